Source: an optimization exercise on an open RTL-to-GDS flow (aim: small area). Production flows keep margins and buffers that such runs may drop. Only simulation tests tie the RTL to the original design; equivalence was not proved. The runs stand in the order in which they began. Some may have run side by side, so a run need not build on the results above it, and the first need not be the original design. The series may have gaps, and a smaller design here may also do less where the tests do not look. The clock input has no modelled driver; a real chip could not lean on it and would need a root buffer or a full tree.

[run.sh]
#!/bin/bash
# synth_recipe.tcl (not shown) runs the flow's synth.tcl, then flattens the netlist and writes it again
# the make line also repeats each setting of config.mk as NAME=value (left out here)
make -C /OpenROAD-flow-scripts/flow DESIGN_CONFIG=/design/flow/config.mk WORK_HOME=/design/flow/orfs CLKGATE_MAP_FILE= SYNTH_SCRIPT=/design/flow/synth_recipe.tcl finish
[config.mk]
export PLATFORM = sky130hd
export DESIGN_NAME = main
export DESIGN_NICKNAME = main
export VERILOG_FILES = /design/flow/design.v
export SDC_FILE = /design/flow/constraint.sdc
export NUM_CORES = 4
export LEC_CHECK = 0
export CAP_MARGIN = 20
export CORE_MARGIN = 2
export CORE_UTILIZATION = 40
export SLEW_MARGIN = 20
[constraint.sdc]
create_clock -name core_clock -period 10.0 [get_ports {clk}]
set_input_delay 2.0000 -clock core_clock [delete_from_list [all_inputs] [get_ports {clk}]]
set_output_delay 2.0000 -clock core_clock [all_outputs]
set_load 0.01 [all_outputs]
[design.v]
`timescale 1ns / 1ps
module FrequencyDividerController (
    input wire clk,
    input wire reset,
    input wire full,
    input wire open_door,
    output reg open_door_output,
    output reg full_output
);
  localparam TICK = 4000;
  reg [ 3:0] full_counter;
  reg [23:0] door_counter;
  reg [25:0] clk_divider_1Hz;
  reg [24:0] clk_divider_2Hz;
  always @(posedge clk or posedge reset) begin
    if (reset) begin
      clk_divider_1Hz <= 0;
      clk_divider_2Hz <= 0;
      full_counter <= 0;
      door_counter <= 0;
      full_output <= 0;
      open_door_output <= 0;
    end else begin
      if (full) begin
        open_door_output <= 0;
        door_counter <= 0;
        if (full_counter < 6) begin  
          if (clk_divider_1Hz == TICK) begin  
            full_counter <= full_counter + 1;
            full_output <= ~full_output;
            clk_divider_1Hz <= 0;
          end else begin
            clk_divider_1Hz <= clk_divider_1Hz + 1;
          end
        end else begin
          full_output <= 0;
        end
      end else if (open_door) begin
        full_output  <= 0;
        full_counter <= 0;
        if (door_counter < 40) begin  
          if (clk_divider_2Hz == TICK / 4) begin  
            door_counter <= door_counter + 1;
            open_door_output <= ~open_door_output;
            clk_divider_2Hz <= 0;
          end else begin
            clk_divider_2Hz <= clk_divider_2Hz + 1;
          end
        end else begin
          open_door_output <= 0;
        end
      end else begin
        open_door_output <= 0;
        full_counter <= 0;
        door_counter <= 0;
        full_output <= 0;
      end
    end
  end
endmodule
module seven_segment_display (
    input wire clk,
    input wire reset,
    input wire [5:0] s1a,
    output reg [7:0] set_Data,
    output reg [4:0] see_sel
);
  reg [ 3:0] digit;
  reg [ 1:0] digit_select;
  reg [21:0] refresh_counter;
  always @(posedge clk or posedge reset) begin   
    if (reset) refresh_counter <= 0;
    else if (refresh_counter[9] == 1) refresh_counter <= 0;
    else refresh_counter <= refresh_counter + 1;
  end
  always @(digit) begin
    case (digit)
      4'd0: set_Data = 8'b00111111;
      4'd1: set_Data = 8'b00000110;
      4'd2: set_Data = 8'b01011011;
      4'd3: set_Data = 8'b01001111;
      4'd4: set_Data = 8'b01100110;
      4'd5: set_Data = 8'b01101101;
      4'd6: set_Data = 8'b01111101;
      4'd7: set_Data = 8'b01000000;
      4'd8: set_Data = 8'b01111111;
      4'd9: set_Data = 8'b01101111;
      default: set_Data = 8'b00000000;
    endcase
  end
  always @(posedge clk or posedge reset) begin  
    if (reset) begin
      digit_select <= 0;
      digit <= 0;
      see_sel <= 0;
    end else if (refresh_counter[9] == 1) begin
      if (digit_select < 3) digit_select <= digit_select + 1;
      else digit_select <= 0;
      case (digit_select)
        2'b11: begin
          digit   <= s1a[2:0];
          see_sel <= 5'b00001;
        end
        2'b10: begin
          digit   <= 4'b0000;
          see_sel <= 5'b00010;
        end
        2'b01: begin
          digit   <= s1a[5:3];
          see_sel <= 5'b00100;
        end
        2'b00: begin
          digit   <= 4'b0000;
          see_sel <= 5'b01000;
        end
      endcase
    end
  end
endmodule
module main (
    input wire clk,
    input wire reset,
    input wire Entry_sensor,
    input wire Exit_sensor,
    input wire [1:0] Exit_parking,
    output wire Full_light,
    output wire Door_Open_light,
    output reg [3:0] parkings,
    output [4:0] seven_seg,
    output [7:0] seg_data
);
  localparam TICK = 4000;
  parameter IDLE = 3'b000,
CHECK_ENTRY = 3'b001,
CHECK_EXIT = 3'b010,
FULL = 3'b011,
DOOR_OPEN = 3'b100;
  reg [2:0] current_state, next_state;
  reg [2:0] location, next_location;
  reg [2:0] capacity, next_capacity;
  reg internal_full, internal_open_door;
  reg next_full, next_open_door;
  reg [31:0] delay_counter;
  reg [3:0] next_parkings;
  reg [5:0] data7;
  wire open_door;
  wire full;
  wire [5:0] data;
  assign data = data7;
  assign full = internal_full;
  assign open_door = internal_open_door;
  seven_segment_display display (
      .clk(clk),
      .reset(reset),
      .s1a(data),
      .set_Data(seg_data),
      .see_sel(seven_seg)
  );
  FrequencyDividerController controller (
      .clk(clk),
      .reset(reset),
      .full(full),
      .open_door(open_door),
      .open_door_output(Door_Open_light),
      .full_output(Full_light)
  );
  always @(posedge clk) begin
    data7[2:0] <= location;
    data7[5:3] <= capacity;
  end
  always @(posedge clk) begin  
    if (reset) begin
      delay_counter <= 0;
    end else if (internal_full) begin
      if (delay_counter <= 6 * TICK) delay_counter <= delay_counter + 1;
      else delay_counter <= 0;
    end else if (internal_open_door) begin
      if (delay_counter <= 10 * TICK) delay_counter <= delay_counter + 1;
      else delay_counter <= 0;
    end else begin
      delay_counter <= 0;
    end
  end
  always @(posedge clk or posedge reset) begin  
    if (reset) begin
      current_state <= IDLE;
      parkings <= 4'b0000;
      location <= 3'b000;
      capacity <= 3'b100;
      internal_full <= 0;
      internal_open_door <= 0;
    end else begin
      current_state <= next_state;
      capacity <= next_capacity;
      parkings <= next_parkings;
      location <= next_location;
      internal_full <= next_full;
      internal_open_door <= next_open_door;
    end
  end
  always @(*) begin
    next_state = current_state;
    next_capacity = capacity;
    next_parkings = parkings;
    next_full = internal_full;
    next_open_door = internal_open_door;
    case (current_state)
      IDLE: begin
        next_full = 0;
        next_open_door = 0;
        if (~Entry_sensor) next_state = CHECK_ENTRY;
        else if (~Exit_sensor) next_state = CHECK_EXIT;
      end
      CHECK_ENTRY: begin
        if (capacity == 0 || location == 3'b111) begin
          next_state = FULL;
        end else begin
          next_parkings[location[1:0]] = 1;
          next_capacity = capacity - 1;
          next_state = DOOR_OPEN;
        end
      end
      FULL: begin
        next_full = 1;
        if (delay_counter == 6 * TICK - 2) begin
          next_full = 0;
          next_state = IDLE;
        end
      end
      DOOR_OPEN: begin
        next_open_door = 1;
        if (delay_counter == 10 * TICK - 2) begin
          next_open_door = 0;
          next_state = IDLE;
        end
      end
      CHECK_EXIT: begin
        if (capacity == 3'b100 || parkings[Exit_parking] == 0) begin
          next_state = IDLE;
        end else begin
          next_parkings[Exit_parking] = 0;
          next_capacity = capacity + 1;
          next_state = DOOR_OPEN;
        end
      end
      default: ;
    endcase
  end
  always @(*) begin
    next_location = (parkings[0] == 0) ? 3'b000 :
                    (parkings[1] == 0) ? 3'b001 :
                    (parkings[2] == 0) ? 3'b010 :
                    (parkings[3] == 0) ? 3'b011 : 3'b111;
  end
endmodule
==> impl_metrics.ini, run 1 <==
[die]
num_rows = 48
ios = 25
die_width_um = 135
die_y_um = 135
start_util = 0.404
die_area_um2 = 18300
core_area_um2 = 17100

[worst_hold_path]
min_from = location[2]
hold_end = data7[2]
hold-path-cell-count = 0
hold_path.class = reg -> reg

[timing]
relSlewSlack = 0.502
clock.fmax_mhz = 255
tns_ps = 0
hold_viol = 0
rsz0062_at_grt = false
skew_ps = 7.03
slew_violations = 0
finalCritPeriodShare = 0.393
period_needed_ps = 3930
worstMarginPinSlew_ps = 747
worst_slack_ps = 6070
setup_violations = 0

[place]
hpwl_um = 8600
gp_congestion = 0.772
place_ws_ps = 5890
io_buffer_count = 22

[setup_path]
cp_top_family = buffers and inverters
timing.critical_path.from = display.digit[1]
crit_type = reg -> out
endpoint_kind = output pin
rrSetupSlack_ps = 7680
start_kind = flip-flop
cpMaxStageDelayCell = clkdlybuf4s50_1
critPathMaxStageDelay_ps = 590
path_cells = inv_1 -> ha_1 -> nand2_1 -> o21ai_0 -> clkdlybuf4s50_1
worst-path-max-fanout = 4
r2r_cells = 6
critPathArrivalTime_ps = 1930
reg2reg_to = controller.clk_divider_1Hz[20]
cp.required_ps = 8000
worst_r2r_startpoint = controller.clk_divider_1Hz[0]
path_buf_inv = 2

[yosys]
synth_top_family_by_area = simple AND/OR/NAND/NOR gates
synth_compound_area_frac = 0.0614
synth_top_flop_cell = dfrtp_1
ys_warn_count = 3
syn_inst = 653
ys_async_sr_fraction = 0.752
synthSimpleGateAreaFrac = 0.238
ys_ff_latch = 153
synth_fa_ha_area_frac = 0.0409
syn_avg_cell_area_um2 = 10.6
synth-xor-area-share = 0.0862
yosysSeqAreaShare = 0.527
synth_cell_type_count = 64
synthMuxAreaShare = 0.0203
synth_edf_count = 0
synth_area_um2 = 6910

[layout]
syn_to_final_growth_pct = 15.0
nNetsFinal = 725
num_antenna_cells = 0
drive_gt1_frac = 0.0944
layout_common_cells = dfrtp_1, nand2_1, nor2_1, xnor2_1, dfxtp_1
layout_commonest_cell = dfrtp_1

[route]
dr.pass1.iters = 4
wl_per_cell_um = 13.2
ant_nets = 0
totalWireLength_um = 12300
viasPerCell = 5.09
first_iter_violations = 223
drcViolationCount = 0
vias = 4757

[cts]
post_cts_buffers = 0
hold_buffers = 0
ctsResizeCount = 0
path_clk_slew_ps = 60
clkSinkCount = 153
insertion_delay_ps = 420
tritoncts = yes
cts-root-buf = clkbuf_16
cts_buffers = 17
clockBufferDepth = 2
h-tree-depth = 4

[run_status]
run_status = timing/DRC/antenna clean

[grt]
grt_max_degree = 61
grt_pass1_wl_um = 22000
track_usage = 0.149
globalRoute.totalOverflow = 0
antenna_found_initial = 0
grt_pass1_vias = 4760

[run]
cap_viol_max_count = 0
==> kinds of logic (layout without fill, tap and decap cells) <==
family          after synthesis  after routing
compound gates               67             67
xor+xnor                     68             68
fa+ha+maj                    22             22
buf+inv                      40             80
flops                       153            153
mux                          12             12
other cells                   1             18
simple gates                290            290
==> registers in the layout, summed over array words and instances, names as in the netlist, 4 cells and up <==
register	count
controller.full_counter	4
controller.clk_divider_1Hz	26
display.refresh_counter	10
display.see_sel	4
delay_counter	32
data7	6
controller.door_counter	24
controller.clk_divider_2Hz	25
parkings	4
==> metrics by stage <==
step / instance area (um2) / util / hold WS, ps / std cells
after detailed placement: 7400 / 0.432 / 376 / 903
after global routing: 7950 / 0.464 / 402 / 935
after floorplan: 6970 / - / 348 / 670
after CTS: 7950 / 0.464 / 390 / 935
after global placement: 7400 / 0.432 / 361 / 903
final: 7950 / 0.464 / 386 / 935
==> how the worst max path moves through the flow <==
stage / to / cells after the start
6_report: seg_data[3] / 5
5_1_grt: seg_data[3] / 5
4_1_cts: seg_data[3] / 5
3_5_place_dp: delay_counter[10] / 4
3_3_place_gp: delay_counter[14] / 4
2_1_floorplan: delay_counter[10] / 4
==> per-layer routing <==
| layer | track usage | vias to the layer above | wire (um) |
|---|---|---|---|
| met5 | 0 | - | 0 |
| met4 | 0.0625 | 0 | 225 |
| met3 | 0.0352 | 17 | 254 |
| met2 | 0.243 | 34 | 6000 |
| met1 | 0.190 | 2349 | 5820 |
| li1 | - | 2357 | - |
==> synth_stat cells (22+ instances only) <==
library cell / number / area (um2)
inv_1: 24 / 90.1
xor2_1: 28 / 245
dfrtp_1: 114 / 2850
nand4_1: 23 / 144
nor4_1: 22 / 138
and2_1: 26 / 163
nor2_1: 51 / 191
nand2_1: 57 / 214
dfxtp_1: 38 / 761
xnor2_1: 40 / 350
nand3_1: 23 / 115
o21ai_0: 33 / 165
==> layout make-up <==
class / instances / area [um2]
fill: 1574 / 9170
tap: 225 / 282
multi-input combinational: 477 / 3150
sequential: 153 / 3640
clock buffer: 22 / 474
inverter: 24 / 92.6
clock inverter: 10 / 70.1
timing repair buffer: 24 / 235
Power of run 1 is not shown: the default activity estimate is doubtful for this run.
==> inputs of run 2 (changes only) <==
==> design.v (replaced) <==
`timescale 1ns / 1ps
module main (
    input wire clk,
    input wire reset,
    input wire Entry_sensor,
    input wire Exit_sensor,
    input wire [1:0] Exit_parking,
    output wire Full_light,
    output wire Door_Open_light,
    output reg [3:0] parkings,
    output [4:0] seven_seg,
    output [7:0] seg_data
);
  localparam IDLE = 3'd0, CHECK_ENTRY = 3'd1, CHECK_EXIT = 3'd2, FULL = 3'd3, DOOR_OPEN = 3'd4;
  reg [2:0] state;
  reg internal_full, internal_open_door;
  reg [15:0] delay_counter;
  reg [11:0] div_full;
  reg [9:0] div_door;
  reg full_light_q, door_light_q;
  reg [9:0] refresh_counter;
  reg [3:0] sel;
  reg [2:0] shown;
  assign Full_light = full_light_q;
  assign Door_Open_light = door_light_q;
  wire [2:0] location = ~parkings[0] ? 3'd0 : ~parkings[1] ? 3'd1 : ~parkings[2] ? 3'd2 :
                        ~parkings[3] ? 3'd3 : 3'd7;
  wire [2:0] free_count = 3'd4 - (parkings[0] + parkings[1] + parkings[2] + parkings[3]);
  reg [2:0] next_state;
  reg [3:0] next_parkings;
  always @(*) begin
    next_state = state;
    next_parkings = parkings;
    case (state)
      IDLE: begin
        if (~Entry_sensor) next_state = CHECK_ENTRY;
        else if (~Exit_sensor) next_state = CHECK_EXIT;
      end
      CHECK_ENTRY: begin
        if (&parkings) next_state = FULL;
        else begin
          next_parkings[location[1:0]] = 1'b1;
          next_state = DOOR_OPEN;
        end
      end
      CHECK_EXIT: begin
        if (parkings[Exit_parking] == 1'b0) next_state = IDLE;
        else begin
          next_parkings[Exit_parking] = 1'b0;
          next_state = DOOR_OPEN;
        end
      end
      FULL: if (delay_counter == 16'd23998) next_state = IDLE;
      DOOR_OPEN: if (delay_counter == 16'd39998) next_state = IDLE;
      default: next_state = IDLE;
    endcase
  end
  always @(posedge clk or posedge reset) begin
    if (reset) begin
      state <= IDLE;
      parkings <= 4'b0000;
      internal_full <= 1'b0;
      internal_open_door <= 1'b0;
    end else begin
      state <= next_state;
      parkings <= next_parkings;
      internal_full <= (state == FULL) && (next_state == FULL);
      internal_open_door <= (state == DOOR_OPEN) && (next_state == DOOR_OPEN);
    end
  end
  always @(posedge clk) begin
    if (reset || !(internal_full || internal_open_door)) delay_counter <= 16'd0;
    else delay_counter <= delay_counter + 16'd1;
  end
  wire full_stopped = (div_full == 12'd0) && (delay_counter >= 16'd20006);
  wire door_stopped = (div_door == 10'd0) && (delay_counter >= 16'd39040);
  wire full_wrap = (div_full == 12'd4000);
  wire door_wrap = (div_door == 10'd1000);
  always @(posedge clk or posedge reset) begin
    if (reset) begin
      div_full <= 12'd0;
      div_door <= 10'd0;
      full_light_q <= 1'b0;
      door_light_q <= 1'b0;
    end else begin
      full_light_q <= internal_full & (full_light_q ^ full_wrap);
      door_light_q <= internal_open_door & (door_light_q ^ door_wrap);
      if (internal_full && !full_stopped) div_full <= full_wrap ? 12'd0 : div_full + 12'd1;
      if (internal_open_door && !door_stopped) div_door <= door_wrap ? 10'd0 : div_door + 10'd1;
    end
  end
  wire tick = refresh_counter[9];
  always @(posedge clk or posedge reset) begin
    if (reset) refresh_counter <= 10'd0;
    else if (tick) refresh_counter <= 10'd0;
    else refresh_counter <= refresh_counter + 10'd1;
  end
  always @(posedge clk or posedge reset) begin
    if (reset) sel <= 4'b0000;
    else if (tick) sel <= (sel[3:1] == 3'b000) ? 4'b1000 : {1'b0, sel[3:1]};
  end
  always @(posedge clk) begin
    if (refresh_counter == 10'd511 && sel[3]) shown <= free_count;
    else if (refresh_counter == 10'd510 && sel[1]) shown <= location;
  end
  wire [2:0] digit = (sel[2] | sel[0]) ? shown : 3'd0;
  assign seven_seg = {1'b0, sel};
  reg [7:0] seg;
  always @(*) begin
    case (digit)
      3'd0: seg = 8'b00111111;
      3'd1: seg = 8'b00000110;
      3'd2: seg = 8'b01011011;
      3'd3: seg = 8'b01001111;
      3'd4: seg = 8'b01100110;
      3'd5: seg = 8'b01101101;
      3'd6: seg = 8'b01111101;
      default: seg = 8'b01000000;
    endcase
  end
  assign seg_data = seg;
endmodule
==> run 2 against run 1 <==
  * Hold slack gained 120 ps
  * Sequential share of layout area shrank 5.9 points
  * Wire length shrank 45%
  * Final area shrank 50%
  * Synthesized cell count shrank 43%
  * First-iteration DRC count shrank 73%
  * Worst setup slack gained 150 ps
  * Register-to-register slack lost 240 ps
  * Global-route usage grew 0.14 points
  * Fmax grew 3.9%
  * Clock skew is essentially flat
  * Critical path depth shrank 1
==> impl_metrics.ini, run 2 <==
[cts]
post_cts_buffers = 0
ctsResizeCount = 0
hold_buffers = 0
insertion_delay_ps = 330
clockBufferDepth = 2
cts-root-buf = clkbuf_8
h-tree-depth = 3
clkSinkCount = 66
path_clk_slew_ps = 70
tritoncts = yes
cts_buffers = 9

[timing]
setup_violations = 0
finalCritPeriodShare = 0.378
skew_ps = 7.25
period_needed_ps = 3780
worstMarginPinSlew_ps = 946
rsz0062_at_grt = false
tns_ps = 0
worst_slack_ps = 6220
clock.fmax_mhz = 264
slew_violations = 0
relSlewSlack = 0.361
hold_viol = 0

[setup_path]
cp.required_ps = 8000
crit_type = reg -> out
worst-path-max-fanout = 5
worst_r2r_startpoint = div_full[1]
r2r_cells = 7
rrSetupSlack_ps = 7440
critPathArrivalTime_ps = 1780
start_kind = flip-flop
endpoint_kind = output pin
reg2reg_to = div_full[10]

[yosys]
yosysMostFrequentCell = dfrtp_1
synth_cell_type_count = 63
yosysTopAreaCell = dfrtp_1
synth_edf_count = 3
ys_async_sr_fraction = 0.712
ys_ff_latch = 66
syn_avg_cell_area_um2 = 9.42
netlist_top_cells_area = dfrtp_1, dfxtp_1, o21ai_0
yosysSeqAreaShare = 0.454
synth_top_area_share = 0.337
ys_warn_count = 1
synth_top_flop_cell = dfrtp_1
synth_area_um2 = 3490
synth_commonest_cells = dfrtp_1, o21ai_0, nand2_1
syn_inst = 371

[die]
die_width_um = 97.5
ios = 25
die_area_um2 = 9500
start_util = 0.407
core_area_um2 = 8590
die_y_um = 97.5
num_rows = 34

[layout]
syn_to_final_growth_pct = 13.7
largest_register = delay_counter
post-route-util = 0.462
largest_register_ffs = 16
final_cells = 503
seqCellArea_um2 = 1590
layout_common_cells = dfrtp_1, o21ai_0, nand2_1, nor2_1, clkdlybuf4s50_1
fill_cells = 845
nNetsFinal = 408
reg.largest.list = delay_counter (16), div_full (12)
multi_input_area_um2 = 1760
num_antenna_cells = 0
drive_gt1_frac = 0.0835
layout_commonest_cell = dfrtp_1

[worst_hold_path]
hold_end = refresh_counter[0]
hold-path-cell-count = 1
min_from = refresh_counter[0]
hold_path.class = reg -> reg

[grt]
grt_pass1_wl_um = 11900
grt_pass1_vias = 2574
globalRoute.totalOverflow = 0
track_usage = 0.150
grt_max_degree = 49
antenna_found_initial = 0

[place]
hpwl_um = 4700
place_ws_ps = 6050
dp_cells = 487
io_buffer_count = 22
gp_congestion = 0.804

[route]
wl_per_cell_um = 13.4
vias = 2742
dr.pass1.iters = 4
first_iter_violations = 61
ant_nets = 0
totalWireLength_um = 6730
viasPerCell = 5.45
drcViolationCount = 0

[run_status]
run_status = timing/DRC/antenna clean

[run]
cap_viol_max_count = 0
==> run 2: final cells by class <==
cell class,count,area share
Multi-Input combinational cell,268,0.444
Sequential cell,66,0.399
Timing Repair Buffer,23,0.0573
Clock buffer,14,0.0410
Tap cell,108,0.0340
Inverter,22,0.0208
Clock inverter,2,0.00315
==> run 2: kinds of logic after synthesis <==
kind of cell / count (synthesis) / synth area share
AND/OR/NAND/NOR: 150 / 0.232
AO/OA/AOI/OAI: 77 / 0.146
flip-flops: 66 / 0.454
buffers and inverters: 38 / 0.0448
XOR/XNOR: 20 / 0.0501
adder cells (fa/ha/maj): 13 / 0.0480
multiplexers: 6 / 0.0233
other: 1 / 0.00107
==> run 2: metal layers <==
metal  wire [um]  vias up  track usage
met4          78        0       0.0556
met1        3280     1314        0.198
met2        3100       49        0.237
met3         269        9       0.0410
li1            -     1370            -
met5           0        -            0
==> run 2: worst max-delay path: stages, from the launching register on <==
cell and delay [ps]:
edfxtp_1 430, inv_1 80, maj3_1 350, nand2_1 70, clkdlybuf4s50_1 520
==> run 2: how the worst max path moves through the flow <==
stage	from	endpoint	slack [ps]	cells past startpoint
2_1_floorplan	reset	delay_counter[10]	6180	4
3_3_place_gp	reset	delay_counter[15]	6100	5
3_5_place_dp	reset	delay_counter[9]	6050	5
4_1_cts	shown[2]	seg_data[5]	6180	4
5_1_grt	shown[0]	seg_data[3]	6140	4
6_report	shown[2]	seg_data[5]	6220	4
==> run 2: metrics by stage <==
stage	instance area, um2	hold slack (ps)
floorplan	3500	460
global placement	3790	491
detailed placement	3790	500
CTS	3960	511
global route	3970	537
finish	3970	506
Power of run 2 is not shown: the default activity estimate is doubtful for this run.
==> inputs of run 3 (changes only) <==
==> design.v (replaced) <==
`timescale 1ns / 1ps
module main (
    input wire clk,
    input wire reset,
    input wire Entry_sensor,
    input wire Exit_sensor,
    input wire [1:0] Exit_parking,
    output wire Full_light,
    output wire Door_Open_light,
    output reg [3:0] parkings,
    output [4:0] seven_seg,
    output [7:0] seg_data
);
  localparam IDLE = 3'b000, CHECK_ENTRY = 3'b001, CHECK_EXIT = 3'b010,
             FULL_0 = 3'b101, FULL = 3'b100, DOOR_0 = 3'b111, DOOR = 3'b110;
  reg [2:0] state;
  reg [11:0] cnt;             
  reg [5:0] blocks;           
  reg full_phase, door_phase;
  reg full_light_q, door_light_q;
  reg [9:0] refresh_counter;
  reg [3:0] sel;
  reg [2:0] shown;
  assign Full_light = full_light_q;
  assign Door_Open_light = door_light_q;
  wire timing = state[2] & ~state[0];
  wire door = state[1];
  wire in_full = timing & ~door;
  wire in_door = timing & door;
  wire wrap = cnt[9] & cnt[8] & cnt[7] & cnt[5] &
              (door ? (cnt[6] & cnt[3]) : (cnt[11] & cnt[10]));
  wire period_end = blocks[2] & blocks[0] & cnt[9] & cnt[8] & cnt[7] & cnt[4] & cnt[3] & cnt[0] &
                    (door ? (blocks[5] & blocks[1] & cnt[5] & cnt[2] & cnt[1]) : (cnt[11] & cnt[10]));
  wire full_toggle = full_phase ? (cnt == 12'd6) : wrap;
  wire door_toggle = door_phase ? (cnt[9:0] == 10'd40) : wrap;
  reg [2:0] next_state;
  reg [3:0] next_parkings;
  always @(*) begin
    next_state = state;
    next_parkings = parkings;
    case (state)
      IDLE: begin
        if (~Entry_sensor) next_state = CHECK_ENTRY;
        else if (~Exit_sensor) next_state = CHECK_EXIT;
      end
      CHECK_ENTRY: begin
        next_parkings = parkings | {&parkings[2:0], &parkings[1:0], parkings[0], 1'b1};
        next_state = (&parkings) ? FULL_0 : DOOR_0;
      end
      CHECK_EXIT: begin
        next_parkings = parkings & ~(4'b0001 << Exit_parking);
        next_state = parkings[Exit_parking] ? DOOR_0 : IDLE;
      end
      FULL_0: next_state = FULL;
      DOOR_0: next_state = DOOR;
      FULL, DOOR: if (period_end) next_state = IDLE;
      default: next_state = IDLE;
    endcase
  end
  always @(posedge clk or posedge reset) begin
    if (reset) parkings <= 4'b0000;
    else parkings <= next_parkings;
  end
  always @(posedge clk) begin
    if (reset) state <= IDLE;
    else state <= next_state;
  end
  always @(posedge clk) begin
    if (timing) begin
      cnt <= wrap ? 12'd0 : cnt + 12'd1;
      blocks <= blocks + {5'd0, wrap};
    end else begin
      cnt <= 12'd0;
      blocks <= 6'd0;
    end
  end
  always @(posedge clk) begin
    if (reset) begin
      full_phase <= 1'b0;
      door_phase <= 1'b0;
    end else begin
      if (in_full & period_end) full_phase <= ~full_phase;
      if (in_door & period_end) door_phase <= ~door_phase;
    end
  end
  always @(posedge clk or posedge reset) begin
    if (reset) begin
      full_light_q <= 1'b0;
      door_light_q <= 1'b0;
    end else begin
      full_light_q <= in_full & (full_light_q ^ full_toggle);
      door_light_q <= in_door & (door_light_q ^ door_toggle);
    end
  end
  wire tick = refresh_counter[9];
  always @(posedge clk) begin
    if (reset | tick) refresh_counter <= 10'd0;
    else refresh_counter <= refresh_counter + 10'd1;
  end
  always @(posedge clk or posedge reset) begin
    if (reset) sel <= 4'b0000;
    else if (tick) sel <= (sel[3:1] == 3'b000) ? 4'b1000 : {1'b0, sel[3:1]};
  end
  wire [2:0] location = ~parkings[0] ? 3'd0 : ~parkings[1] ? 3'd1 : ~parkings[2] ? 3'd2 :
                        ~parkings[3] ? 3'd3 : 3'd7;
  wire [2:0] free_count = 3'd4 - (parkings[0] + parkings[1] + parkings[2] + parkings[3]);
  always @(posedge clk) begin
    if (&refresh_counter[8:0] && sel[3]) shown <= free_count;
    else if (&refresh_counter[8:1] && ~refresh_counter[0] && sel[1]) shown <= location;
  end
  wire [2:0] digit = (sel[2] | sel[0]) ? shown : 3'd0;
  assign seven_seg = {1'b0, sel};
  reg [7:0] seg;
  always @(*) begin
    case (digit)
      3'd0: seg = 8'b00111111;
      3'd1: seg = 8'b00000110;
      3'd2: seg = 8'b01011011;
      3'd3: seg = 8'b01001111;
      3'd4: seg = 8'b01100110;
      3'd5: seg = 8'b01101101;
      3'd6: seg = 8'b01111101;
      default: seg = 8'b01000000;
    endcase
  end
  assign seg_data = seg;
endmodule
==> run 3 against run 2 <==
  * Global-route usage shrank 0.42 points
  * Die area shrank 32%
  * Wire length shrank 37%
  * Final cell count shrank 32%
  * Register-to-register slack gained 160 ps
  * Still clean
  * Critical endpoint unchanged
  * Utilization grew 1.7 points
  * Clock skew shrank 3.6 ps
  * Synthesized area shrank 33%
  * Non-clock buffer count shrank 1
==> impl_metrics.ini, run 3 <==
[yosys]
synth_edf_count = 3
ys_ff_latch = 46
ys_warn_count = 1
synth_compound_area_frac = 0.0689
netlist_top_cells_area = dfxtp_1, dfrtp_1, ha_1
yosysTopAreaCell = dfxtp_1
ys_async_sr_fraction = 0.217
synth_area_um2 = 2340
yosysSeqAreaShare = 0.427
yosysMostFrequentCell = dfxtp_1
syn_avg_cell_area_um2 = 9.19
synth_top_area_share = 0.282
synth-xor-area-share = 0.0748
syn_inst = 255
synth_fa_ha_area_frac = 0.0662
synth_cell_type_count = 50
synth_top_family_by_area = simple AND/OR/NAND/NOR gates
synthSimpleGateAreaFrac = 0.261
synth_top_flop_cell = dfxtp_1
synth_commonest_cells = dfxtp_1, nor2_1, nand2_1
synthMuxAreaShare = 0.0497

[die]
start_util = 0.420
num_rows = 27
die_area_um2 = 6480
die_y_um = 80.5
die_width_um = 80.5
core_area_um2 = 5570
ios = 25

[layout]
multi_input_area_um2 = 1230
layout_commonest_cell = dfxtp_1
largest_register = cnt
num_antenna_cells = 0
seqCellArea_um2 = 1000
nNetsFinal = 289
syn_to_final_growth_pct = 13.9
layout_common_cells = dfxtp_1, nor2_1, clkdlybuf4s50_1, nand2_1, nand3_1
drive_gt1_frac = 0.0735
post-route-util = 0.479
fill_cells = 544
reg.largest.list = cnt (12), refresh_counter (10), blocks (6)
final_cells = 344
largest_register_ffs = 12

[timing]
finalCritPeriodShare = 0.375
relSlewSlack = 0.483
rsz0062_at_grt = false
tns_ps = 0
skew_ps = 3.66
worstMarginPinSlew_ps = 773
setup_violations = 0
slew_violations = 0
timing.hold.ws_ps = 502
hold_viol = 0
clock.fmax_mhz = 267
period_needed_ps = 3750

[grt]
track_usage = 0.146
grt_max_degree = 18
globalRoute.totalOverflow = 0
antenna_found_initial = 0
grt_pass1_wl_um = 7470
grt_pass1_vias = 1604

[cts]
hold_buffers = 0
tritoncts = yes
post_cts_buffers = 0
insertion_delay_ps = 290
cts-root-buf = clkbuf_8
ctsResizeCount = 0
clockBufferDepth = 2
h-tree-depth = 2
clkSinkCount = 46
path_clk_slew_ps = 80
cts_buffers = 5

[run]
cap_viol_max_count = 0

[setup_path]
critPathArrivalTime_ps = 1750
worst_r2r_startpoint = state[1]
cpMaxStageDelayCell = clkdlybuf4s50_1
critPathMaxStageDelay_ps = 520
path_cells = inv_1 -> maj3_1 -> nand2_1 -> clkdlybuf4s50_1
worst-path-max-fanout = 5
r2r_cells = 7
start_kind = flip-flop
timing.critical_path.from = shown[2]
rrSetupSlack_ps = 7600
reg2reg_to = blocks[5]
cp.required_ps = 8000
crit_type = reg -> out
endpoint_kind = output pin

[route]
maxUsedRoutingLayer = met4
totalWireLength_um = 4210
first_iter_violations = 70
wl_met3_um = 175
viasPerCell = 5.15
drcViolationCount = 0
wl_per_cell_um = 12.2
ant_nets = 0
dr.pass1.iters = 4
met2_length_um = 1790
wl_met1_um = 2200
vias = 1773

[worst_hold_path]
min_from = full_phase
hold_path.class = reg -> reg
hold-path-cell-count = 2
hold_end = full_phase

[run_status]
run_status = timing/DRC/antenna clean

[place]
io_buffer_count = 22
dp_cells = 337
gp_congestion = 0.735
hpwl_um = 3050
run 3: cells by family (layout without fill, tap and decap cells):
| group | Yosys count | after routing |
|---|---|---|
| buffers and inverters | 27 | 43 |
| other | 1 | 2 |
| DFF | 46 | 46 |
| adders and majority gates | 12 | 12 |
| xor gates and xnor gates | 20 | 20 |
| muxes | 10 | 10 |
| and+or+nand+nor | 113 | 113 |
| AOI/OAI and AO/OA | 26 | 26 |
run 3: worst max-delay path, delay by kind of cell, from the launching register on:
family / cells / cell delay, ps
buffers and inverters: 2 / 600
flip-flops: 1 / 440
adder cells (fa/ha/maj): 1 / 350
AND/OR/NAND/NOR: 1 / 70
run 3: layer usage:
metal,global-route usage,vias up
li1,-,909
met1,0.203,835
met2,0.223,25
met3,0.0337,4
met4,0.0458,0
met5,0,-
run 3: cell type report:
| cell class | count | share of cell area |
|---|---|---|
| Clock buffer | 5 | 0.0258 |
| Sequential cell | 46 | 0.375 |
| Tap cell | 72 | 0.0338 |
| Inverter | 14 | 0.0197 |
| Timing Repair Buffer | 22 | 0.0825 |
| Multi-Input combinational cell | 183 | 0.459 |
| Clock inverter | 2 | 0.00375 |
run 3: through the flow:
stage          setup slack, ps  area (um2)
6_report                  6250        2670
2_1_floorplan             6910        2350
3_3_place_gp              6330        2590
5_1_grt                   6170        2670
4_1_cts                   6240        2670
3_5_place_dp              6310        2590
run 3: worst max-delay path by stage:
stage                     cells after the start  slack [ps]           to
after floorplan                               4        6910  seg_data[3]
after detailed placement                      5        6310     state[1]
after CTS                                     4        6240  seg_data[5]
after global placement                        5        6330     state[1]
after global routing                          4        6170  seg_data[5]
final                                         4        6250  seg_data[5]
Power of run 3 is not shown: the default activity estimate is doubtful for this run.
==> inputs of run 4 (changes only) <==
==> design.v (replaced) <==
`timescale 1ns / 1ps
module main (
    input wire clk,
    input wire reset,
    input wire Entry_sensor,
    input wire Exit_sensor,
    input wire [1:0] Exit_parking,
    output wire Full_light,
    output wire Door_Open_light,
    output reg [3:0] parkings,
    output [4:0] seven_seg,
    output [7:0] seg_data
);
  localparam IDLE_F = 3'b000, IDLE_D = 3'b010, CHECK_ENTRY = 3'b001, CHECK_EXIT = 3'b011,
             FULL_0 = 3'b101, FULL = 3'b100, DOOR_0 = 3'b111, DOOR = 3'b110;
  reg [2:0] state;
  reg [11:0] cnt;             
  reg [5:0] blocks;           
  reg full_phase, door_phase;
  reg [9:0] refresh_counter;
  reg [3:0] sel;
  reg [2:0] shown;
  wire timing = state[2] & ~state[0];
  wire door = state[1];
  wire in_full = timing & ~door;
  wire in_door = timing & door;
  assign Full_light = blocks[0] & ~door;
  assign Door_Open_light = blocks[0] & door;
  wire wrap = cnt[9] & cnt[8] & cnt[7] & cnt[5] &
              (door ? (cnt[6] & cnt[3]) : (cnt[11] & cnt[10]));
  wire period_end = cnt[9] & cnt[8] & cnt[7] & cnt[4] &
      (door ? (door_phase ? (blocks[5] & blocks[3] & cnt[2] & cnt[1])
                          : (blocks[5] & blocks[2] & blocks[1] & blocks[0] & cnt[5] & cnt[3] & cnt[2] & cnt[1] & cnt[0]))
            : (full_phase ? (blocks[2] & blocks[1] & cnt[11] & cnt[10] & cnt[1])
                          : (blocks[2] & blocks[0] & cnt[11] & cnt[10] & cnt[3] & cnt[0])));
  wire [11:0] start = door ? (door_phase ? 12'd960 : 12'd0) : (full_phase ? 12'd3994 : 12'd0);
  reg [2:0] next_state;
  reg [3:0] next_parkings;
  always @(*) begin
    next_state = state;
    next_parkings = parkings;
    case (state)
      IDLE_F, IDLE_D: begin
        if (~Entry_sensor) next_state = CHECK_ENTRY;
        else if (~Exit_sensor) next_state = CHECK_EXIT;
      end
      CHECK_ENTRY: begin
        next_parkings = parkings | {&parkings[2:0], &parkings[1:0], parkings[0], 1'b1};
        next_state = (&parkings) ? FULL_0 : DOOR_0;
      end
      CHECK_EXIT: begin
        next_parkings = parkings & ~(4'b0001 << Exit_parking);
        next_state = parkings[Exit_parking] ? DOOR_0 : IDLE_D;
      end
      FULL_0: next_state = FULL;
      DOOR_0: next_state = DOOR;
      FULL: if (period_end) next_state = IDLE_F;
      DOOR: if (period_end) next_state = IDLE_D;
      default: next_state = IDLE_F;
    endcase
  end
  always @(posedge clk or posedge reset) begin
    if (reset) parkings <= 4'b0000;
    else parkings <= next_parkings;
  end
  always @(posedge clk) begin
    if (reset) state <= IDLE_F;
    else state <= next_state;
  end
  always @(posedge clk) begin
    if (timing) cnt <= wrap ? 12'd0 : cnt + 12'd1;
    else cnt <= start;
  end
  always @(posedge clk or posedge reset) begin
    if (reset) blocks <= 6'd0;
    else if (timing) blocks <= blocks + {5'd0, wrap};
    else blocks <= 6'd0;
  end
  always @(posedge clk) begin
    if (reset) begin
      full_phase <= 1'b0;
      door_phase <= 1'b0;
    end else begin
      if (in_full & period_end) full_phase <= ~full_phase;
      if (in_door & period_end) door_phase <= ~door_phase;
    end
  end
  wire tick = refresh_counter[9];
  always @(posedge clk) begin
    if (reset | tick) refresh_counter <= 10'd0;
    else refresh_counter <= refresh_counter + 10'd1;
  end
  always @(posedge clk or posedge reset) begin
    if (reset) sel <= 4'b0000;
    else if (tick) sel <= (sel[3:1] == 3'b000) ? 4'b1000 : {1'b0, sel[3:1]};
  end
  wire [2:0] free_code, location_code;
  assign free_code[0] = (parkings == 4'd0) | (parkings == 4'd1) | (parkings == 4'd2) | (parkings == 4'd3) | (parkings == 4'd4) | (parkings == 4'd5) | (parkings == 4'd6) | (parkings == 4'd8) | (parkings == 4'd9) | (parkings == 4'd10) | (parkings == 4'd12);
  assign free_code[1] = (parkings == 4'd1) | (parkings == 4'd2) | (parkings == 4'd3) | (parkings == 4'd4) | (parkings == 4'd5) | (parkings == 4'd6) | (parkings == 4'd7) | (parkings == 4'd8) | (parkings == 4'd9) | (parkings == 4'd10) | (parkings == 4'd11) | (parkings == 4'd12) | (parkings == 4'd13) | (parkings == 4'd14);
  assign free_code[2] = (parkings == 4'd3) | (parkings == 4'd5) | (parkings == 4'd6) | (parkings == 4'd9) | (parkings == 4'd10) | (parkings == 4'd12);
  assign location_code[0] = (parkings == 4'd3) | (parkings == 4'd7) | (parkings == 4'd11);
  assign location_code[1] = (parkings == 4'd1) | (parkings == 4'd3) | (parkings == 4'd5) | (parkings == 4'd7) | (parkings == 4'd9) | (parkings == 4'd11) | (parkings == 4'd13) | (parkings == 4'd15);
  assign location_code[2] = (parkings == 4'd3) | (parkings == 4'd11) | (parkings == 4'd15);
  always @(posedge clk) begin
    if (&refresh_counter[8:0] && sel[3]) shown <= free_code;
    else if (&refresh_counter[8:1] && ~refresh_counter[0] && sel[1]) shown <= location_code;
  end
  assign seven_seg = {1'b0, sel};
  wire [7:0] seg =
    (~(sel[2] | sel[0])) ? 8'b00111111 :
    (shown == 3'd0) ? 8'b00111111 :
    (shown == 3'd1) ? 8'b01100110 :
    (shown == 3'd2) ? 8'b00000110 :
    (shown == 3'd3) ? 8'b01001111 :
    (shown == 3'd4) ? 8'b00000000 :
    (shown == 3'd5) ? 8'b00000000 :
    (shown == 3'd6) ? 8'b01000000 :
    8'b01011011;
  assign seg_data = seg;
endmodule
==> run 4 against run 3 <==
  * Critical endpoint is now seg_data[0]
  * Synthesized area shrank 6.5%
  * Clock skew grew 5.8 ps
  * Sequential cell count decreased by 2
  * Fmax fell by 2.7%
  * Largest cell class unchanged
  * First-iteration DRC count is 8.6% higher
  * Final cell count down 2.0%
  * Wire length rose by 3.0%
  * Worst setup slack got worse by 100 ps
  * Global-route usage rose by 1.3 points
==> impl_metrics.ini, run 4 <==
[die]
ios = 25
core_area_um2 = 5200
die_width_um = 78.0
die_y_um = 78.0
num_rows = 26
die_area_um2 = 6080
start_util = 0.421

[layout]
nNetsFinal = 277
layout_commonest_cell = dfxtp_1
largest_register = cnt
reg.largest.list = cnt (12), refresh_counter (10), blocks (6)
layout_common_cells = dfxtp_1, nor2_1, nand2_1, clkdlybuf4s50_1, o21ai_0
post-route-util = 0.489
num_antenna_cells = 0
syn_to_final_growth_pct = 16.1
largest_register_ffs = 12
drive_gt1_frac = 0.0712

[cts]
ctsResizeCount = 0
path_clk_slew_ps = 90
cts-root-buf = clkbuf_8
cts_buffers = 5
post_cts_buffers = 0
clockBufferDepth = 2
tritoncts = yes
clkSinkCount = 44
insertion_delay_ps = 300
hold_buffers = 0
h-tree-depth = 2

[yosys]
synth_edf_count = 3
synth_commonest_cells = dfxtp_1, nor2_1, nand2_1
ys_async_sr_fraction = 0.318
synth_area_um2 = 2190
synth_top_family_by_area = simple AND/OR/NAND/NOR gates
synth_compound_area_frac = 0.147
synth_top_flop_cell = dfxtp_1
yosysSeqAreaShare = 0.448
yosysMostFrequentCell = dfxtp_1
synthSimpleGateAreaFrac = 0.238
ys_warn_count = 1
yosysTopAreaCell = dfxtp_1
syn_avg_cell_area_um2 = 8.91
synth_cell_type_count = 48
syn_inst = 246
netlist_top_cells_area = dfxtp_1, dfrtp_1, o21ai_0
synthMuxAreaShare = 0.0303
ys_ff_latch = 44
synth-xor-area-share = 0.0720
synth_top_area_share = 0.247
synth_fa_ha_area_frac = 0.0286

[route]
totalWireLength_um = 4340
vias = 1767
ant_nets = 0
drcViolationCount = 0
first_iter_violations = 76
wl_per_cell_um = 12.9
viasPerCell = 5.24
dr.pass1.iters = 4

[place]
gp_congestion = 0.787
place_ws_ps = 6480
hpwl_um = 3080
io_buffer_count = 22

[run_status]
run_status = timing/DRC/antenna clean

[grt]
antenna_found_initial = 0
grt_pass1_wl_um = 7700
grt_pass1_vias = 1616
globalRoute.totalOverflow = 0
grt_max_degree = 17
track_usage = 0.159

[setup_path]
r2r_cells = 8
cp.required_ps = 8000
crit_type = reg -> out
worst-path-max-fanout = 6
start_kind = flip-flop
critPathArrivalTime_ps = 1850
endpoint_kind = output pin

[timing]
worstMarginPinSlew_ps = 706
skew_ps = 9.49
hold_viol = 0
rsz0062_at_grt = false
relSlewSlack = 0.526
worst_slack_ps = 6150
clock.fmax_mhz = 260
setup_violations = 0
slew_violations = 0
finalCritPeriodShare = 0.385
tns_ps = 0
period_needed_ps = 3850

[run]
cap_viol_max_count = 0

[worst_hold_path]
hold_path.class = reg -> reg
hold-path-cell-count = 2
-- run 4: changes by cell type after synthesis, sizes merged, moves of 4 or more --
cell	before	now
and2	5	9
dfrtp	10	14
dfxtp	33	27
ha	10	5
inv	14	7
mux2i	6	1
nand2	18	23
nand2b	5	1
nor2	30	24
nor3	3	7
o21ai	7	21
-- run 4: logic make-up (layout without fill, tap and decap cells) --
kind of cell    count (synthesis)  count (layout)
other cells                     1               2
buf+inv                        17              37
compound gates                 52              52
simple gates                  104             104
fa+ha+maj                       5               5
flops                          44              44
xor+xnor                       18              18
mux                             5               5
-- run 4: worst paths after layout --
path | from | slack, ps | to
max reg2reg | state[1] | 8100 | blocks[5]
max | shown[2] | 6150 | seg_data[0]
min | refresh_counter[5] | 490 | refresh_counter[5]
min in group asynchronous | reset | 2270 | blocks[2]
max in group asynchronous | reset | 7330 | parkings[2]
min reg2reg | refresh_counter[5] | 490 | refresh_counter[5]
-- run 4: critical path, stage by stage (launching register included) --
cell             delay, ps
edfxtp_1               470
or3_1                  420
nand3_1                110
clkdlybuf4s50_1        540
-- run 4: final cells by class --
type | instances | area [um2]
Fill cell | 520 | 2660
Sequential cell | 44 | 981
Clock inverter | 3 | 23.8
Clock buffer | 5 | 68.8
Tap cell | 70 | 87.6
Timing Repair Buffer | 22 | 220
Inverter | 7 | 26.3
Multi-Input combinational cell | 186 | 1140
-- run 4: per-stage QoR --
stage,area (um2),hold slack (ps),cells
4_1_cts,2540,491,337
2_1_floorplan,2190,440,247
3_5_place_dp,2450,472,329
3_3_place_gp,2450,469,329
6_report,2540,488,337
5_1_grt,2540,532,337
-- run 4: metal layers --
| layer | share of wire | global-route usage | vias up |
|---|---|---|---|
| li1 | - | - | 900 |
| met1 | 0.49 | 0.216 | 838 |
| met2 | 0.46 | 0.247 | 24 |
| met3 | 0.035 | 0.0395 | 5 |
| met4 | 0.012 | 0.0526 | 0 |
| met5 | 0 | 0 | - |
Power of run 4 is not shown: the default activity estimate is doubtful for this run.
==> inputs of run 5 (changes only) <==
==> flow/run.sh (new file) <==
#!/bin/bash
set -euo pipefail
here=$(pwd)
export AREA_ABC_SCRIPT="$here/flow/area.abc"
bash standard.sh \
  "SYNTH_SCRIPT=$here/flow/area_synth.tcl" \
  "ADDER_MAP_FILE=" \
  "BUFFER_PORTS_ARGS=-buffer_cell sky130_fd_sc_hd__buf_1" \
  finish > "$here/flow.log" 2>&1
==> flow/area.abc (new file) <==
&get -n
&st
&dch -f
&if -K 4
&st
&dch -f
&nf -R 1000
&put
==> flow/area_synth.tcl (new file) <==
# The standard synthesis script, with one change: abc maps the logic with
# an area-oriented script (flow/area.abc) instead of ORFS's speed script.
# Registers are mapped before abc runs, so they are the standard synthesis's.
proc synth {args} { yosys synth -nofsm -noshare {*}$args }
proc abc {args} {
  set i [lsearch -exact $args -script]
  if {$i >= 0} { lset args [expr {$i + 1}] $::env(AREA_ABC_SCRIPT) }
  yosys abc {*}$args
}
source $::env(SCRIPTS_DIR)/synth.tcl
# left out here: clear keep_hierarchy, flatten, clean up, hide names made inside functions, write 1_2_yosys.v
==> standard.sh (new file) <==
#!/bin/bash
# synth_recipe.tcl (not shown) runs the flow's synth.tcl, then flattens the netlist and writes it again
# the make line also repeats each setting of config.mk as NAME=value (left out here)
make -C /OpenROAD-flow-scripts/flow DESIGN_CONFIG=/design/flow/config.mk WORK_HOME=/design/flow/orfs CLKGATE_MAP_FILE= SYNTH_SCRIPT=/design/flow/synth_recipe.tcl "${@:-finish}"
removed: run.sh
==> run 5 against run 4 <==
  * Wire length fell by 16%
  * Still clean
  * Final area down 11%
  * Via count fell by 8.4%
  * Sequential cell count did not move
  * Critical path type unchanged
  * Global-route usage fell by 0.41 points
  * Final cell count fell by 5.0%
  * Clock skew shrank 3.6 ps
  * Synthesized cell count is 8.5% lower
  * Highest routed layer unchanged
  * Utilization decreased by 1.4 points
  * Worst setup slack better by 550 ps
==> impl_metrics.ini, run 5 <==
[layout]
layout_commonest_cell = nor2_1
drive_gt1_frac = 0.0356
num_antenna_cells = 0
reg.largest.list = cnt (12), refresh_counter (10), blocks (6)
largest_register_ffs = 12
syn_to_final_growth_pct = 13.8
layout_common_cells = nor2_1, dfxtp_1, nand2_1, buf_1, o21ai_0
final_cells = 320
nNetsFinal = 258
largest_register = cnt

[place]
gp_congestion = 0.793
dp_cells = 312
hpwl_um = 2680
io_buffer_count = 22

[setup_path]
worst-path-max-fanout = 8
cpMostUsedCell = nand2_1
cp.required_ps = 8000
endpoint_kind = output pin
cpMaxStageDelayCell = dfrtp_1
cp_top_family = flip-flops
critPathMaxStageDelay_ps = 450
critPathArrivalTime_ps = 1300
path_buf_inv = 1
path_cells = o21ai_0 -> nand2_1 -> nand2_1 -> buf_1
crit_type = reg -> out
start_kind = flip-flop

[route]
totalWireLength_um = 3640
first_iter_violations = 78
viasPerCell = 5.06
wl_per_cell_um = 11.4
ant_nets = 0
drcViolationCount = 0
vias = 1618
dr.pass1.iters = 4

[die]
die_y_um = 74.4
ios = 25
core_area_um2 = 4750
num_rows = 25
start_util = 0.417
die_area_um2 = 5540
die_width_um = 74.4

[cts]
cts-root-buf = clkbuf_8
cts_buffers = 5
ctsResizeCount = 0
clkSinkCount = 44
path_clk_slew_ps = 80
post_cts_buffers = 0
clockBufferDepth = 2
insertion_delay_ps = 290
hold_buffers = 0
h-tree-depth = 2
tritoncts = yes

[yosys]
ys_ff_latch = 44
yosysSeqAreaShare = 0.494
ys_warn_count = 1
synth_cell_type_count = 33
syn_inst = 225
synth_top_flop_cell = dfxtp_1
syn_avg_cell_area_um2 = 8.82
synth_edf_count = 3
yosysTopAreaCell = dfxtp_1
synth_commonest_cells = nor2_1, dfxtp_1, nand2_1
yosysMostFrequentCell = nor2_1
netlist_top_cells_area = dfxtp_1, dfrtp_1, nor2_1
synth_area_um2 = 1980
synth_top_area_share = 0.272
ys_async_sr_fraction = 0.318

[timing]
skew_ps = 5.89
relSlewSlack = 0.599
period_needed_ps = 3300
hold_viol = 0
tns_ps = 0
clock.fmax_mhz = 303
timing.hold.ws_ps = 486
finalCritPeriodShare = 0.330
worstMarginPinSlew_ps = 602
slew_violations = 0
rsz0062_at_grt = false
setup_violations = 0

[run_status]
run_status = timing/DRC/antenna clean

[grt]
grt_pass1_wl_um = 6610
antenna_found_initial = 0
grt_pass1_vias = 1462
grt_max_degree = 16
globalRoute.totalOverflow = 0
track_usage = 0.155

[worst_hold_path]
hold_path.class = reg -> reg

[run]
cap_viol_max_count = 0
run 5: cell count changes after synthesis, moves of 5 or more:
| cell | change |
|---|---|
| and2_0 | +7 |
| and2_1 | -9 |
| clkbuf_1 | -5 |
| ha_1 | -5 |
| inv_1 | -7 |
| nand2b_1 | +5 |
| nand3_1 | -5 |
| nor3_1 | +8 |
| xor2_1 | -5 |
run 5: cells by family after synthesis:
kind of cell,synth area share
flops,0.494
simple gates,0.270
mux,0.0340
compound gates,0.132
other cells,0.00189
xor+xnor,0.0485
buf+inv,0.0189
run 5: final timing paths:
path / from / end / slack [ps] / depth (start not counted)
min: cnt[0] / cnt[0] / 490 / 1
min reg2reg: cnt[0] / cnt[0] / 490 / 1
min in group asynchronous: reset / blocks[1] / 1790 / 2
max in group asynchronous: reset / sel[0] / 7930 / 2
max: sel[2] / seg_data[3] / 6700 / 4
max reg2reg: state[1] / blocks[5] / 7910 / 8
run 5: final cells by class:
cell class / instances / area (um2)
fillers: 483 / 2500
flip-flops and latches: 44 / 981
multi-input cells: 175 / 970
clock buffers: 7 / 96.3
well taps: 67 / 83.8
repair buffers: 22 / 82.6
clock inverters: 1 / 30.0
inverters: 4 / 15.0
run 5: worst reg2reg max path, stage by stage, from the launching register on:
cell and delay (ps):
dfxtp_1 580, a21oi_1 80, nor2_1 160, and3_1 210, and2_0 230, and3_1 230
and2_0 250, and3_1 180, nor3_1 40
run 5: stage by stage:
| stage | util | area, um2 | setup slack [ps] |
|---|---|---|---|
| after floorplan | - | 1990 | 6880 |
| after global placement | 0.448 | 2130 | 6760 |
| after detailed placement | 0.448 | 2130 | 6730 |
| after CTS | 0.475 | 2260 | 6690 |
| after global routing | 0.475 | 2260 | 6610 |
| final | 0.475 | 2260 | 6700 |
run 5: layer usage:
layer	GRT usage	wire length, um	vias to the layer above
li1	-	-	849
met1	0.210	1810	735
met2	0.237	1600	29
met3	0.0407	155	5
met4	0.0595	62	0
met5	0	0	-
Power of run 5 is not shown: the default activity estimate is doubtful for this run.
==> inputs of run 6 (changes only) <==
--- a/flow/run.sh
+++ b/flow/run.sh
@@ -1,2 +1,9 @@
 #!/bin/bash
+# Own layout flow: the standard flow (standard.sh) with three changes:
+#  - synthesis maps logic with an area-oriented abc script (flow/area_synth.tcl,
+#    flow/area.abc) and without ORFS's adder extraction; registers are unchanged;
+#  - ports are buffered with sky130_fd_sc_hd__buf_1;
+#  - clock tree synthesis runs with the options in flow/cts.args.
+# make's full output goes to flow.log in the work folder; ORFS keeps each
+# step's own log under orfs/logs/.
 set -euo pipefail
@@ -8,2 +15,3 @@
   "BUFFER_PORTS_ARGS=-buffer_cell sky130_fd_sc_hd__buf_1" \
+  "CTS_ARGS=$(cat "$here/flow/cts.args")" \
   finish > "$here/flow.log" 2>&1
==> flow/cts.args (new file) <==
-sink_clustering_enable -repair_clock_nets -dont_use_dummy_load -buf_list sky130_fd_sc_hd__clkbuf_8
==> run 6 against run 5 <==
  * Via count shrank 0.62%
  * Wire length down 0.33%
  * Hold slack lost 4.7 ps
==> impl_metrics.ini, run 6 <==
[run_status]
run_status = timing/DRC/antenna clean

[setup_path]
cpMaxStageDelayCell = dfrtp_1
cp_top_family = flip-flops
path_cells = o21ai_0 -> nand2_1 -> nand2_1 -> buf_1
endpoint_kind = output pin
critPathMaxStageDelay_ps = 450
cp.required_ps = 8000
start_kind = flip-flop
worst-path-max-fanout = 8
critPathArrivalTime_ps = 1290
path_buf_inv = 1
cpMostUsedCell = nand2_1
crit_type = reg -> out

[yosys]
syn_inst = 225
synth_commonest_cells = nor2_1, dfxtp_1, nand2_1
synth_top_flop_cell = dfxtp_1
synth_area_um2 = 1980
yosysTopAreaCell = dfxtp_1
ys_ff_latch = 44
yosysSeqAreaShare = 0.494
ys_warn_count = 1
ys_async_sr_fraction = 0.318
yosysMostFrequentCell = nor2_1
synth_top_area_share = 0.272
netlist_top_cells_area = dfxtp_1, dfrtp_1, nor2_1
synth_edf_count = 3
syn_avg_cell_area_um2 = 8.82
synth_cell_type_count = 33

[layout]
syn_to_final_growth_pct = 10.9
fin_area_um2 = 2200
num_antenna_cells = 0
largest_register = cnt
layout_commonest_cell = nor2_1
drive_gt1_frac = 0.0240
final_cells = 317
seqCellArea_um2 = 981
layout_common_cells = nor2_1, dfxtp_1, nand2_1, buf_1, o21ai_0
fill_cells = 487
largest_register_ffs = 12
nNetsFinal = 258
reg.largest.list = cnt (12), refresh_counter (10), blocks (6)
multi_input_area_um2 = 970

[cts]
cts_buffers = 5
clockBufferDepth = 2
cts-root-buf = clkbuf_8
ctsResizeCount = 0
clkSinkCount = 44
h-tree-depth = 2
hold_buffers = 0
insertion_delay_ps = 290
tritoncts = yes
post_cts_buffers = 0
path_clk_slew_ps = 70

[worst_hold_path]
hold_path.class = reg -> reg

[place]
dp_cells = 312
hpwl_um = 2680
place_ws_ps = 6730
gp_congestion = 0.793
io_buffer_count = 22
place_area_um2 = 2130

[grt]
grt_pass1_wl_um = 6600
antenna_found_initial = 0
track_usage = 0.155
grt_max_degree = 16
globalRoute.totalOverflow = 0
grt_pass1_vias = 1467

[timing]
finalCritPeriodShare = 0.329
period_needed_ps = 3290
worstMarginPinSlew_ps = 596
relSlewSlack = 0.603
skew_ps = 12.6
setup_violations = 0
tns_ps = 0
worst_slack_ps = 6710
slew_violations = 0
clock.fmax_mhz = 304
hold_viol = 0
rsz0062_at_grt = false

[route]
wl_per_cell_um = 11.4
vias = 1608
dr.pass1.iters = 4
viasPerCell = 5.07
totalWireLength_um = 3620
drcViolationCount = 0
ant_nets = 0
first_iter_violations = 87

[run]
cap_viol_max_count = 0

[die]
core_area_um2 = 4750
start_util = 0.417
die_area_um2 = 5540
die_width_um = 74.4
ios = 25
die_y_um = 74.4
num_rows = 25
==> run 6: worst paths after layout <==
kind / end / slack, ps / from / depth (start not counted)
max: seg_data[3] / 6710 / sel[2] / 4
min: cnt[0] / 480 / cnt[0] / 1
max reg2reg: blocks[5] / 7910 / state[1] / 8
min reg2reg: cnt[0] / 480 / cnt[0] / 1
max in group asynchronous: sel[2] / 7920 / reset / 2
min in group asynchronous: parkings[1] / 1800 / reset / 2
==> run 6: stage by stage <==
step                      utilization  hold slack [ps]
after floorplan                     -              445
after global placement          0.448              470
after detailed placement        0.448              476
after CTS                       0.463              492
after global routing            0.463              530
final                           0.463              481
==> run 6: layout make-up <==
| class | count | share of cell area |
|---|---|---|
| clock buffers | 5 | 0.0313 |
| inverters | 4 | 0.00682 |
| multi-input cells | 175 | 0.441 |
| flip-flops and latches | 44 | 0.446 |
| well taps | 67 | 0.0381 |
| repair buffers | 22 | 0.0375 |
==> run 6: logic make-up (layout without fill, tap and decap cells) <==
group	after synthesis	after routing	share of synthesized area
multiplexers	5	5	0.0340
AND/OR/NAND/NOR	110	110	0.270
XOR/XNOR	11	11	0.0485
other	1	2	0.00189
AO/OA/AOI/OAI	47	47	0.132
flip-flops	44	44	0.494
buffers and inverters	7	31	0.0189
==> run 6: per-layer routing <==
| layer | wire length, um | track usage | vias up |
|---|---|---|---|
| met5 | 0 | 0 | - |
| met4 | 61 | 0.0655 | 0 |
| met3 | 154 | 0.0407 | 5 |
| met2 | 1580 | 0.234 | 30 |
| met1 | 1830 | 0.211 | 730 |
| li1 | - | - | 843 |
==> run 6: worst reg2reg max path: stages, from the launching register on <==
cell and delay, ps:
dfxtp_1 580, a21oi_1 80, nor2_1 170, and3_1 210, and2_0 240, and3_1 230, and2_0 240, and3_1 180
nor3_1 40
Power of run 6 is not shown: the default activity estimate is doubtful for this run.
==> inputs of run 7 (changes only) <==
==> flow/cts.args (replaced) <==
-sink_clustering_enable -repair_clock_nets -dont_use_dummy_load -buf_list sky130_fd_sc_hd__clkbuf_4 -root_buf sky130_fd_sc_hd__clkbuf_8
==> run 7 against run 6 <==
  * Still clean
  * Synthesized area unchanged
  * Worst setup slack stayed put
  * Final cell count unchanged
  * Critical endpoint unchanged
  * Highest routed layer unchanged
==> impl_metrics.ini, run 7 <==
[run_status]
run_status = timing/DRC/antenna clean

[grt]
track_usage = 0.155
grt_pass1_vias = 1467
grt_max_degree = 16
grt_pass1_wl_um = 6600
antenna_found_initial = 0
globalRoute.totalOverflow = 0

[timing]
setup_violations = 0
relSlewSlack = 0.603
hold_viol = 0
tns_ps = 0
clock.fmax_mhz = 304
period_needed_ps = 3290
slew_violations = 0
finalCritPeriodShare = 0.329
worstMarginPinSlew_ps = 596
rsz0062_at_grt = false
skew_ps = 12.6

[die]
num_rows = 25
core_area_um2 = 4750
die_width_um = 74.4
die_area_um2 = 5540
die_y_um = 74.4
ios = 25
start_util = 0.417

[layout]
layout_commonest_cell = nor2_1
nNetsFinal = 258
syn_to_final_growth_pct = 10.9
drive_gt1_frac = 0.0240
reg.largest.list = cnt (12), refresh_counter (10), blocks (6)
largest_register_ffs = 12
num_antenna_cells = 0
post-route-util = 0.463
largest_register = cnt
layout_common_cells = nor2_1, dfxtp_1, nand2_1, buf_1, o21ai_0

[route]
dr.pass1.iters = 4
drcViolationCount = 0
viasPerCell = 5.07
ant_nets = 0
vias = 1608
wl_per_cell_um = 11.4
first_iter_violations = 87
totalWireLength_um = 3620

[cts]
tritoncts = yes
cts_buffers = 5
post_cts_buffers = 0
cts-root-buf = clkbuf_8
ctsResizeCount = 0
path_clk_slew_ps = 70
h-tree-depth = 2
clkSinkCount = 44
insertion_delay_ps = 290
clockBufferDepth = 2
hold_buffers = 0

[yosys]
yosysMostFrequentCell = nor2_1
synth_area_um2 = 1980
syn_inst = 225
synth_edf_count = 3
ys_async_sr_fraction = 0.318
synth_cell_type_count = 33
yosysSeqAreaShare = 0.494
yosysTopAreaCell = dfxtp_1
ys_ff_latch = 44
syn_avg_cell_area_um2 = 8.82
ys_warn_count = 1
netlist_top_cells_area = dfxtp_1, dfrtp_1, nor2_1
synth_top_flop_cell = dfxtp_1
synth_top_area_share = 0.272
synth_commonest_cells = nor2_1, dfxtp_1, nand2_1

[run]
cap_viol_max_count = 0

[setup_path]
r2r_cells = 8
cp.required_ps = 8000
timing.critical_path.from = sel[2]
crit_type = reg -> out
worst_r2r_startpoint = state[1]
critPathArrivalTime_ps = 1290
start_kind = flip-flop
worst-path-max-fanout = 8
endpoint_kind = output pin

[worst_hold_path]
min_from = cnt[0]
hold-path-cell-count = 1
hold_path.class = reg -> reg

[place]
io_buffer_count = 22
hpwl_um = 2680
gp_congestion = 0.793
run 7: cell counts in the layout (fill, tap and decap cells not counted):
Identical to the previous run, type by type.
run 7: logic make-up (layout without fill, tap and decap cells):
group / count (synthesis) / after routing / share of synthesized area
AND/OR/NAND/NOR: 110 / 110 / 0.270
AO/OA/AOI/OAI: 47 / 47 / 0.132
flip-flops: 44 / 44 / 0.494
XOR/XNOR: 11 / 11 / 0.0485
buffers and inverters: 7 / 31 / 0.0189
multiplexers: 5 / 5 / 0.0340
other: 1 / 2 / 0.00189
run 7: path summary, 6_finish.rpt:
kind                               endpoint  slack (ps)
min in group asynchronous       parkings[1]        1800
worst max register to register    blocks[5]        7910
worst min register to register       cnt[0]         480
worst min-delay path                 cnt[0]         480
worst max-delay path            seg_data[3]        6710
max in group asynchronous            sel[2]        7920
run 7: layout make-up:
type | count | area, um2
Fill cell | 487 | 2550
Timing Repair Buffer | 22 | 82.6
Clock buffer | 5 | 68.8
Multi-Input combinational cell | 175 | 970
Sequential cell | 44 | 981
Tap cell | 67 | 83.8
Inverter | 4 | 15.0
run 7: layer usage:
layer / share of wire / wire length (um) / track usage
met5: 0 / 0 / 0
met4: 0.017 / 61 / 0.0655
met3: 0.042 / 154 / 0.0407
met2: 0.44 / 1580 / 0.234
met1: 0.50 / 1830 / 0.211
run 7: metrics by stage:
step | hold slack (ps) | setup slack [ps] | cell area, um2 | instances
4_1_cts | 492 | 6690 | 2200 | 317
2_1_floorplan | 445 | 6880 | 1990 | 226
6_report | 481 | 6710 | 2200 | 317
3_5_place_dp | 476 | 6730 | 2130 | 312
3_3_place_gp | 470 | 6760 | 2130 | 312
5_1_grt | 530 | 6620 | 2200 | 317
run 7: worst max-delay path: stages, from the launching register on:
cell     delay, ps
dfrtp_1        450
o21ai_0        230
nand2_1        100
nand2_1         80
buf_1          150
Power of run 7 is not shown: the default activity estimate is doubtful for this run.
==> inputs of run 8 (changes only) <==
==> flow/cts.args (replaced) <==
-dont_use_dummy_load -buf_list sky130_fd_sc_hd__clkbuf_4 -root_buf sky130_fd_sc_hd__clkbuf_4
==> run 8 against run 7 <==
  * Critical path depth unchanged
  * Critical path type unchanged
  * Still clean
  * Hold slack better by 9.5 ps
  * Clock skew up 11 ps
==> impl_metrics.ini, run 8 <==
[grt]
track_usage = 0.154
antenna_found_initial = 0
grt_max_degree = 16
grt_pass1_wl_um = 6580
grt_pass1_vias = 1467
globalRoute.totalOverflow = 0

[cts]
insertion_delay_ps = 340
cts-root-buf = clkbuf_4
post_cts_buffers = 0
tritoncts = yes
clockBufferDepth = 2
path_clk_slew_ps = 110
h-tree-depth = 2
cts_buffers = 5
ctsResizeCount = 0
hold_buffers = 0
clkSinkCount = 44

[yosys]
netlist_top_cells_area = dfxtp_1, dfrtp_1, nor2_1
yosysSeqAreaShare = 0.494
ys_warn_count = 1
syn_avg_cell_area_um2 = 8.82
ys_ff_latch = 44
synth_commonest_cells = nor2_1, dfxtp_1, nand2_1
syn_inst = 225
synth_top_area_share = 0.272
yosysMostFrequentCell = nor2_1
synth_top_flop_cell = dfxtp_1
synth_area_um2 = 1980
ys_async_sr_fraction = 0.318
synth_edf_count = 3
yosysTopAreaCell = dfxtp_1
synth_cell_type_count = 33

[worst_hold_path]
hold_path.class = reg -> reg

[die]
die_y_um = 74.4
ios = 25
die_width_um = 74.4
core_area_um2 = 4750
start_util = 0.417
die_area_um2 = 5540
num_rows = 25

[setup_path]
path_buf_inv = 1
critPathMaxStageDelay_ps = 460
cpMaxStageDelayCell = dfrtp_1
path_cells = o21ai_0 -> nand2_1 -> nand2_1 -> buf_1
worst-path-max-fanout = 8
critPathArrivalTime_ps = 1360
crit_type = reg -> out
cp_top_family = flip-flops
cpMostUsedCell = nand2_1
cp.required_ps = 8000
start_kind = flip-flop
endpoint_kind = output pin

[layout]
layout_common_cells = nor2_1, dfxtp_1, nand2_1, buf_1, o21ai_0
seqCellArea_um2 = 981
layout_commonest_cell = nor2_1
reg.largest.list = cnt (12), refresh_counter (10), blocks (6)
largest_register = cnt
drive_gt1_frac = 0.0240
fill_cells = 494
num_antenna_cells = 0
multi_input_area_um2 = 970
largest_register_ffs = 12
nNetsFinal = 258
syn_to_final_growth_pct = 9.33

[timing]
period_needed_ps = 3360
worstMarginPinSlew_ps = 606
rsz0062_at_grt = false
slew_violations = 0
finalCritPeriodShare = 0.336
relSlewSlack = 0.596
clock.fmax_mhz = 298
skew_ps = 23.6
tns_ps = 0
hold_viol = 0
setup_violations = 0
timing.hold.ws_ps = 491

[route]
totalWireLength_um = 3610
ant_nets = 0
drcViolationCount = 0
vias = 1611
wl_per_cell_um = 11.4
viasPerCell = 5.08
dr.pass1.iters = 4
first_iter_violations = 95

[run_status]
run_status = timing/DRC/antenna clean

[place]
hpwl_um = 2680
gp_congestion = 0.793
io_buffer_count = 22

[run]
cap_viol_max_count = 0
## run 8: per-layer routing
layer / track usage / share of wire / vias up
met4: 0.0595 / 0.0086 / 0
li1: - / - / 842
met3: 0.0407 / 0.039 / 2
met5: 0 / 0 / -
met2: 0.235 / 0.44 / 29
met1: 0.210 / 0.51 / 738
## run 8: layout make-up
class                      instances  share of cell area
clock buffer                       5              0.0173
sequential                        44               0.452
inverter                           4             0.00692
timing repair buffer              22              0.0381
multi-input combinational        175               0.447
tap                               67              0.0386
## run 8: cells by family (layout without fill, tap and decap cells)
kind of cell | Yosys count | in the layout | share of synthesized area
multiplexers | 5 | 5 | 0.0340
buffers and inverters | 7 | 31 | 0.0189
AO/OA/AOI/OAI | 47 | 47 | 0.132
AND/OR/NAND/NOR | 110 | 110 | 0.270
XOR/XNOR | 11 | 11 | 0.0485
other | 1 | 2 | 0.00189
flip-flops | 44 | 44 | 0.494
## run 8: final timing paths
kind	start	slack [ps]	to	cells past startpoint
hold / removal	cnt[0]	490	cnt[0]	1
setup reg to reg	state[1]	7900	blocks[5]	8
min in group asynchronous	reset	1740	parkings[1]	2
hold reg to reg	cnt[0]	490	cnt[0]	1
max in group asynchronous	reset	7980	sel[2]	2
setup / recovery	sel[2]	6640	seg_data[3]	4
## run 8: per-stage QoR
step | util | instances | cell area (um2) | setup slack [ps]
floorplan | - | 226 | 1990 | 6880
global placement | 0.448 | 312 | 2130 | 6760
detailed placement | 0.448 | 312 | 2130 | 6730
CTS | 0.456 | 317 | 2170 | 6620
global route | 0.456 | 317 | 2170 | 6550
finish | 0.456 | 317 | 2170 | 6640
## run 8: worst register-to-register path, stage by stage (launching register included)
cell and delay, ps:
dfxtp_1 600, a21oi_1 80, nor2_1 160, and3_1 210, and2_0 240, and3_1 230, and2_0 240, and3_1 180
nor3_1 40
Power of run 8 is not shown: the default activity estimate is doubtful for this run.
==> inputs of run 9 (changes only) <==
==> flow/cts.args (replaced) <==
-sink_clustering_enable -sink_clustering_size 50 -sink_clustering_max_diameter 500 -dont_use_dummy_load -buf_list sky130_fd_sc_hd__clkbuf_16 -root_buf sky130_fd_sc_hd__clkbuf_16
==> run 9 against run 8 <==
  * Utilization increased by 1.8 points
  * Register-to-register slack about the same
  * First-iteration DRC count increased by 16%
  * Count of clock-buffer cells in the layout unchanged
  * Die area unchanged
  * Synthesized cell count unchanged
  * Critical path depth unchanged
  * Sequential share of layout area decreased by 1.8 points
  * Synthesized area unchanged
  * Final area increased by 4.0%
  * Clock skew decreased by 13 ps
  * Via count increased by 0.25%
==> impl_metrics.ini, run 9 <==
[route]
vias = 1615
wl_per_cell_um = 11.6
dr.pass1.iters = 4
first_iter_violations = 110
viasPerCell = 5.09
ant_nets = 0
drcViolationCount = 0
totalWireLength_um = 3690

[yosys]
synth_edf_count = 3
yosysTopAreaCell = dfxtp_1
synth_commonest_cells = nor2_1, dfxtp_1, nand2_1
synth_top_area_share = 0.272
netlist_top_cells_area = dfxtp_1, dfrtp_1, nor2_1
ys_ff_latch = 44
ys_warn_count = 1
yosysSeqAreaShare = 0.494
ys_async_sr_fraction = 0.318
synth_top_flop_cell = dfxtp_1
yosysMostFrequentCell = nor2_1
syn_avg_cell_area_um2 = 8.82
synth_area_um2 = 1980
synth_cell_type_count = 33
syn_inst = 225

[timing]
setup_violations = 0
relSlewSlack = 0.603
clock.fmax_mhz = 304
worstMarginPinSlew_ps = 595
finalCritPeriodShare = 0.329
slew_violations = 0
skew_ps = 10.1
period_needed_ps = 3290
rsz0062_at_grt = false
hold_viol = 0
tns_ps = 0

[layout]
layout_commonest_cell = nor2_1
final_cells = 317
fill_cells = 482
num_antenna_cells = 0
syn_to_final_growth_pct = 13.7
largest_register_ffs = 12
nNetsFinal = 258
drive_gt1_frac = 0.0240
layout_common_cells = nor2_1, dfxtp_1, nand2_1, buf_1, o21ai_0
largest_register = cnt
reg.largest.list = cnt (12), refresh_counter (10), blocks (6)

[setup_path]
endpoint_kind = output pin
start_kind = flip-flop
critPathArrivalTime_ps = 1290
rrSetupSlack_ps = 7900
crit_type = reg -> out
worst-path-max-fanout = 8
cp.required_ps = 8000

[cts]
h-tree-depth = 2
path_clk_slew_ps = 50
clkSinkCount = 44
post_cts_buffers = 0
hold_buffers = 0
tritoncts = yes
insertion_delay_ps = 280
cts_buffers = 5
cts-root-buf = clkbuf_16
ctsResizeCount = 0
clockBufferDepth = 2

[place]
dp_cells = 312
io_buffer_count = 22
gp_congestion = 0.793
hpwl_um = 2680

[grt]
use_met1 = 0.211
grt_max_degree = 16
antenna_found_initial = 0
grt_pass1_wl_um = 6630
top_usage_layer = met2
grt_use_met2 = 0.236
gr-usage-met3 = 0.0407
track_usage = 0.156
globalRoute.totalOverflow = 0
grt_pass1_vias = 1466

[run_status]
run_status = timing/DRC/antenna clean

[die]
die_width_um = 74.4
num_rows = 25
start_util = 0.417
die_area_um2 = 5540
die_y_um = 74.4
core_area_um2 = 4750
ios = 25

[worst_hold_path]
hold_path.class = reg -> reg

[run]
cap_viol_max_count = 0
run 9: cells by family (layout without fill, tap and decap cells):
family | count (synthesis) | after routing | share of synthesized area
AO/OA/AOI/OAI | 47 | 47 | 0.132
XOR/XNOR | 11 | 11 | 0.0485
buffers and inverters | 7 | 31 | 0.0189
flip-flops | 44 | 44 | 0.494
multiplexers | 5 | 5 | 0.0340
other | 1 | 2 | 0.00189
AND/OR/NAND/NOR | 110 | 110 | 0.270
run 9: layout make-up:
| class | count | area, um2 | share of cell area |
|---|---|---|---|
| Inverter | 4 | 15.0 | 0.00665 |
| Timing Repair Buffer | 22 | 82.6 | 0.0366 |
| Tap cell | 67 | 83.8 | 0.0371 |
| Multi-Input combinational cell | 175 | 970 | 0.430 |
| Sequential cell | 44 | 981 | 0.435 |
| Clock buffer | 5 | 125 | 0.0554 |
run 9: worst paths after layout:
check / depth (start not counted) / endpoint / from
min: 1 / cnt[0] / cnt[0]
min in group asynchronous: 2 / sel[3] / reset
max reg2reg: 8 / blocks[5] / state[1]
min reg2reg: 1 / cnt[0] / cnt[0]
max in group asynchronous: 2 / parkings[1] / reset
max: 4 / seg_data[3] / sel[2]
run 9: metrics by stage:
| step | instance area [um2] | hold slack (ps) | utilization | setup slack (ps) |
|---|---|---|---|---|
| 5_1_grt | 2260 | 525 | 0.475 | 6630 |
| 3_5_place_dp | 2130 | 476 | 0.448 | 6730 |
| 2_1_floorplan | 1990 | 445 | - | 6880 |
| 3_3_place_gp | 2130 | 470 | 0.448 | 6760 |
| 4_1_cts | 2260 | 488 | 0.475 | 6700 |
| 6_report | 2260 | 479 | 0.475 | 6710 |
run 9: worst max-delay path, stage by stage, from the launching register on:
cell,delay [ps]
dfrtp_1,450
o21ai_0,240
nand2_1,100
nand2_1,80
buf_1,150
run 9: metal layers:
metal  share of wire  vias up
li1                -      845
met5               0        -
met3           0.043        5
met1            0.50      732
met4           0.017        0
met2            0.45       33
Power of run 9 is not shown: the default activity estimate is doubtful for this run.
==> inputs of run 10 (changes only) <==
--- a/design.v
+++ b/design.v
@@ -20,3 +20,5 @@
   reg [9:0] refresh_counter;
-  reg [3:0] sel;
+  reg [1:0] digit_select;
+  reg started;
+  wire [3:0] sel;
   reg [2:0] shown;
@@ -73,7 +75,8 @@
   end
+  wire [5:0] next_blocks = timing ? blocks + {5'd0, wrap} : 6'd0;
   always @(posedge clk or posedge reset) begin
-    if (reset) blocks <= 6'd0;
-    else if (timing) blocks <= blocks + {5'd0, wrap};
-    else blocks <= 6'd0;
+    if (reset) blocks[0] <= 1'b0;
+    else blocks[0] <= next_blocks[0];
   end
+  always @(posedge clk) blocks[5:1] <= next_blocks[5:1];
   always @(posedge clk) begin
@@ -87,11 +90,20 @@
   end
-  wire tick = refresh_counter[9];
+  wire tick = refresh_counter == 10'd496;
+  wire strobe_free = refresh_counter == 10'd248;
+  wire strobe_location = refresh_counter == 10'd124;
   always @(posedge clk) begin
     if (reset | tick) refresh_counter <= 10'd0;
-    else refresh_counter <= refresh_counter + 10'd1;
+    else refresh_counter <= {refresh_counter[8:0], ~(refresh_counter[9] ^ refresh_counter[6])};
   end
   always @(posedge clk or posedge reset) begin
-    if (reset) sel <= 4'b0000;
-    else if (tick) sel <= (sel[3:1] == 3'b000) ? 4'b1000 : {1'b0, sel[3:1]};
+    if (reset) begin
+      digit_select <= 2'd0;
+      started <= 1'b0;
+    end else begin
+      digit_select <= digit_select + {1'b0, tick};
+      started <= started | tick;
+    end
   end
+  assign sel = {digit_select == 2'd1, digit_select == 2'd2, digit_select == 2'd3,
+                started & (digit_select == 2'd0)};
   wire [2:0] free_code, location_code;
@@ -104,4 +116,4 @@
   always @(posedge clk) begin
-    if (&refresh_counter[8:0] && sel[3]) shown <= free_code;
-    else if (&refresh_counter[8:1] && ~refresh_counter[0] && sel[1]) shown <= location_code;
+    if (strobe_free && sel[3]) shown <= free_code;
+    else if (strobe_location && sel[1]) shown <= location_code;
   end
==> flow/cts.args (replaced) <==
-dont_use_dummy_load -buf_list sky130_fd_sc_hd__clkbuf_8 -root_buf sky130_fd_sc_hd__clkbuf_8
==> run 10 against run 9 <==
  * Register-to-register slack about the same
  * Hold slack got worse by 22 ps
  * Final area shrank 6.8%
  * Global-route usage fell by 1.3 points
  * Critical path type unchanged
  * Wire length fell by 2.5%
  * Clock skew up 1.3 ps
  * Final cell count shrank 7.6%
  * Utilization decreased by 2.3 points
  * First-iteration DRC count fell by 44%
  * Non-clock buffer count is the same
==> impl_metrics.ini, run 10 <==
[layout]
layout_commonest_cell = dfxtp_1
nNetsFinal = 247
reg.largest.list = cnt (12), refresh_counter (10), blocks (6)
fill_cells = 477
syn_to_final_growth_pct = 10.5
largest_register = cnt
largest_register_ffs = 12
layout_common_cells = dfxtp_1, nand2_1, buf_1, nor2_1, a21oi_1
num_antenna_cells = 0
drive_gt1_frac = 0.0251

[route]
totalWireLength_um = 3590
first_iter_violations = 62
wl_per_cell_um = 12.3
viasPerCell = 5.31
dr.pass1.iters = 4
ant_nets = 0
vias = 1556
drcViolationCount = 0

[timing]
clock.fmax_mhz = 276
skew_ps = 11.4
worstMarginPinSlew_ps = 660
finalCritPeriodShare = 0.362
slew_violations = 0
relSlewSlack = 0.560
setup_violations = 0
tns_ps = 0
timing.hold.ws_ps = 456
rsz0062_at_grt = false
period_needed_ps = 3620
hold_viol = 0

[cts]
path_clk_slew_ps = 80
ctsResizeCount = 0
cts-root-buf = clkbuf_8
clkSinkCount = 43
post_cts_buffers = 0
insertion_delay_ps = 290
hold_buffers = 0
cts_buffers = 5
tritoncts = yes
clockBufferDepth = 2
h-tree-depth = 2

[yosys]
synthSimpleGateAreaFrac = 0.287
synth-xor-area-share = 0.0414
synth_cell_type_count = 39
synth_compound_area_frac = 0.132
syn_avg_cell_area_um2 = 8.89
syn_inst = 214
synth_top_family_by_area = simple AND/OR/NAND/NOR gates
ys_async_sr_fraction = 0.186
ys_ff_latch = 43
synthMuxAreaShare = 0.0237
yosysMostFrequentCell = dfxtp_1
synth_area_um2 = 1900
ys_warn_count = 1
synth_edf_count = 3
synth_top_flop_cell = dfxtp_1
synth_top_area_share = 0.337
netlist_top_cells_area = dfxtp_1, dfrtp_1, edfxtp_1
synth_fa_ha_area_frac = 0.00526
synth_commonest_cells = dfxtp_1, nand2_1, nor2_1
yosysTopAreaCell = dfxtp_1
yosysSeqAreaShare = 0.489

[worst_hold_path]
min_from = blocks[4]
hold-path-cell-count = 1
hold_end = blocks[4]
hold_path.class = reg -> reg

[die]
core_area_um2 = 4660
num_rows = 25
ios = 25
die_y_um = 73.0
die_area_um2 = 5330
die_width_um = 73.0
start_util = 0.408

[setup_path]
crit_type = reg -> out
critPathArrivalTime_ps = 1620
endpoint_kind = output pin
worst-path-max-fanout = 6
cp.required_ps = 8000
start_kind = flip-flop
worst_r2r_startpoint = state[1]
rrSetupSlack_ps = 7900
reg2reg_to = blocks[5]
r2r_cells = 9

[grt]
grt_pass1_wl_um = 5890
grt_max_degree = 14
antenna_found_initial = 0
grt_pass1_vias = 1378
globalRoute.totalOverflow = 0
track_usage = 0.143

[run]
cap_viol_max_count = 0

[run_status]
run_status = timing/DRC/antenna clean

[place]
hpwl_um = 2620
io_buffer_count = 22
gp_congestion = 0.814
-- run 10: metal layers --
| metal | wire, um | vias to the layer above | GRT usage |
|---|---|---|---|
| li1 | - | 805 | - |
| met5 | 0 | - | 0 |
| met4 | 59 | 0 | 0.0617 |
| met3 | 130 | 8 | 0.0414 |
| met2 | 1630 | 28 | 0.238 |
| met1 | 1770 | 715 | 0.172 |
-- run 10: layout make-up --
cell class | instances | area [um2] | share of cell area
inverter | 4 | 15.0 | 0.00714
clock buffer | 5 | 68.8 | 0.0327
multi-input combinational | 165 | 938 | 0.446
timing repair buffer | 22 | 82.6 | 0.0393
tap | 54 | 67.6 | 0.0321
sequential | 43 | 931 | 0.443
-- run 10: worst max path at each step --
stage                    startpoint     endpoint  slack, ps  cells after the start
floorplan           digit_select[0]  seg_data[3]       6540                      5
global placement    Exit_parking[0]     state[2]       6650                      5
detailed placement  Exit_parking[0]     state[2]       6630                      5
CTS                 digit_select[0]  seg_data[0]       6350                      5
global route        digit_select[0]  seg_data[3]       6250                      5
finish              digit_select[0]  seg_data[0]       6380                      5
-- run 10: logic make-up after synthesis --
kind of cell               Yosys count
AOI/OAI and AO/OA                   42
xor gates and xnor gates             9
adders and majority gates            1
buffers and inverters                7
DFF                                 43
muxes                                3
other                                1
and+or+nand+nor                    108
-- run 10: critical path: stages (launching register included) --
cell	delay, ps
dfrtp_1	430
nor3b_1	260
or2_0	250
o31a_1	190
nand2_1	70
buf_1	120
-- run 10: stage by stage --
stage | utilization | instance area [um2] | cells | setup slack, ps
final | 0.451 | 2100 | 293 | 6380
after global routing | 0.451 | 2100 | 293 | 6250
after CTS | 0.451 | 2100 | 293 | 6350
after detailed placement | 0.437 | 2030 | 288 | 6630
after global placement | 0.437 | 2030 | 288 | 6650
after floorplan | - | 1910 | 215 | 6540
Power of run 10 is not shown: the default activity estimate is doubtful for this run.
==> inputs of run 11 (changes only) <==
==> flow/cts.args (replaced) <==
-dont_use_dummy_load -buf_list sky130_fd_sc_hd__clkbuf_4 -root_buf sky130_fd_sc_hd__clkbuf_4
--- a/config.mk
+++ b/config.mk
@@ -10,2 +10,3 @@
 export CORE_UTILIZATION = 40
+export PLACE_DENSITY = 0.85
 export SLEW_MARGIN = 20
==> run 11 against run 10 <==
  * Fmax fell by 2.6%
  * Clock skew rose by 8.7 ps
  * Synthesized area did not move
  * Die area did not move
  * Register-to-register slack got worse by 30 ps
  * Highest routed layer unchanged
  * Largest cell class unchanged
  * Hold slack improved by 3.7 ps
  * Sequential cell count did not move
  * Still clean
==> impl_metrics.ini, run 11 <==
[run_status]
run_status = timing/DRC/antenna clean

[run]
cap_viol_max_count = 0

[layout]
syn_to_final_growth_pct = 8.88
num_antenna_cells = 0
layout_common_cells = dfxtp_1, nand2_1, buf_1, nor2_1, a21oi_1
largest_register = cnt
fill_cells = 459
largest_register_ffs = 12
drive_gt1_frac = 0.0251
reg.largest.list = cnt (12), refresh_counter (10), blocks (6)
nNetsFinal = 247
layout_commonest_cell = dfxtp_1

[timing]
rsz0062_at_grt = false
tns_ps = 0
worstMarginPinSlew_ps = 604
skew_ps = 20.2
timing.hold.ws_ps = 460
period_needed_ps = 3720
hold_viol = 0
clock.fmax_mhz = 269
slew_violations = 0
relSlewSlack = 0.597
setup_violations = 0
finalCritPeriodShare = 0.372

[cts]
cts-root-buf = clkbuf_4
clkSinkCount = 43
hold_buffers = 0
tritoncts = yes
insertion_delay_ps = 350
path_clk_slew_ps = 120
ctsResizeCount = 0
clockBufferDepth = 2
post_cts_buffers = 0
h-tree-depth = 2
cts_buffers = 5

[grt]
grt_max_degree = 14
grt_pass1_wl_um = 6010
globalRoute.totalOverflow = 0
antenna_found_initial = 0
grt_pass1_vias = 1409
track_usage = 0.142

[setup_path]
worst-path-max-fanout = 6
rrSetupSlack_ps = 7870
crit_type = reg -> out
worst_r2r_startpoint = state[1]
start_kind = flip-flop
r2r_cells = 9
cp.required_ps = 8000
reg2reg_to = blocks[5]
endpoint_kind = output pin
critPathArrivalTime_ps = 1720

[worst_hold_path]
hold_path.class = reg -> reg
hold_end = blocks[4]
hold-path-cell-count = 1
min_from = blocks[4]

[yosys]
synth_top_flop_cell = dfxtp_1
yosysMostFrequentCell = dfxtp_1
netlist_top_cells_area = dfxtp_1, dfrtp_1, edfxtp_1
yosysTopAreaCell = dfxtp_1
yosysSeqAreaShare = 0.489
synth_top_area_share = 0.337
ys_ff_latch = 43
synth_area_um2 = 1900
ys_async_sr_fraction = 0.186
syn_avg_cell_area_um2 = 8.89
synth_cell_type_count = 39
synth_commonest_cells = dfxtp_1, nand2_1, nor2_1
ys_warn_count = 1
syn_inst = 214
synth_edf_count = 3

[route]
viasPerCell = 5.34
ant_nets = 0
vias = 1566
wl_per_cell_um = 12.0
drcViolationCount = 0
dr.pass1.iters = 4
first_iter_violations = 110
totalWireLength_um = 3530

[place]
hpwl_um = 2610
io_buffer_count = 22
gp_congestion = 0.777

[die]
die_width_um = 73.0
ios = 25
num_rows = 25
die_area_um2 = 5330
die_y_um = 73.0
start_util = 0.408
core_area_um2 = 4660
-- run 11: kinds of logic (layout without fill, tap and decap cells) --
kind of cell | after synthesis | in the layout | synth area share
AND/OR/NAND/NOR | 108 | 108 | 0.287
flip-flops | 43 | 43 | 0.489
AO/OA/AOI/OAI | 42 | 42 | 0.132
XOR/XNOR | 9 | 9 | 0.0414
buffers and inverters | 7 | 31 | 0.0197
multiplexers | 3 | 3 | 0.0237
adder cells (fa/ha/maj) | 1 | 1 | 0.00526
other | 1 | 2 | 0.00197
-- run 11: through the flow --
stage / cell area, um2 / cells / util / setup WS, ps
floorplan: 1910 / 215 / - / 6540
global placement: 2030 / 288 / 0.437 / 6670
detailed placement: 2030 / 288 / 0.437 / 6650
CTS: 2070 / 293 / 0.445 / 6260
global route: 2070 / 293 / 0.445 / 6120
finish: 2070 / 293 / 0.445 / 6280
-- run 11: routing by layer --
| metal | global-route usage | vias to the layer above | wire length [um] |
|---|---|---|---|
| li1 | - | 808 | - |
| met1 | 0.186 | 727 | 1680 |
| met2 | 0.225 | 29 | 1680 |
| met3 | 0.0387 | 2 | 143 |
| met4 | 0.0494 | 0 | 22 |
| met5 | 0 | - | 0 |
-- run 11: worst max path at each step --
stage / end / cells after the start / slack, ps / startpoint
finish: seg_data[3] / 5 / 6280 / digit_select[0]
global placement: state[2] / 5 / 6670 / Exit_parking[0]
CTS: seg_data[0] / 5 / 6260 / digit_select[0]
global route: seg_data[0] / 5 / 6120 / digit_select[0]
floorplan: seg_data[3] / 5 / 6540 / digit_select[0]
detailed placement: state[2] / 5 / 6650 / Exit_parking[0]
-- run 11: worst max-delay path, stage by stage, from the launching register on --
cell	delay, ps
dfrtp_1	450
nor3b_1	260
or2_0	260
o31a_1	200
nand2_1	70
buf_1	120
-- run 11: cell type report --
class | instances | area [um2] | area share
Clock buffer | 5 | 37.5 | 0.0181
Inverter | 4 | 15.0 | 0.00725
Multi-Input combinational cell | 165 | 938 | 0.453
Sequential cell | 43 | 931 | 0.449
Tap cell | 54 | 67.6 | 0.0326
Timing Repair Buffer | 22 | 82.6 | 0.0399
Power of run 11 is not shown: the default activity estimate is doubtful for this run.
==> inputs of run 12 (changes only) <==
--- a/flow/run.sh
+++ b/flow/run.sh
@@ -5,3 +5,4 @@
 #  - ports are buffered with sky130_fd_sc_hd__buf_1;
-#  - clock tree synthesis runs with the options in flow/cts.args.
+#  - clock tree synthesis runs with the options in flow/cts.args, and
+#    flow/post_cts.tcl then upsizes any clock buffer whose sinks see a slow edge.
 # make's full output goes to flow.log in the work folder; ORFS keeps each
@@ -16,2 +17,3 @@
   "CTS_ARGS=$(cat "$here/flow/cts.args")" \
+  "POST_CTS_TCL=$here/flow/post_cts.tcl" \
   finish > "$here/flow.log" 2>&1
==> flow/post_cts.tcl (new file) <==
# Runs at the end of the clock tree step (POST_CTS_TCL): a clock-tree buffer
# whose flip-flops would see a clock edge slower than 100 ps (placement
# estimate) is upsized to clkbuf_8, then placement is legalised again.
estimate_parasitics -placement
set upsized 0
foreach inst [get_cells clkbuf_*] {
  set out [get_pins -of_objects $inst -filter "direction==output"]
  set net [get_nets -of_objects $out]
  set worst 0.0
  foreach pin [get_pins -of_objects $net -filter "direction==input"] {
    foreach edge {rise fall} {
      set s [expr {[sta::time_ui_sta [get_property $pin slew_max_$edge]] * 1e12}]
      if {$s > $worst} { set worst $s }
    }
  }
  puts "clock buffer [get_full_name $inst] [get_property $inst ref_name]: slowest sink edge [format %.1f $worst] ps"
  if {$worst > 100.0} {
    replace_cell $inst sky130_fd_sc_hd__clkbuf_8
    incr upsized
  }
}
puts "upsized $upsized clock buffers"
if {$upsized > 0} {
  detailed_placement
  check_placement -verbose
  estimate_parasitics -placement
}
==> run 12 against run 11 <==
  * Sequential share of layout area fell by 0.40 points
  * Final cell count did not move
  * Critical path depth did not move
  * Wire length rose by 0.23%
  * Register-to-register slack improved by 60 ps
  * Die area did not move
  * Final area rose by 0.91%
  * Fmax rose by 0.52%
==> impl_metrics.ini, run 12 <==
[timing]
clock.fmax_mhz = 270
setup_violations = 0
worstMarginPinSlew_ps = 611
skew_ps = 28.1
hold_viol = 0
relSlewSlack = 0.592
tns_ps = 0
slew_violations = 0
period_needed_ps = 3700
rsz0062_at_grt = false
finalCritPeriodShare = 0.370

[die]
die_area_um2 = 5330
num_rows = 25
core_area_um2 = 4660
die_y_um = 73.0
start_util = 0.408
die_width_um = 73.0
ios = 25

[cts]
tritoncts = yes
insertion_delay_ps = 350
clkSinkCount = 43
path_clk_slew_ps = 90

[yosys]
yosysSeqAreaShare = 0.489
ys_async_sr_fraction = 0.186
synth_top_area_share = 0.337
synth_top_flop_cell = dfxtp_1
syn_avg_cell_area_um2 = 8.89
synth_area_um2 = 1900
yosysTopAreaCell = dfxtp_1
syn_inst = 214
ys_ff_latch = 43
synth_commonest_cells = dfxtp_1, nand2_1, nor2_1
netlist_top_cells_area = dfxtp_1, dfrtp_1, edfxtp_1
ys_warn_count = 1
yosysMostFrequentCell = dfxtp_1
synth_edf_count = 3
synth_cell_type_count = 39

[route]
totalWireLength_um = 3540
viasPerCell = 5.37
first_iter_violations = 76
vias = 1573
dr.pass1.iters = 4
ant_nets = 0
drcViolationCount = 0
wl_per_cell_um = 12.1

[run_status]
run_status = timing/DRC/antenna clean

[grt]
grt_pass1_wl_um = 6020
antenna_found_initial = 0
track_usage = 0.143
grt_pass1_vias = 1407
grt_max_degree = 14
globalRoute.totalOverflow = 0

[layout]
largest_register = cnt
largest_register_ffs = 12
syn_to_final_growth_pct = 9.86
drive_gt1_frac = 0.0251
reg.largest.list = cnt (12), refresh_counter (10), blocks (6)
fin_area_um2 = 2090
nNetsFinal = 247
layout_common_cells = dfxtp_1, nand2_1, buf_1, nor2_1, a21oi_1
layout_commonest_cell = dfxtp_1
fill_cells = 456
num_antenna_cells = 0
post-route-util = 0.449

[place]
io_buffer_count = 22
hpwl_um = 2610
place_area_um2 = 2030
gp_congestion = 0.777

[setup_path]
endpoint_kind = output pin
crit_type = reg -> out
worst-path-max-fanout = 6
cp.required_ps = 8000
start_kind = flip-flop
critPathArrivalTime_ps = 1700

[run]
cap_viol_max_count = 0

[worst_hold_path]
hold_path.class = reg -> reg
-- run 12: cell types whose count changed in the layout (fill, tap and decap cells not counted) --
| cell | delta |
|---|---|
| clkbuf_4 | -3 |
| clkbuf_8 | +3 |
-- run 12: critical path, stage by stage, from the launching register on --
cell,delay [ps]
dfrtp_1,440
nor3b_1,260
or2_0,270
o31a_1,200
nand2_1,70
buf_1,120
-- run 12: cell type report --
class,instances,area [um2],area share
well taps,54,67.6,0.0323
multi-input cells,165,938,0.449
flip-flops and latches,43,931,0.445
repair buffers,22,82.6,0.0395
inverters,4,15.0,0.00718
clock buffers,5,56.3,0.0269
-- run 12: worst paths after layout --
check | startpoint | to | cells past startpoint | slack, ps
max reg2reg | state[1] | blocks[5] | 9 | 7930
max | digit_select[0] | seg_data[3] | 5 | 6300
max in group asynchronous | reset | digit_select[1] | 2 | 8040
min in group asynchronous | reset | parkings[3] | 2 | 1730
min reg2reg | blocks[4] | blocks[4] | 1 | 460
min | blocks[4] | blocks[4] | 1 | 460
-- run 12: cell families after synthesis --
logic type | share of synthesized area
and+or+nand+nor | 0.287
DFF | 0.489
AOI/OAI and AO/OA | 0.132
xor gates and xnor gates | 0.0414
buffers and inverters | 0.0197
muxes | 0.0237
adders and majority gates | 0.00526
other | 0.00197
-- run 12: metrics by stage --
step	instances	setup slack, ps	hold WS (ps)
6_report	293	6300	461
5_1_grt	293	6160	499
3_5_place_dp	288	6650	448
3_3_place_gp	288	6670	439
2_1_floorplan	215	6540	427
-- run 12: routing by layer --
layer,part of all wire,track usage,vias up
met5,0,0,-
met4,0.0088,0.0432,0
met3,0.047,0.0511,4
met2,0.47,0.225,32
met1,0.48,0.186,729
li1,-,-,808
Power of run 12 is not shown: the default activity estimate is doubtful for this run.
==> inputs of run 13 (changes only) <==
--- a/flow/post_cts.tcl
+++ b/flow/post_cts.tcl
@@ -1,3 +1,3 @@
 # Runs at the end of the clock tree step (POST_CTS_TCL): a clock-tree buffer
-# whose flip-flops would see a clock edge slower than 100 ps (placement
+# whose flip-flops would see a clock edge slower than 110 ps (placement
 # estimate) is upsized to clkbuf_8, then placement is legalised again.
@@ -16,3 +16,3 @@
   puts "clock buffer [get_full_name $inst] [get_property $inst ref_name]: slowest sink edge [format %.1f $worst] ps"
-  if {$worst > 100.0} {
+  if {$worst > 110.0} {
     replace_cell $inst sky130_fd_sc_hd__clkbuf_8
==> run 13 against run 12 <==
  * Synthesized area stayed put
  * Critical path depth stayed put
  * Via count is 0.32% lower
  * Non-clock buffer count stayed put
  * Sequential cell count stayed put
==> impl_metrics.ini, run 13 <==
[layout]
largest_register = cnt
layout_commonest_cell = dfxtp_1
num_antenna_cells = 0
layout_common_cells = dfxtp_1, nand2_1, buf_1, nor2_1, a21oi_1
post-route-util = 0.447
largest_register_ffs = 12
fill_cells = 455
syn_to_final_growth_pct = 9.53
reg.largest.list = cnt (12), refresh_counter (10), blocks (6)
drive_gt1_frac = 0.0251
nNetsFinal = 247

[yosys]
synth_edf_count = 3
netlist_top_cells_area = dfxtp_1, dfrtp_1, edfxtp_1
ys_warn_count = 1
synth_commonest_cells = dfxtp_1, nand2_1, nor2_1
synth_area_um2 = 1900
syn_inst = 214
synth_cell_type_count = 39
ys_ff_latch = 43
yosysTopAreaCell = dfxtp_1
synth_top_flop_cell = dfxtp_1
ys_async_sr_fraction = 0.186
synth_top_area_share = 0.337
syn_avg_cell_area_um2 = 8.89
yosysMostFrequentCell = dfxtp_1
yosysSeqAreaShare = 0.489

[grt]
grt_max_degree = 14
track_usage = 0.141
antenna_found_initial = 0
globalRoute.totalOverflow = 0
grt_pass1_wl_um = 6000
grt_pass1_vias = 1406

[cts]
tritoncts = yes
insertion_delay_ps = 350
clkSinkCount = 43
path_clk_slew_ps = 90

[route]
wl_per_cell_um = 12.1
first_iter_violations = 90
dr.pass1.iters = 4
ant_nets = 0
drcViolationCount = 0
viasPerCell = 5.35
vias = 1568
totalWireLength_um = 3540

[die]
ios = 25
die_width_um = 73.0
die_y_um = 73.0
core_area_um2 = 4660
num_rows = 25
start_util = 0.408
die_area_um2 = 5330

[timing]
clock.fmax_mhz = 272
relSlewSlack = 0.602
worstMarginPinSlew_ps = 593
period_needed_ps = 3680
finalCritPeriodShare = 0.368
hold_viol = 0
tns_ps = 0
rsz0062_at_grt = false
slew_violations = 0
skew_ps = 25.4
worst_slack_ps = 6320
setup_violations = 0

[setup_path]
start_kind = flip-flop
timing.critical_path.from = digit_select[0]
endpoint_kind = output pin
worst-path-max-fanout = 6
worst_r2r_startpoint = cnt[1]
crit_type = reg -> out
critPathArrivalTime_ps = 1680
cp.required_ps = 8000

[place]
place_ws_ps = 6650
gp_congestion = 0.777
hpwl_um = 2610
io_buffer_count = 22

[run_status]
run_status = timing/DRC/antenna clean

[worst_hold_path]
min_from = blocks[4]
hold_path.class = reg -> reg

[run]
cap_viol_max_count = 0
-- run 13: routing by layer --
metal  global-route usage  up-vias  routed length [um]
met4               0.0494        0                  24
li1                     -      806                   -
met5                    0        -                   0
met2                0.225       28                1700
met1                0.186      732                1710
met3               0.0345        2                 110
-- run 13: worst max-delay path: stages (launching register included) --
cell and delay (ps):
dfrtp_1 440, nor3b_1 260, or2_0 270, o31a_1 200, nand2_1 70, buf_1 120
-- run 13: per-stage QoR --
stage	hold slack, ps	std cells	cell area [um2]
floorplan	427	215	1910
global placement	439	288	2030
detailed placement	448	288	2030
global route	499	293	2080
finish	460	293	2080
-- run 13: kinds of logic (layout without fill, tap and decap cells) --
family	Yosys count	count (layout)	synth area share
adder cells (fa/ha/maj)	1	1	0.00526
AND/OR/NAND/NOR	108	108	0.287
AO/OA/AOI/OAI	42	42	0.132
multiplexers	3	3	0.0237
buffers and inverters	7	31	0.0197
XOR/XNOR	9	9	0.0414
flip-flops	43	43	0.489
other	1	2	0.00197
-- run 13: worst paths after layout --
| path | slack [ps] | cells after the start | end |
|---|---|---|---|
| worst max-delay path | 6320 | 5 | seg_data[3] |
| worst min-delay path | 460 | 1 | blocks[4] |
| worst max register to register | 7900 | 7 | cnt[10] |
| worst min register to register | 460 | 1 | blocks[4] |
| max in group asynchronous | 8020 | 2 | digit_select[1] |
| min in group asynchronous | 1740 | 2 | parkings[2] |
-- run 13: layout make-up --
cell class              count  area [um2]  share of cell area
clock buffers               5        50.0              0.0240
inverters                   4        15.0             0.00720
multi-input cells         165         938               0.450
flip-flops and latches     43         931               0.447
well taps                  54        67.6              0.0324
repair buffers             22        82.6              0.0396
Power of run 13 is not shown: the default activity estimate is doubtful for this run.
==> inputs of run 14 (changes only) <==
==> flow/area.abc (replaced) <==
&get -n
&st
&dch -f
&if -K 4
&st
&dch -f
&nf -R 1000
&put
&get -n
&st
&dch -f
&nf -R 1000
&put
==> run 14 against run 13 <==
  * Global-route usage grew 1.1 points
  * Register-to-register slack is essentially flat
  * Sequential cell count is the same
  * Critical path type unchanged
  * Highest routed layer unchanged
==> impl_metrics.ini, run 14 <==
[grt]
track_usage = 0.152
antenna_found_initial = 0
grt_max_degree = 17
globalRoute.totalOverflow = 0
grt_pass1_wl_um = 6240
grt_pass1_vias = 1482

[setup_path]
critPathMaxStageDelay_ps = 430
path_buf_inv = 1
crit_type = reg -> out
worst-path-max-fanout = 6
cpMostUsedCell = nand2_1
cp_top_family = simple AND/OR/NAND/NOR gates
start_kind = flip-flop
cpMaxStageDelayCell = dfrtp_1
path_cells = nor3b_1 -> or2_0 -> o21ai_0 -> nand2_1 -> nand2_1 -> buf_1
critPathArrivalTime_ps = 1740
endpoint_kind = output pin
cp.required_ps = 8000

[run_status]
run_status = timing/DRC/antenna clean

[yosys]
syn_avg_cell_area_um2 = 8.81
netlist_top_cells_area = dfxtp_1, dfrtp_1, nand2_1
synth_area_um2 = 1880
ys_ff_latch = 43
synth_edf_count = 3
synth_commonest_cells = dfxtp_1, nand2_1, nor2_1
synth_top_flop_cell = dfxtp_1
syn_inst = 214
yosysTopAreaCell = dfxtp_1
synth_cell_type_count = 34
ys_warn_count = 1
yosysSeqAreaShare = 0.494
synth_top_area_share = 0.340
ys_async_sr_fraction = 0.186
yosysMostFrequentCell = dfxtp_1

[die]
core_area_um2 = 4440
die_width_um = 72.6
ios = 25
start_util = 0.424
num_rows = 24
die_area_um2 = 5280
die_y_um = 72.6

[timing]
hold_viol = 0
setup_violations = 0
worstMarginPinSlew_ps = 525
rsz0062_at_grt = false
skew_ps = 27.9
relSlewSlack = 0.650
clock.fmax_mhz = 267
slew_violations = 0
period_needed_ps = 3740
finalCritPeriodShare = 0.374
tns_ps = 0

[worst_hold_path]
hold_path.class = reg -> reg

[layout]
layout_commonest_cell = dfxtp_1
reg.largest.list = cnt (12), refresh_counter (10), blocks (6)
largest_register = cnt
largest_register_ffs = 12
num_antenna_cells = 0
drive_gt1_frac = 0.0251
layout_common_cells = dfxtp_1, nand2_1, buf_1, nor2_1, a21oi_1
nNetsFinal = 247
syn_to_final_growth_pct = 9.50

[cts]
insertion_delay_ps = 360
tritoncts = yes
clkSinkCount = 43
path_clk_slew_ps = 80

[route]
viasPerCell = 5.50
vias = 1601
totalWireLength_um = 3670
drcViolationCount = 0
dr.pass1.iters = 4
first_iter_violations = 84
wl_per_cell_um = 12.6
ant_nets = 0

[place]
gp_congestion = 0.866
hpwl_um = 2750
io_buffer_count = 22

[run]
cap_viol_max_count = 0
## run 14: cell types whose count changed after synthesis, moves of 3 or more
cell | previous run | this run
and3_1 | 4 | 12
and2_0 | 13 | 6
a21oi_1 | 14 | 18
nand2_1 | 24 | 27
nor3_1 | 13 | 10
xor2_1 | 4 | 1
## run 14: layout make-up
class	instances	area, um2
inverter	3	11.3
tap	52	65.1
sequential	43	931
timing repair buffer	22	82.6
clock buffer	5	50.0
multi-input combinational	166	923
fill	420	2380
## run 14: logic make-up (layout without fill, tap and decap cells)
family	count (synthesis)	after routing	share of synthesized area
flops	43	43	0.494
other cells	1	2	0.00199
compound gates	46	46	0.143
xor+xnor	6	6	0.0279
simple gates	110	110	0.297
buf+inv	6	30	0.0179
mux	2	2	0.0179
## run 14: final timing paths
check	cells after the start	from	slack [ps]	endpoint
setup reg to reg	8	cnt[1]	7890	cnt[10]
min in group asynchronous	2	reset	1760	digit_select[0]
max in group asynchronous	2	reset	8010	parkings[2]
hold reg to reg	1	started	470	started
hold / removal	1	started	470	started
setup / recovery	6	digit_select[0]	6260	seg_data[0]
## run 14: metrics by stage
stage / instance area, um2 / util / worst slack [ps] / instances / hold slack, ps
after floorplan: 1890 / - / 6370 / 215 / 425
after global placement: 2010 / 0.453 / 6720 / 286 / 448
after detailed placement: 2010 / 0.453 / 6600 / 286 / 448
after global routing: 2060 / 0.464 / 6060 / 291 / 502
final: 2060 / 0.464 / 6260 / 291 / 469
## run 14: layer usage
layer	track usage	vias to the layer above	share of wire
met5	0	-	0
met4	0.0679	0	0.019
met3	0.0511	8	0.046
met2	0.249	37	0.46
met1	0.179	744	0.47
li1	-	812	-
Power of run 14 is not shown: the default activity estimate is doubtful for this run.
==> inputs of run 15 (changes only) <==
==> flow/run.sh (replaced) <==
#!/bin/bash
set -euo pipefail
here=$(pwd)
export AREA_ABC_SCRIPT="$here/flow/area.abc"
bash standard.sh \
  "SYNTH_SCRIPT=$here/flow/area_synth.tcl" \
  "ADDER_MAP_FILE=" \
  "BUFFER_PORTS_ARGS=-buffer_cell sky130_fd_sc_hd__buf_1" \
  "CTS_ARGS=$(cat "$here/flow/cts.args")" \
  "POST_CTS_TCL=$here/flow/post_cts.tcl" \
  finish > "$here/flow.log" 2>&1
--- a/flow/area.abc
+++ b/flow/area.abc
@@ -10,3 +10,3 @@
 &st
-&dch -f
+&dch
 &nf -R 1000
--- a/flow/post_cts.tcl
+++ b/flow/post_cts.tcl
@@ -1,6 +1,6 @@
-# Runs at the end of the clock tree step (POST_CTS_TCL): a clock-tree buffer
-# whose flip-flops would see a clock edge slower than 110 ps (placement
-# estimate) is upsized to clkbuf_8, then placement is legalised again.
+# Runs at the end of the clock tree step (POST_CTS_TCL).
+# 1. A clock-tree buffer whose flip-flops would see a clock edge slower than
+#    110 ps (placement estimate) is upsized to clkbuf_8.
 estimate_parasitics -placement
-set upsized 0
+set changed 0
 foreach inst [get_cells clkbuf_*] {
@@ -18,7 +18,30 @@
     replace_cell $inst sky130_fd_sc_hd__clkbuf_8
-    incr upsized
+    incr changed
   }
 }
-puts "upsized $upsized clock buffers"
-if {$upsized > 0} {
+puts "upsized $changed clock buffers"
+
+set root [get_cells -quiet clkbuf_0_clk]
+if {[llength $root] == 1} {
+  set in_net [get_nets -of_objects [get_pins clkbuf_0_clk/A]]
+  set out_net [get_nets -of_objects [get_pins clkbuf_0_clk/X]]
+  set loads [get_pins -of_objects $out_net -filter "direction==input"]
+  set port_loads [get_pins -quiet -of_objects $in_net -filter "direction==input"]
+  set all_buffers 1
+  foreach pin $loads {
+    if {![string match "sky130_fd_sc_hd__clkbuf_*" [get_property [get_cells -of_objects $pin] ref_name]]} { set all_buffers 0 }
+  }
+  if {[get_full_name $in_net] eq "clk" && [llength $port_loads] == 1 && [llength $loads] <= 4 && $all_buffers} {
+    foreach pin $loads {
+      disconnect_pin $out_net $pin
+      connect_pin $in_net $pin
+    }
+    disconnect_pin $in_net clkbuf_0_clk/A
+    delete_instance clkbuf_0_clk
+    incr changed
+    puts "removed the root clock buffer; the clock port drives [llength $loads] clock buffers"
+  }
+}
+
+if {$changed > 0} {
   detailed_placement
==> run 15 against run 14 <==
  * Global-route usage decreased by 0.97 points
  * Sequential share of layout area fell by 0.082 points
  * Worst setup slack gained 98 ps
  * Via count up 2.6%
  * First-iteration DRC count shrank 6.0%
  * Largest cell class unchanged
  * Still clean on timing, DRC and antenna
==> impl_metrics.ini, run 15 <==
[timing]
setup_violations = 0
skew_ps = 25.6
relSlewSlack = 0.666
finalCritPeriodShare = 0.365
clock.fmax_mhz = 274
slew_violations = 0
rsz0062_at_grt = false
hold_viol = 0
timing.hold.ws_ps = 463
tns_ps = 0
worst_slack_ps = 6350
period_needed_ps = 3650
worstMarginPinSlew_ps = 497

[worst_hold_path]
hold_path.class = reg -> reg
hold-path-cell-count = 1

[yosys]
yosysTopAreaCell = dfxtp_1
synth_area_um2 = 1890
yosysSeqAreaShare = 0.492
syn_avg_cell_area_um2 = 8.68
yosysMostFrequentCell = dfxtp_1
ys_async_sr_fraction = 0.186
synth_commonest_cells = dfxtp_1, nand2_1, nor2_1, o21ai_0, a21oi_1
ys_ff_latch = 43
synth_cell_type_count = 34
synth_top_flop_cell = dfxtp_1
syn_inst = 218
synth_top_area_share = 0.338
synth_edf_count = 3
ys_warn_count = 1
netlist_top_cells_area = dfxtp_1, dfrtp_1, nand2_1

[die]
die_width_um = 72.8
start_util = 0.409
die_area_um2 = 5300
die_y_um = 72.8
core_area_um2 = 4630
ios = 25
num_rows = 25

[grt]
grt_pass1_vias = 1402
grt_pass1_wl_um = 6000
grt_max_degree = 16
antenna_found_initial = 0
globalRoute.totalOverflow = 0
track_usage = 0.142

[place]
hpwl_um = 2680
place_ws_ps = 6560
gp_congestion = 0.880
io_buffer_count = 22

[route]
wl_per_cell_um = 12.3
vias = 1642
drcViolationCount = 0
first_iter_violations = 79
viasPerCell = 5.55
ant_nets = 0
totalWireLength_um = 3640
dr.pass1.iters = 4

[cts]
path_clk_slew_ps = 100
clkSinkCount = 43
insertion_delay_ps = 160

[setup_path]
start_kind = flip-flop
cp.required_ps = 8000
worst-path-max-fanout = 6
crit_type = reg -> out
r2r_cells = 8
endpoint_kind = output pin
critPathArrivalTime_ps = 1650

[layout]
largest_register = cnt
drive_gt1_frac = 0.0207
syn_to_final_growth_pct = 9.19
nNetsFinal = 251
reg.largest.list = cnt (12), refresh_counter (10), blocks (6)
layout_commonest_cell = dfxtp_1
fill_cells = 452
largest_register_ffs = 12
num_antenna_cells = 0
layout_common_cells = dfxtp_1, nand2_1, buf_1, nor2_1, o21ai_0
post-route-util = 0.446

[run_status]
run_status = timing/DRC/antenna clean

[run]
cap_viol_max_count = 0
## run 15: cell types whose count changed after synthesis, moves of 2 or more
cell and delta:
nand3_1 +4, and2_0 +3, a21oi_1 -2, nor4_1 +2
nand4_1 -4, o21ai_0 +4, nor2_1 -3
## run 15: layout make-up
cell class | count | area [um2] | area share
Sequential cell | 43 | 931 | 0.450
Tap cell | 54 | 67.6 | 0.0327
Timing Repair Buffer | 22 | 82.6 | 0.0400
Clock buffer | 4 | 42.5 | 0.0206
Multi-Input combinational cell | 169 | 928 | 0.449
Inverter | 4 | 15.0 | 0.00726
## run 15: cell families (layout without fill, tap and decap cells)
kind of cell / after synthesis / count (layout) / synth area share
AOI/OAI and AO/OA: 49 / 49 / 0.150
DFF: 43 / 43 / 0.492
and+or+nand+nor: 111 / 111 / 0.297
other: 1 / 2 / 0.00198
xor gates and xnor gates: 6 / 6 / 0.0278
buffers and inverters: 7 / 30 / 0.0198
muxes: 1 / 1 / 0.0119
## run 15: path summary, 6_finish.rpt
check	start	endpoint	slack, ps
setup / recovery	digit_select[0]	seg_data[0]	6350
hold / removal	started	started	460
setup reg to reg	cnt[1]	cnt[10]	7960
hold reg to reg	started	started	460
max in group asynchronous	reset	blocks[0]	7780
min in group asynchronous	reset	digit_select[0]	1940
## run 15: metrics by stage
step                      instance area, um2  instances
after detailed placement                2020        292
final                                   2070        296
after global routing                    2070        296
after global placement                  2020        292
after floorplan                         1900        219
## run 15: critical path, stage by stage, from the launching register on
cell	delay [ps]
dfrtp_1	450
nor3b_1	270
or2_0	290
o21ai_0	180
nand2_1	100
nand2_1	60
buf_1	120
## run 15: metal layers
layer | up-vias | GRT usage | part of all wire
li1 | 830 | - | -
met1 | 766 | 0.178 | 0.46
met2 | 42 | 0.238 | 0.49
met3 | 4 | 0.0414 | 0.041
met4 | 0 | 0.0391 | 0.012
met5 | - | 0 | 0
Power of run 15 is not shown: the default activity estimate is doubtful for this run.
==> inputs of run 16 (changes only) <==
==> flow/area.abc (replaced) <==
&get -n
&st
&dch -f
&if -K 4
&st
&dch -f
&nf -R 1000
&put
&get -n
&st
&dch -f
&nf -R 1000
&put
&get -n
&st
&dch -f
&nf -R 1000
&put
&get -n
&st
&dch -f
&nf -R 1000
&put
==> run 16 against run 15 <==
  * Critical endpoint unchanged
  * Count of clock-buffer cells in the layout unchanged
  * Wire length decreased by 4.1%
  * Utilization increased by 1.4 points
  * Final area shrank 0.91%
==> impl_metrics.ini, run 16 <==
[run_status]
run_status = timing/DRC/antenna clean

[yosys]
ys_warn_count = 1
syn_inst = 214
yosysSeqAreaShare = 0.496
synth_top_flop_cell = dfxtp_1
netlist_top_cells_area = dfxtp_1, dfrtp_1, nand2_1
yosysTopAreaCell = dfxtp_1
ys_async_sr_fraction = 0.186
syn_avg_cell_area_um2 = 8.77
synth_cell_type_count = 34
ys_ff_latch = 43
yosysMostFrequentCell = dfxtp_1
synth_area_um2 = 1880
synth_commonest_cells = dfxtp_1, nand2_1, nor2_1
synth_top_area_share = 0.341
synth_edf_count = 3

[timing]
setup_violations = 0
clock.fmax_mhz = 280
rsz0062_at_grt = false
worstMarginPinSlew_ps = 564
worst_slack_ps = 6430
hold_viol = 0
relSlewSlack = 0.624
slew_violations = 0
skew_ps = 17.3
finalCritPeriodShare = 0.357
tns_ps = 0
period_needed_ps = 3570

[place]
place_area_um2 = 2010
gp_congestion = 0.827
io_buffer_count = 22
place_ws_ps = 6590
hpwl_um = 2580

[die]
core_area_um2 = 4440
die_width_um = 72.5
ios = 25
die_area_um2 = 5260
start_util = 0.422
num_rows = 24
die_y_um = 72.5

[layout]
largest_register_ffs = 12
syn_to_final_growth_pct = 9.13
num_antenna_cells = 0
drive_gt1_frac = 0.0210
layout_commonest_cell = dfxtp_1
post-route-util = 0.461
layout_common_cells = dfxtp_1, nand2_1, nor2_1, buf_1, o21ai_0
reg.largest.list = cnt (12), refresh_counter (10), blocks (6)
nNetsFinal = 247
largest_register = cnt
fin_area_um2 = 2050

[grt]
grt_pass1_vias = 1416
globalRoute.totalOverflow = 0
track_usage = 0.142
grt_max_degree = 19
grt_pass1_wl_um = 6030
antenna_found_initial = 0

[cts]
insertion_delay_ps = 160
clkSinkCount = 43
path_clk_slew_ps = 70

[setup_path]
worst-path-max-fanout = 6
endpoint_kind = output pin
cp.required_ps = 8000
start_kind = flip-flop
critPathArrivalTime_ps = 1570
crit_type = reg -> out
r2r_cells = 8

[route]
vias = 1562
viasPerCell = 5.39
wl_per_cell_um = 12.0
first_iter_violations = 96
maxUsedRoutingLayer = met4
wl_met3_um = 154
totalWireLength_um = 3490
dr.pass1.iters = 4
drcViolationCount = 0
wl_met1_um = 1720
met2_length_um = 1580
ant_nets = 0

[run]
cap_viol_max_count = 0

[worst_hold_path]
hold-path-cell-count = 1
hold_path.class = reg -> reg
==> run 16: cell families after synthesis <==
family	count (synthesis)	share of synthesized area
other cells	1	0.00200
simple gates	109	0.290
buf+inv	5	0.0160
xor+xnor	7	0.0327
flops	43	0.496
compound gates	48	0.151
mux	1	0.0120
==> run 16: final timing paths <==
kind | startpoint | slack, ps | to
max | digit_select[0] | 6430 | seg_data[0]
min | started | 470 | started
max reg2reg | cnt[0] | 7860 | cnt[10]
min reg2reg | started | 470 | started
max in group asynchronous | reset | 7780 | digit_select[0]
min in group asynchronous | reset | 1950 | blocks[0]
==> run 16: cell type report <==
cell class / count / area, um2
Clock buffer: 4 / 42.5
Tap cell: 52 / 65.1
Multi-Input combinational cell: 167 / 920
Inverter: 2 / 7.51
Sequential cell: 43 / 931
Timing Repair Buffer: 22 / 82.6
Fill cell: 431 / 2400
==> run 16: layer usage <==
metal | up-vias | track usage
met5 | - | 0
met1 | 713 | 0.182
met4 | 0 | 0.0412
met3 | 5 | 0.0292
met2 | 37 | 0.243
li1 | 807 | -
==> run 16: per-stage QoR <==
stage	instances	hold WS (ps)
after floorplan	215	425
after global placement	286	452
after detailed placement	286	453
after global routing	290	493
final	290	473
==> run 16: critical path, cell delays in order, from the launching register on <==
cell and delay (ps):
dfrtp_1 440, nor3b_1 250, or2_0 280, o21ai_0 180
nand2_1 110, nand2_1 60, buf_1 120
Power of run 16 is not shown: the default activity estimate is doubtful for this run.
==> inputs of run 17 (changes only) <==
--- a/design.v
+++ b/design.v
@@ -91,4 +91,2 @@
   wire tick = refresh_counter == 10'd496;
-  wire strobe_free = refresh_counter == 10'd248;
-  wire strobe_location = refresh_counter == 10'd124;
   always @(posedge clk) begin
@@ -116,4 +114,3 @@
   always @(posedge clk) begin
-    if (strobe_free && sel[3]) shown <= free_code;
-    else if (strobe_location && sel[1]) shown <= location_code;
+    if ((sel[3] | (sel[1] & (state != DOOR_0))) & ~tick) shown <= digit_select[1] ? location_code : free_code;
   end
==> run 17 against run 16 <==
  * Highest routed layer unchanged
  * Final area is 1.9% lower
  * Die area decreased by 2.0%
  * Synthesized area decreased by 2.1%
  * Synthesized cell count down 5.1%
  * Non-clock buffer count did not move
  * Final cell count fell by 3.8%
  * Via count shrank 3.0%
  * Worst setup slack lost 57 ps
==> impl_metrics.ini, run 17 <==
[layout]
num_antenna_cells = 0
syn_to_final_growth_pct = 9.33
largest_register_ffs = 12
fill_cells = 439
nNetsFinal = 236
drive_gt1_frac = 0.0220
largest_register = cnt
post-route-util = 0.458
layout_commonest_cell = dfxtp_1
reg.largest.list = cnt (12), refresh_counter (10), blocks (6)
layout_common_cells = dfxtp_1, buf_1, nand2_1, a21oi_1, nor2_1

[yosys]
synth_top_flop_cell = dfxtp_1
synth_commonest_cells = dfxtp_1, nand2_1, a21oi_1
yosysSeqAreaShare = 0.506
synth_area_um2 = 1840
ys_ff_latch = 43
syn_inst = 203
ys_async_sr_fraction = 0.186
ys_warn_count = 1
synth_top_area_share = 0.349
synth_edf_count = 3
syn_avg_cell_area_um2 = 9.05
yosysMostFrequentCell = dfxtp_1
netlist_top_cells_area = dfxtp_1, dfrtp_1, a21oi_1
synth_cell_type_count = 34
yosysTopAreaCell = dfxtp_1

[timing]
relSlewSlack = 0.499
tns_ps = 0
hold_viol = 0
period_needed_ps = 3630
clock.fmax_mhz = 275
setup_violations = 0
skew_ps = 32.6
finalCritPeriodShare = 0.363
worstMarginPinSlew_ps = 741
rsz0062_at_grt = false
slew_violations = 0

[route]
viasPerCell = 5.43
wl_per_cell_um = 12.2
totalWireLength_um = 3410
drcViolationCount = 0
dr.pass1.iters = 4
vias = 1515
ant_nets = 0
first_iter_violations = 91

[cts]
clkSinkCount = 43
path_clk_slew_ps = 110
insertion_delay_ps = 170

[place]
io_buffer_count = 22
gp_congestion = 0.810
hpwl_um = 2510

[setup_path]
endpoint_kind = output pin
cpMostUsedCell = nand2_1
rrSetupSlack_ps = 7800
cp.required_ps = 8000
path_buf_inv = 1
worst-path-max-fanout = 11
critPathMaxStageDelay_ps = 500
critPathArrivalTime_ps = 1630
cp_top_family = simple AND/OR/NAND/NOR gates
path_cells = nor3b_1 -> or2_0 -> o21ai_0 -> nand2_1 -> nand2_1 -> buf_1
cpMaxStageDelayCell = dfrtp_1
crit_type = reg -> out
start_kind = flip-flop

[die]
core_area_um2 = 4380
die_area_um2 = 5150
ios = 25
num_rows = 24
start_util = 0.419
die_width_um = 71.8
die_y_um = 71.8

[run]
cap_viol_max_count = 0

[grt]
antenna_found_initial = 0
grt_pass1_wl_um = 5980
globalRoute.totalOverflow = 0
grt_max_degree = 16
track_usage = 0.144
grt_pass1_vias = 1386

[run_status]
run_status = timing/DRC/antenna clean

[worst_hold_path]
hold_path.class = reg -> reg
run 17: changes by cell type after synthesis, sizes merged, moves of 3 or more:
cell,delta
and2,+6
nand2,-6
nor2,-6
and3,-5
a21oi,+3
run 17: layout make-up:
class | instances | area, um2 | area share
multi-input combinational | 157 | 885 | 0.440
sequential | 43 | 931 | 0.463
tap | 52 | 65.1 | 0.0324
clock buffer | 4 | 42.5 | 0.0212
timing repair buffer | 22 | 82.6 | 0.0411
inverter | 1 | 3.75 | 0.00187
run 17: metal layers:
metal | vias to the layer above | part of all wire | global-route usage | wire (um)
met5 | - | 0 | 0 | 0
met4 | 0 | 0.0073 | 0.0524 | 25
met3 | 4 | 0.039 | 0.0267 | 132
met2 | 29 | 0.47 | 0.229 | 1600
met1 | 711 | 0.48 | 0.194 | 1650
li1 | 771 | - | - | -
run 17: path summary, 6_finish.rpt:
kind                                      end  depth (start not counted)               start
max                               seg_data[0]                          6     digit_select[1]
min                        refresh_counter[3]                          1  refresh_counter[2]
max reg2reg                           cnt[10]                          9              cnt[0]
min reg2reg                refresh_counter[3]                          1  refresh_counter[2]
max in group asynchronous         parkings[2]                          2               reset
min in group asynchronous     digit_select[1]                          2               reset
run 17: metrics by stage:
| step | worst slack (ps) | area [um2] | cells | hold WS [ps] |
|---|---|---|---|---|
| after detailed placement | 6550 | 1970 | 275 | 452 |
| final | 6370 | 2010 | 279 | 433 |
| after global routing | 6180 | 2010 | 279 | 451 |
| after floorplan | 6350 | 1840 | 204 | 431 |
| after global placement | 6670 | 1970 | 275 | 447 |
run 17: kinds of logic (layout without fill, tap and decap cells):
| family | Yosys count | after routing | synth area share |
|---|---|---|---|
| multiplexers | 1 | 1 | 0.0123 |
| XOR/XNOR | 6 | 6 | 0.0286 |
| other | 1 | 2 | 0.00204 |
| flip-flops | 43 | 43 | 0.506 |
| buffers and inverters | 4 | 27 | 0.0143 |
| AND/OR/NAND/NOR | 100 | 100 | 0.283 |
| AO/OA/AOI/OAI | 48 | 48 | 0.153 |
run 17: worst reg2reg max path: cells and delay by family (launching register included):
kind | cells | cell delay, ps
compound gates | 2 | 180
simple gates | 7 | 1500
flops | 1 | 410
Power of run 17 is not shown: the default activity estimate is doubtful for this run.

==> re-timing with driven ports <==
No port has a modelled driver above. Below, the same layouts with a new extraction and two added sets of constraints. Step 1 assumes that a clkbuf_16 drives the clock port and a buf_2 every other input. Step 2 moves the port delays by t, midway between the first and last clock arrival at a register: inputs arrive t later, outputs are due t later. That takes back most of the time a late clock gives input paths. Three values: ideal, step 1, step 2; two values: the first two.
run | t (ns) | setup slack, ns | clock arrival spread, ns
run 1 | 0.460 | 6.072 / 6.028 / 5.954 | 0.009 / 0.010
run 2 | 0.360 | 6.218 / 6.187 / 6.370 | 0.007 / 0.008
run 3 | 0.314 | 6.250 / 6.223 / 6.315 | 0.004 / 0.003
run 4 | 0.327 | 6.146 / 6.119 / 6.446 | 0.010 / 0.010
run 5 | 0.316 | 6.701 / 6.672 / 6.735 | 0.006 / 0.007
run 6 | 0.309 | 6.706 / 6.678 / 6.731 | 0.012 / 0.013
run 7 | 0.309 | 6.706 / 6.678 / 6.731 | 0.012 / 0.013
run 8 | 0.357 | 6.645 / 6.618 / 6.743 | 0.024 / 0.024
run 9 | 0.307 | 6.707 / 6.674 / 6.725 | 0.010 / 0.010
run 10 | 0.311 | 6.379 / 6.353 / 6.621 | 0.012 / 0.012
run 11 | 0.360 | 6.282 / 6.262 / 6.622 | 0.020 / 0.020
run 12 | 0.357 | 6.301 / 6.281 / 6.630 | 0.028 / 0.028
run 13 | 0.353 | 6.323 / 6.304 / 6.621 | 0.026 / 0.026
run 14 | 0.371 | 6.256 / 6.232 / 6.603 | 0.028 / 0.028
run 15 | 0.197 | 6.355 / 6.305 / 6.502 | 0.026 / 0.026
run 16 | 0.192 | 6.427 / 6.382 / 6.574 | 0.024 / 0.024
run 17 | 0.194 | 6.370 / 6.326 / 6.519 | 0.033 / 0.033
After both steps setup and hold are still met in every run listed. The setup slack of run 1, which loses most, moves by -0.044 ns with the drivers and by -0.118 ns with both steps.
